What follows belongs to an exercise in optimizing a design on an open flow for a short achievable clock period and few clock cycles; a production flow would make more cautious choices. The RTL was checked by simulation tests, not by an equivalence proof against the original design. Order is by start time. A run may have started before the one above it ended, and the first run may already hold edits. Not every run is shown, and edits may drop behaviour that the tests do not exercise. Power is estimated from default activity; no workload was simulated.

**flow/config.mk**
```make
export PLATFORM = sky130hd
export DESIGN_NAME = cpu_top
export DESIGN_NICKNAME = cpu_top
export VERILOG_FILES = /design/flow/design.v
export SDC_FILE = /design/flow/constraint.sdc
export NUM_CORES = 4
export LEC_CHECK = 0
export CAP_MARGIN = 20
export CORE_MARGIN = 2
export CORE_UTILIZATION = 40
export PLACE_DENSITY = 0.6
export SETUP_SLACK_MARGIN = 0.2
export SLEW_MARGIN = 20
```
**flow/constraint.sdc**
```tcl
create_clock -name core_clock -period 10.0 [get_ports {clk}]
set_input_delay 2.0000 -clock core_clock [delete_from_list [all_inputs] [get_ports {clk}]]
set_output_delay 2.0000 -clock core_clock [all_outputs]
set_load 0.01 [all_outputs]
```
**flow/design.v**
```verilog
module alu (
    input  wire [17:0] A,         
    input  wire [17:0] B,         
    input  wire [2:0]  ALUctrl,   
    output reg  [17:0] ALU_out,   
    output wire        zero       
);
always @(*) begin
    case (ALUctrl)
        3'b000: ALU_out = A + B;                  
        3'b001: ALU_out = A - B;                  
        3'b010: ALU_out = ~(A & B);               
        3'b011: ALU_out = ~(A | B);               
        3'b100: ALU_out = A >> B[4:0];            
        3'b101: ALU_out = $signed(A) >>> B[4:0];  
        default: ALU_out = 18'b0;
    endcase
end
assign zero = (ALU_out == 18'b0);
endmodule
module extend_unit (
    input  wire [4:0]  imm,
    input  wire        ExtSel,
    output wire [17:0] ExtImm
);
assign ExtImm = (ExtSel == 1'b0) ?
                {{13{imm[4]}}, imm} :
                {13'b0, imm};
endmodule
module register_file (
    input  wire        clk,
    input  wire        reset,
    input  wire        regWrite,
    input  wire [3:0]  writeReg,
    input  wire [17:0] writeData,
    input  wire [3:0]  readReg1,
    input  wire [3:0]  readReg2,
    output wire [17:0] readData1,
    output wire [17:0] readData2
);
    reg [17:0] regs [0:15];
    integer i;
    always @(posedge clk or posedge reset) begin
        if (reset) begin
            for (i = 0; i < 16; i = i + 1)
                regs[i] <= 18'b0;
        end else if (regWrite) begin
            regs[writeReg] <= writeData;
        end
    end
    assign readData1 = regs[readReg1];
    assign readData2 = regs[readReg2];
endmodule
module control_unit (
    input  wire        clk,
    input  wire        reset,
    input  wire [4:0]  opcode,    
    output reg         IRWrite,   
    output reg         PCWrite,
    output reg         PCSrc,     
    output reg         RegWrite,
    output reg         RegDstSP,  
    output reg  [1:0]  WBSel,     
    output reg         ASelSP,    
    output reg         BSelRd,    
    output reg  [1:0]  ALUSrc,    
    output reg         ALUOutWrite,
    output reg         MDRWrite,
    output reg         MemWrite,
    output reg         AddrSP,    
    output reg         ExtSel,
    output reg  [2:0]  ALUCtrl,
    output reg         Halted
);
    reg [3:0] state, next_state;
    localparam FETCH        = 4'b0000,
               DECODE       = 4'b0001,
               EXECUTE      = 4'b0010,
               WB_RTYPE     = 4'b0011,
               MEM_READ     = 4'b0100,
               WB_LD        = 4'b0101,
               MEM_WRITE    = 4'b0110,
               STACK_WRITE  = 4'b0111,
               STACK_DEC    = 4'b1000,
               STACK_READ   = 4'b1001,
               POP_WRITE    = 4'b1010,
               STACK_INC    = 4'b1011,
               JUMP_JAL     = 4'b1100,
               HALT         = 4'b1101;
    localparam OP_ADD   = 5'b00000,
               OP_SUB   = 5'b00001,
               OP_NAND  = 5'b00010,
               OP_NOR   = 5'b00011,
               OP_SRL   = 5'b00100,
               OP_SRA   = 5'b00101,
               OP_ADDI  = 5'b00110,
               OP_SUBI  = 5'b00111,
               OP_NANDI = 5'b01000,
               OP_NORI  = 5'b01001,
               OP_JUMP  = 5'b01010,
               OP_JAL   = 5'b01011,
               OP_LD    = 5'b01100,
               OP_ST    = 5'b01101,
               OP_PUSH  = 5'b01110,
               OP_POP   = 5'b01111,
               OP_LUI   = 5'b10000,
               OP_CMOV  = 5'b10001,
               OP_HALT  = 5'b11111;
    always @(posedge clk or posedge reset) begin
        if (reset)
            state <= FETCH;
        else
            state <= next_state;
    end
    always @(*) begin
        next_state = FETCH;
        case (state)
            FETCH: next_state = DECODE;
            DECODE: begin
                case (opcode)
                    OP_ADD, OP_SUB, OP_NAND, OP_NOR, OP_SRL, OP_SRA,
                    OP_ADDI, OP_SUBI, OP_NANDI, OP_NORI,
                    OP_LUI, OP_CMOV:
                        next_state = EXECUTE;
                    OP_JUMP, OP_JAL:
                        next_state = JUMP_JAL;
                    OP_LD:   next_state = MEM_READ;
                    OP_ST:   next_state = MEM_WRITE;
                    OP_PUSH: next_state = STACK_WRITE;
                    OP_POP:  next_state = STACK_INC;
                    OP_HALT: next_state = HALT;
                    default: next_state = FETCH;  
                endcase
            end
            EXECUTE:     next_state = WB_RTYPE;
            WB_RTYPE:    next_state = FETCH;
            MEM_READ:    next_state = WB_LD;
            WB_LD:       next_state = FETCH;
            MEM_WRITE:   next_state = FETCH;
            STACK_WRITE: next_state = STACK_DEC;
            STACK_DEC:   next_state = FETCH;
            STACK_INC:   next_state = STACK_READ;
            STACK_READ:  next_state = POP_WRITE;
            POP_WRITE:   next_state = FETCH;
            JUMP_JAL:    next_state = FETCH;
            HALT:        next_state = HALT;
            default:     next_state = FETCH;
        endcase
    end
    always @(*) begin
        IRWrite     = 0;
        PCWrite     = 0;
        PCSrc       = 0;
        RegWrite    = 0;
        RegDstSP    = 0;
        WBSel       = 2'b00;
        ASelSP      = 0;
        BSelRd      = 0;
        ALUSrc      = 2'b00;
        ALUOutWrite = 0;
        MDRWrite    = 0;
        MemWrite    = 0;
        AddrSP      = 0;
        ExtSel      = 0;
        ALUCtrl     = 3'b000;
        Halted      = 0;
        case (state)
            FETCH: begin
                IRWrite = 1;
                PCWrite = 1;
            end
            EXECUTE: begin
                ALUOutWrite = 1;
                case (opcode)
                    OP_ADD:   ALUCtrl = 3'b000;
                    OP_SUB:   ALUCtrl = 3'b001;
                    OP_NAND:  ALUCtrl = 3'b010;
                    OP_NOR:   ALUCtrl = 3'b011;
                    OP_SRL:   ALUCtrl = 3'b100;
                    OP_SRA:   ALUCtrl = 3'b101;
                    OP_ADDI:  begin ALUCtrl = 3'b000; ALUSrc = 2'b01; end
                    OP_SUBI:  begin ALUCtrl = 3'b001; ALUSrc = 2'b01; end
                    OP_NANDI: begin ALUCtrl = 3'b010; ALUSrc = 2'b01; end
                    OP_NORI:  begin ALUCtrl = 3'b011; ALUSrc = 2'b01; end
                    default:  ALUCtrl = 3'b000;
                endcase
            end
            WB_RTYPE: begin
                RegWrite = 1;
            end
            MEM_READ: begin
                ALUSrc   = 2'b01;
                MDRWrite = 1;
            end
            WB_LD: begin
                RegWrite = 1;
                WBSel    = 2'b01;
            end
            MEM_WRITE: begin
                ALUSrc   = 2'b01;
                BSelRd   = 1;
                MemWrite = 1;
            end
            STACK_WRITE: begin
                ASelSP   = 1;
                AddrSP   = 1;
                BSelRd   = 1;
                MemWrite = 1;
            end
            STACK_DEC: begin
                ASelSP   = 1;
                ALUSrc   = 2'b10;
                ALUCtrl  = 3'b001;
                RegWrite = 1;
                RegDstSP = 1;
                WBSel    = 2'b11;
            end
            STACK_INC: begin
                ASelSP   = 1;
                ALUSrc   = 2'b10;
                ALUCtrl  = 3'b000;
                RegWrite = 1;
                RegDstSP = 1;
                WBSel    = 2'b11;
            end
            STACK_READ: begin
                ASelSP   = 1;
                AddrSP   = 1;
                MDRWrite = 1;
            end
            POP_WRITE: begin
                RegWrite = 1;
                WBSel    = 2'b01;
            end
            JUMP_JAL: begin
                PCWrite = 1;
                PCSrc   = 1;
                if (opcode == OP_JAL) begin
                    RegWrite = 1;
                    WBSel    = 2'b10;
                end
            end
            HALT: begin
                Halted = 1;
            end
            default: ;
        endcase
    end
endmodule
module cpu_top (
    input  wire        clk,
    input  wire        reset,
    output wire [11:0] imem_addr,
    input  wire [17:0] imem_data,
    output wire [11:0] dmem_addr,
    output wire [17:0] dmem_wdata,
    output wire        dmem_we,
    input  wire [17:0] dmem_rdata,
    output wire        halted
);
    wire IRWrite, PCWrite, PCSrc, RegWrite, RegDstSP;
    wire ASelSP, BSelRd, ALUOutWrite, MDRWrite, MemWrite, AddrSP, ExtSel;
    wire [1:0] WBSel, ALUSrc;
    wire [2:0] ALUCtrl;
    reg [17:0] IR;
    always @(posedge clk or posedge reset) begin
        if (reset)
            IR <= 18'd0;
        else if (IRWrite)
            IR <= imem_data;
    end
    wire [4:0] opcode = IR[17:13];
    wire [3:0] rd     = IR[12:9];
    wire [3:0] rs1    = IR[8:5];
    wire [3:0] rs2    = IR[4:1];
    wire [4:0] imm5   = IR[4:0];
    reg  [11:0] PC;
    wire [11:0] PC_next;
    wire [11:0] PC_plus1;
    wire [11:0] PC_branch;
    wire [11:0] PC_offset;
    assign PC_offset = opcode[0] ? {{3{IR[8]}}, IR[8:0]} : IR[11:0];
    assign PC_plus1  = PC + 12'd1;
    assign PC_branch = PC + PC_offset;  
    always @(posedge clk or posedge reset) begin
        if (reset)
            PC <= 12'd0;
        else if (PCWrite)
            PC <= PC_next;
    end
    assign PC_next   = (PCSrc) ? PC_branch : PC_plus1;
    assign imem_addr = PC;
    control_unit CU (
        .clk(clk),
        .reset(reset),
        .opcode(opcode),
        .IRWrite(IRWrite),
        .PCWrite(PCWrite),
        .PCSrc(PCSrc),
        .RegWrite(RegWrite),
        .RegDstSP(RegDstSP),
        .WBSel(WBSel),
        .ASelSP(ASelSP),
        .BSelRd(BSelRd),
        .ALUSrc(ALUSrc),
        .ALUOutWrite(ALUOutWrite),
        .MDRWrite(MDRWrite),
        .MemWrite(MemWrite),
        .AddrSP(AddrSP),
        .ExtSel(ExtSel),
        .ALUCtrl(ALUCtrl),
        .Halted(halted)
    );
    wire [17:0] regA, regB, writeBackData;
    wire [3:0]  readA  = ASelSP   ? 4'd15 : rs1;
    wire [3:0]  readB  = BSelRd   ? rd    : rs2;
    wire [3:0]  writeR = RegDstSP ? 4'd15 : rd;
    wire cmov_skip = (opcode == 5'b10001) && (regB == 18'd0);
    wire doWrite   = RegWrite && !cmov_skip;
    register_file RF (
        .clk(clk),
        .reset(reset),
        .regWrite(doWrite),
        .writeReg(writeR),
        .writeData(writeBackData),
        .readReg1(readA),
        .readReg2(readB),
        .readData1(regA),
        .readData2(regB)
    );
    wire [17:0] ExtImm;
    extend_unit EU (
        .imm(imm5),
        .ExtSel(ExtSel),
        .ExtImm(ExtImm)
    );
    wire [17:0] ALU_in2;
    wire [17:0] ALU_out;
    assign ALU_in2 = (ALUSrc == 2'b01) ? ExtImm :
                     (ALUSrc == 2'b10) ? 18'd1  : regB;
    alu ALU (
        .A(regA),
        .B(ALU_in2),
        .ALUctrl(ALUCtrl),
        .ALU_out(ALU_out),
        .zero()
    );
    reg [17:0] ALUOut;
    always @(posedge clk or posedge reset) begin
        if (reset)
            ALUOut <= 18'd0;
        else if (ALUOutWrite) begin
            if (opcode == 5'b10000)       
                ALUOut <= {IR[8:0], 9'd0};
            else if (opcode == 5'b10001)  
                ALUOut <= regA;
            else
                ALUOut <= ALU_out;
        end
    end
    reg [17:0] MDR;
    always @(posedge clk or posedge reset) begin
        if (reset)
            MDR <= 18'd0;
        else if (MDRWrite)
            MDR <= dmem_rdata;
    end
    assign dmem_addr  = AddrSP ? regA[11:0] : ALU_out[11:0];
    assign dmem_wdata = regB;
    assign dmem_we    = MemWrite;
    assign writeBackData = (WBSel == 2'b00) ? ALUOut :
                           (WBSel == 2'b01) ? MDR    :
                           (WBSel == 2'b10) ? {6'd0, PC} : ALU_out;
endmodule
```
**flow/run.sh**
```bash
#!/bin/bash
# synth_recipe.tcl (not shown) runs the flow's synth.tcl, then flattens the netlist and writes it again
# the make line also repeats each setting of config.mk as NAME=value (left out here)
make -C /OpenROAD-flow-scripts/flow DESIGN_CONFIG=/design/flow/config.mk WORK_HOME=/design/flow/orfs CLKGATE_MAP_FILE= SYNTH_SCRIPT=/design/flow/synth_recipe.tcl finish
```
==> qor.yml, run 1 <==
synth_top_family_by_area: "compound AO/OA/AOI/OAI gates"
cp-startpoint: "IR[2]"
synth.mux.area_fraction: 0.1073
finish.instance_area_um2: 27900
reg2reg_depth: 21
drt_iter0_drc: 3805
cts.path.max_buffers: 3
yosysSeqAreaShare: 0.3669
setup_viol: 0
ys_ff_latch: 358
vias_per_cell: 6.897
worst_slew_pin_slew_ns: 1.212
drive_above_1_share: 0.1451
core-area_um2: 60360
synth_common_cells: "nand2_1, dfrtp_1, o21ai_0"
critPathBufInv: 3
start_util: 0.4045
synth_top_cell_by_area: "dfrtp_1"
worstHoldPathType: "reg -> reg"
multi_input_area_um2: 14240
antenna_found_initial: 9
hold_depth: 2
cp_slowest_cell: "dfrtp_1"
wire_per_inst_um: 36.19
num-nets-final: 2943
clock.fmax_ghz: 0.1053
synth_cell_types: 104
synth_warnings: 5
async_flop_share: 1.000
r2r_slack_ns: 2.37
cts_buffers: 42
status: "timing/DRC/antenna clean"
min_period_ns: 9.495
crit_fanout: 28
synth.avg_cell_area_um2: 8.646
min_period_over_period: 0.9495
path_common_cell: "a21o_1"
slowest_delay_ns: 1.04
min_from: "RF.regs[14][7]"
yosysTopAreaCellShare: 0.3669
fp.dieH_um: 251.1
grt_pass1_vias: 24460
synthTopCellsByArea: "dfrtp_1, o21ai_0, nand2_1"
cts.sinks: 358
stdcell_count: 3685
postRouteAntennaNets: 0
timing.rr.end: "ALUOut[17]"
synth-xor-area-share: 0.01419
synth_edf_count: 0
grt_max_degree: 140
synthCells: 2824
clock_latency_ns: 0.61
drc: 0
nFillCells: 5880
die_w_um: 251.1
place_congestion: 1.066
rows: 90
synthSimpleGateAreaFrac: 0.1786
arrival_ns: 7.49
slew_headroom: 0.1892
hold_viol_final: 0
globalRouteOverflowTotal: 0
post-synth-top-count-cell: "nand2_1"
numPortBuffers: 81
drt-pass1-iter-count: 7
synth_nets: 2895
crit_chain: "buf_4, nand2b_1, mux2i_1, o31ai_1, o2111ai_1, o21ai_2, nand2_4, inv_1, ha_1, nor2_1, xnor2_1, ha_1, nor2b_1, o21ai_0, nand2_1, a21o_1, a21o_1, a21o_1, a311oi_1, xor2_1, o221ai_1, a21oi_1, a21oi_1, clkdlybuf4s50_1"
vias: 25420
fin_skew_ns: 0.04330
track_usage: 0.4157
clk_pin_slew_ns: 0.08
syn-cell-area_um2: 24420
grt_pass1_wl_um: 186900
io_pins: 82
routed_wirelength_um: 133400
hold_path_end: "RF.regs[14][7]"
critical-path-top-delay-family: "compound AO/OA/AOI/OAI gates"
dp.final_hpwl_um: 97160
synthFlopType: "dfrtp_1"
final-max-slew-violation-count: 0
hold_buffers: 0
area_growth_pct: 14.25
clock-root-buffer: "clkbuf_16"
synth_fa_ha_area_frac: 0.02203
path_class: "reg -> out"
setup_tns_ns: 0
dpl.cell_count: 3609
rsz0062_at_grt: "false"
drv_cap: 0
end_kind: "output port"
tritoncts: "yes"
synth-compound-area-share: 0.2570
h-tree-depth: 2
seq_area_um2: 8964
dieArea_um2: 63040
place_area_um2: 26410
startpoint_type: "flip-flop"
r2r-start: "CU.state[1]"
crit_required_ns: 8.00
## flip-flops by register name (all words and copies together), names as in the netlist
register / count
RF.regs: 288
ALUOut: 18
IR: 18
MDR: 18
PC: 12
CU.state: 4
## per-stage QoR
step           setup WS (ns)    util  hold slack [ns]
3_5_place_dp          0.9961  0.4375           0.4701
6_report              0.5052  0.4622           0.4773
5_1_grt               0.2324  0.4621           0.5102
2_1_floorplan          3.077       -           0.4498
3_3_place_gp           1.012  0.4372           0.4618
4_1_cts               0.3296  0.4614           0.4835
## cell usage in the layout (no fill, tap or decap), drive strengths merged, types with 38 or more instances in the layout
master           n
inv             62
dfrtp          358
nor3            45
mux2i          108
mux2           127
a21oi          125
o21ai          336
clkdlybuf4s50   81
a22oi           99
nand2b          42
buf            153
a31oi           38
nand2          419
o22ai           50
nand3           46
clkbuf          56
nor2           174
## worst max path at each step
stage,to,slack [ns],cells after the start
finish,dmem_addr[10],0.51,24
global route,dmem_addr[10],0.23,23
CTS,dmem_addr[10],0.33,23
detailed placement,dmem_addr[10],1.0,23
global placement,dmem_addr[10],1.01,24
floorplan,dmem_addr[10],3.08,25
## area by class of cell
cell class | count | share of cell area
Timing Repair Buffer | 234 | 0.07288
Clock buffer | 56 | 0.04391
Inverter | 60 | 0.008387
Clock inverter | 17 | 0.007670
Tap cell | 782 | 0.03507
Sequential cell | 358 | 0.3213
Antenna cell | 2 | 0.0001794
Multi-Input combinational cell | 2176 | 0.5106
## worst reg2reg max path, cell delays in order (launching register included)
cell and delay [ns]:
dfrtp_1 0.69, nand3b_1 0.32, inv_6 0.38, mux2i_4 0.82, mux2_2 0.44, a222oi_1 0.32, and4b_1 0.46, a21oi_1 0.15
a21oi_1 0.54, nand2_1 0.09, or2_1 0.26, o31ai_1 0.47, nand2_1 0.14, xnor2_1 0.16, ha_1 0.35, a21oi_1 0.14
o21ai_0 0.19, a21o_1 0.24, a21oi_1 0.18, xnor3_1 0.42, a21oi_1 0.53, o21ai_0 0.16
## repair_timing
action | 4_1_cts | 5_1_grt
resized for setup | 0 | 7
endpoints found under the setup margin | 0 | 4
buffers inserted | 0 | 0
## cells by family (layout without fill, tap and decap cells)
group / after synthesis / count (layout)
AOI/OAI and AO/OA: 944 / 944
and+or+nand+nor: 912 / 912
DFF: 358 / 358
buffers and inverters: 290 / 367
muxes: 238 / 238
adders and majority gates: 44 / 44
xor gates and xnor gates: 38 / 38
other: 0 / 2
## routing by layer
metal	GRT usage	part of all wire	vias up
met5	0	0.00037	-
met4	0.2782	0.082	8
met3	0.1175	0.11	554
met2	0.6135	0.42	1880
met1	0.5297	0.39	12400
li1	-	-	10570
Testbench counts, summed over its fixed seeds: cycles 88,488.
Power of run 1 is left out: the tool's default activity adds up to more than one toggle a clock period on the data nets, which glitch-free logic cannot reach.
==> run 2, diff against run 1 <==
==> flow/design.v (replaced) <==
module cpu_top (
    input  wire        clk,
    input  wire        reset,
    output wire [11:0] imem_addr,
    input  wire [17:0] imem_data,
    output wire [11:0] dmem_addr,
    output wire [17:0] dmem_wdata,
    output wire        dmem_we,
    input  wire [17:0] dmem_rdata,
    output wire        halted
);
    reg [11:0] pc;
    reg [17:0] ir;
    reg        ir_v;
    reg [11:0] ir_pc1;      
    reg        halted_r;
    reg [11:0] m_addr;
    reg [17:0] m_wdata;
    reg        m_we;
    reg        m_ld;
    reg [3:0]  m_rd;
    reg [17:0] R [0:15];
    wire [4:0]  f_op  = imem_data[17:13];
    wire        f_jmp = (f_op[4:1] == 4'b0101);                
    wire [11:0] f_off = f_op[0] ? {{3{imem_data[8]}}, imem_data[8:0]}
                                : imem_data[11:0];
    wire [11:0] pc1   = pc + 12'd1;
    wire [12:0] f_sum = {pc, 1'b1} + {f_off, 1'b1};              
    wire [11:0] f_tgt = f_sum[12:1];
    wire [4:0]  op  = ir[17:13];
    wire [3:0]  rd  = ir[12:9];
    wire [3:0]  rs1 = ir[8:5];
    wire [3:0]  rs2 = ir[4:1];
    wire [17:0] sx  = {{13{ir[4]}}, ir[4:0]};
    wire d_rr    = (op[4:3] == 2'b00) && (op[2:1] != 2'b11);    
    wire d_addsub= (op == 5'd0) || (op == 5'd1) || (op == 5'd6) || (op == 5'd7);
    wire d_logic = (op == 5'd2) || (op == 5'd3) || (op == 5'd8) || (op == 5'd9);
    wire d_shift = (op == 5'd4) || (op == 5'd5);
    wire d_imm   = (op == 5'd6) || (op == 5'd7) || (op == 5'd8) || (op == 5'd9);
    wire d_jal   = (op == 5'd11);
    wire d_ld    = (op == 5'd12);
    wire d_st    = (op == 5'd13);
    wire d_push  = (op == 5'd14);
    wire d_pop   = (op == 5'd15);
    wire d_lui   = (op == 5'd16);
    wire d_cmov  = (op == 5'd17);
    wire d_halt  = (op == 5'd31);
    wire use_rs1 = d_rr | d_imm | d_ld | d_st | d_cmov;
    wire use_rs2 = d_rr | d_cmov;
    wire use_rd  = d_st | d_push;
    wire use_sp  = d_push | d_pop;
    wire hazard = m_ld & ((use_rs1 & (m_rd == rs1)) |
                          (use_rs2 & (m_rd == rs2)) |
                          (use_rd  & (m_rd == rd))  |
                          (use_sp  & (m_rd == 4'd15)));
    wire run   = ir_v & ~halted_r;
    wire stall = run & hazard;
    wire go    = run & ~hazard;
    wire [17:0] a   = R[rs1];
    wire [17:0] br  = R[rs2];
    wire [17:0] rdv = R[rd];
    wire [17:0] sp  = R[15];
    wire [17:0] b     = d_imm ? sx : br;
    wire        sub   = op[0];
    wire [17:0] sum   = a + (b ^ {18{sub}}) + {17'd0, sub};
    wire [17:0] lgc   = op[0] ? ~(a | b) : ~(a & b);
    wire        sfill = op[0] & a[17];
    wire [18:0] shx   = $signed({sfill, a}) >>> br[4:0];
    wire [17:0] shr   = shx[17:0];
    wire [17:0] sp_pm = sp + {{17{~op[0]}}, 1'b1};                
    wire [17:0] x_res = ({18{d_addsub}}      & sum)
                      | ({18{d_logic}}       & lgc)
                      | ({18{d_shift}}       & shr)
                      | ({18{d_lui}}         & {ir[8:0], 9'd0})
                      | ({18{d_cmov}}        & a)
                      | ({18{d_jal}}         & {6'd0, ir_pc1})
                      | ({18{d_push|d_pop}}  & sp_pm);
    wire x_we = go & (d_rr | d_imm | d_lui | d_jal | d_push | d_pop |
                      (d_cmov & (br != 18'd0)));
    wire [3:0] x_wa = (d_push | d_pop) ? 4'd15 : rd;
    wire [11:0] ea = a[11:0] + sx[11:0];
    always @(posedge clk or posedge reset) begin
        if (reset) begin
            pc     <= 12'd0;
            ir     <= 18'd0;
            ir_v   <= 1'b0;
            ir_pc1 <= 12'd0;
        end else if (!stall) begin
            pc     <= f_jmp ? f_tgt : pc1;
            ir     <= imem_data;
            ir_v   <= 1'b1;
            ir_pc1 <= pc1;
        end
    end
    always @(posedge clk or posedge reset) begin
        if (reset) begin
            halted_r <= 1'b0;
            m_addr   <= 12'd0;
            m_wdata  <= 18'd0;
            m_we     <= 1'b0;
            m_ld     <= 1'b0;
            m_rd     <= 4'd0;
        end else begin
            if (go & d_halt)
                halted_r <= 1'b1;
            m_addr  <= d_push ? sp[11:0] : d_pop ? sp_pm[11:0] : ea;
            m_wdata <= rdv;
            m_we    <= go & (d_st | d_push);
            m_ld    <= go & (d_ld | d_pop);
            m_rd    <= rd;
        end
    end
    integer i;
    always @(posedge clk or posedge reset) begin
        if (reset) begin
            for (i = 0; i < 16; i = i + 1)
                R[i] <= 18'd0;
        end else begin
            for (i = 0; i < 16; i = i + 1) begin
                if (x_we && x_wa == i[3:0])
                    R[i] <= x_res;
                else if (m_ld && m_rd == i[3:0])
                    R[i] <= dmem_rdata;
            end
        end
    end
    assign imem_addr  = pc;
    assign dmem_addr  = m_addr;
    assign dmem_wdata = m_wdata;
    assign dmem_we    = m_we;
    assign halted     = halted_r;
endmodule
--- a/flow/config.mk
+++ b/flow/config.mk
@@ -6,8 +6,9 @@
 export NUM_CORES = 4
 export LEC_CHECK = 0
+export ABC_CLOCK_PERIOD_IN_PS = 2500
 export CAP_MARGIN = 20
 export CORE_MARGIN = 2
 export CORE_UTILIZATION = 40
 export PLACE_DENSITY = 0.6
-export SETUP_SLACK_MARGIN = 0.2
+export SETUP_SLACK_MARGIN = 5
 export SLEW_MARGIN = 20
==> run 2 against run 1 <==
  * Still clean on timing, DRC and antenna
  * Final cell count rose by 13%
  * Sequential share of layout area fell by 5.4 points
  * Clock skew fell by 0.022 ns
  * Routed wire length rose by 26%
  * Critical path type is now reg -> reg
  * Largest cell class unchanged
==> qor.yml, run 2 <==
clock_latency_ns: 0.61
powerDensity_nw_per_um2: 248.0
worstHoldPathType: "reg -> reg"
hold_buffers: 0
die_w_um: 275.4
largest_reg_flops: 288
synthCells: 3126
utilization: 0.4733
crit_fanout: 18
dp.final_hpwl_um: 111500
synthFlopType: "dfrtp_1"
slowest_delay_ns: 0.54
clkPwrFrac: 0.215
synth_cell_types: 98
grt_pass1_vias: 28930
dpl.cell_count: 4001
final_cell_mix: "mux2i_1, dfrtp_1, a21oi_1"
cp_slowest_cell: "dfrtp_4"
core-area_um2: 72960
startpoint_type: "flip-flop"
combPwrFrac: 0.433
drt-pass1-iter-count: 9
synthTopCellsByArea: "dfrtp_1, mux2i_1, a22oi_1"
hold_viol_final: 0
post-place-ws_ns: 2.923
finish.instance_area_um2: 34530
drv_cap: 0
syn-cell-area_um2: 29470
ir_drop_mv: 0.1829
yosysTopAreaCellShare: 0.3125
ys_ff_latch: 368
start_util: 0.4039
drt_iter0_drc: 4885
final-max-slew-violation-count: 0
synth_edf_count: 0
vias_per_cell: 7.336
yosysSeqAreaShare: 0.3125
slew_headroom: 0.1740
p_sw_mw: 3.850
antenna_found_initial: 12
drive_above_1_share: 0.1708
clock-root-buffer: "clkbuf_16"
path_class: "reg -> reg"
p_seq_frac: 0.353
post-synth-top-count-cell: "mux2i_1"
cts.path.max_buffers: 3
critical-path-top-delay-family: "compound AO/OA/AOI/OAI gates"
drc: 0
track_usage: 0.4330
place_area_um2: 31380
final_common_cell: "mux2i_1"
switching_share: 0.4495
synth_top_cell_by_area: "dfrtp_1"
numPortBuffers: 81
dieArea_um2: 75850
setup_tns_ns: 0
cts.sinks: 368
power_mw: 8.565
worst_slew_pin_slew_ns: 1.236
grt_pass1_wl_um: 230700
arrival_ns: 5.75
rows: 99
reg_top3: "R x288, ir x18, m_wdata x18"
h-tree-depth: 2
end_kind: "flip-flop"
grt_max_degree: 159
setup_ws_ns: 4.698
worst_hold_slack_ns: 0.5258
synth_common_cells: "mux2i_1, dfrtp_1, a21oi_1"
num-nets-final: 3266
area_growth_pct: 17.18
fin_skew_ns: 0.02163
intPower_mw: 4.715
synth.avg_cell_area_um2: 9.426
p_leak_nw: 13.94
setup_viol: 0
clock.fmax_ghz: 0.1886
min_period_ns: 5.302
min_period_over_period: 0.5302
fp.dieH_um: 275.4
vias: 30540
synth_nets: 3223
place_congestion: 1.065
crit_required_ns: 10.45
tritoncts: "yes"
regMostFlops: "R"
wire_per_inst_um: 40.37
crit_chain: "buf_8, nor2b_1, a221oi_1, nor3_2, o32a_4, mux2i_4, nor2b_2, or2_4, fa_2, a211o_1, a2111oi_4, o221ai_2, a31o_2, nand2_2, buf_6, o31ai_4, a311oi_2, buf_4, and3_4, mux2i_1"
async_flop_share: 1.000
critPathBufInv: 3
cts_buffers: 46
clk_pin_slew_ns: 0.07
globalRouteOverflowTotal: 0
status: "timing/DRC/antenna clean"
synth_warnings: 2
stdcell_count: 4163
io_pins: 82
postRouteAntennaNets: 0
rsz0062_at_grt: "true"
routed_wirelength_um: 168100
==> run 2: cell types whose count changed in the layout (fill, tap and decap cells not counted), sizes merged, moves of 41 or more <==
cell | previous run | this run
mux2i | 108 | 609
o21ai | 336 | 111
buf | 153 | 207
nand2 | 419 | 141
xnor2 | 22 | 70
nor2b | 17 | 58
mux2 | 127 | 82
a21oi | 125 | 176
==> run 2: cells by family (layout without fill, tap and decap cells) <==
group,count (synthesis),in the layout,share of synthesized area
AO/OA/AOI/OAI,876,877,0.2138
multiplexers,697,697,0.2432
AND/OR/NAND/NOR,690,691,0.1219
flip-flops,368,368,0.3125
buffers and inverters,343,417,0.05469
XOR/XNOR,84,84,0.02497
adder cells (fa/ha/maj),67,67,0.02879
other,1,3,0.0001273
==> run 2: area by class of cell <==
cell class | count | area [um^2]
Inverter | 45 | 183.9
Multi-Input combinational cell | 2417 | 19400
Clock inverter | 21 | 309.0
Sequential cell | 368 | 9235
Clock buffer | 60 | 1305
Timing Repair Buffer | 291 | 2895
Antenna cell | 2 | 5.005
Tap cell | 959 | 1200
Fill cell | 6695 | 38430
==> run 2: layer usage <==
layer / GRT usage / vias up / share of wire
met2: 0.6082 / 2501 / 0.40
met5: 0 / - / 0.00016
met3: 0.1329 / 690 / 0.13
li1: - / 12000 / -
met4: 0.2383 / 4 / 0.072
met1: 0.5889 / 15340 / 0.40
==> run 2: worst reg2reg max path: stages, from the launching register on <==
cell	delay, ns
dfrtp_4	0.54
buf_8	0.28
nor2b_1	0.12
a221oi_1	0.35
nor3_2	0.15
o32a_4	0.44
mux2i_4	0.20
nor2b_2	0.07
or2_4	0.25
fa_2	0.34
a211o_1	0.35
a2111oi_4	0.45
o221ai_2	0.19
a31o_2	0.32
nand2_2	0.10
buf_6	0.12
o31ai_4	0.05
a311oi_2	0.21
buf_4	0.20
and3_4	0.28
mux2i_1	0.12
==> run 2: power by group through the flow <==
stage          logic (mW)  clock network [mW]  registers [mW]
2_1_floorplan        2.23                   0            2.50
3_3_place_gp         3.24                   0            2.99
3_5_place_dp         3.31                   0            2.97
4_1_cts              3.53                1.85            2.95
5_1_grt              3.91                1.91            3.03
6_report             3.70                1.84            3.02
==> run 2: final timing paths <==
path                                from        to  slack (ns)  cells past startpoint
worst min-delay path            halted_r  halted_r        0.53                      1
worst min register to register  halted_r  halted_r        0.53                      1
max in group asynchronous          reset    ir[13]        6.83                      3
worst max register to register     ir[3]  R[1][16]        4.70                     20
min in group asynchronous          reset   R[7][7]        1.79                      2
worst max-delay path               ir[3]  R[1][16]        4.70                     20
==> run 2: timing repair <==
item / CTS / global route
endpoints found under the hold margin: 0 / 0
buffers inserted: 63 / 7
resized for setup: 126 / 34
pin swaps: 33 / 18
setup endpoints to repair: 290 / 208
gates cloned: 8 / 1
Testbench counts for the RTL of run 2, summed over its fixed seeds: cycles 23,427.
==> run 3, diff against run 2 <==
==> flow/design.v (replaced) <==
module cpu_top (
    input  wire        clk,
    input  wire        reset,
    output wire [11:0] imem_addr,
    input  wire [17:0] imem_data,
    output wire [11:0] dmem_addr,
    output wire [17:0] dmem_wdata,
    output wire        dmem_we,
    input  wire [17:0] dmem_rdata,
    output wire        halted
);
    reg [11:0] pc;
    reg [17:0] ir;
    reg        ir_v;
    reg [11:0] ir_pc1;         
    reg        x_v;
    reg [17:0] x_a, x_b, x_c;
    reg        x_add, x_sub, x_lgc, x_nor, x_shf, x_sra, x_pass;
    reg        x_wen;          
    reg        x_cmov;         
    reg [3:0]  x_wa;
    reg        x_ld, x_st, x_push, x_halt;
    reg [3:0]  x_rd;
    reg [11:0] m_addr;
    reg [17:0] m_wdata;
    reg        m_we;
    reg        m_ld;
    reg [3:0]  m_rd;
    reg        halted_r;
    reg [17:0] R [0:15];
    wire [4:0]  f_op   = imem_data[17:13];
    wire        f_jmp  = (f_op[4:1] == 4'b0101);                
    wire [11:0] pc1    = pc + 12'd1;
    wire [12:0] f_sj   = {pc, 1'b1} + {imem_data[11:0], 1'b1};    
    wire [12:0] f_sl   = {pc, 1'b1} + {{3{imem_data[8]}}, imem_data[8:0], 1'b1};  
    wire [11:0] f_next = !f_jmp   ? pc1 :
                         f_op[0]  ? f_sl[12:1] : f_sj[12:1];
    wire [17:0] s_add = x_a + x_b;
    wire [17:0] s_sub = x_a - x_b;
    wire [17:0] lgc   = x_nor ? ~(x_a | x_b) : ~(x_a & x_b);
    wire [18:0] shx   = $signed({x_sra & x_a[17], x_a}) >>> x_b[4:0];
    wire [17:0] x_res = ({18{x_add}}  & s_add)
                      | ({18{x_sub}}  & s_sub)
                      | ({18{x_lgc}}  & lgc)
                      | ({18{x_shf}}  & shx[17:0])
                      | ({18{x_pass}} & x_a);
    wire        x_we  = x_v & (x_wen | (x_cmov & (x_b != 18'd0)));
    wire [4:0]  op  = ir[17:13];
    wire [3:0]  rd  = ir[12:9];
    wire [3:0]  rs1 = ir[8:5];
    wire [3:0]  rs2 = ir[4:1];
    wire [17:0] sx  = {{13{ir[4]}}, ir[4:0]};
    wire d_rr    = (op[4:3] == 2'b00) && (op[2:1] != 2'b11);    
    wire d_imm   = (op == 5'd6) || (op == 5'd7) || (op == 5'd8) || (op == 5'd9);
    wire d_add   = (op == 5'd0) || (op == 5'd6);
    wire d_sub   = (op == 5'd1) || (op == 5'd7);
    wire d_lgc   = (op == 5'd2) || (op == 5'd3) || (op == 5'd8) || (op == 5'd9);
    wire d_shf   = (op == 5'd4) || (op == 5'd5);
    wire d_jal   = (op == 5'd11);
    wire d_ld    = (op == 5'd12);
    wire d_st    = (op == 5'd13);
    wire d_push  = (op == 5'd14);
    wire d_pop   = (op == 5'd15);
    wire d_lui   = (op == 5'd16);
    wire d_cmov  = (op == 5'd17);
    wire d_halt  = (op == 5'd31);
    wire use_rs1 = d_rr | d_imm | d_ld | d_st | d_cmov;
    wire use_rs2 = d_rr | d_cmov;
    wire use_rd  = d_st | d_push;
    wire use_sp  = d_push | d_pop;
    wire hazard = x_v & x_ld & ((use_rs1 & (x_rd == rs1)) |
                                (use_rs2 & (x_rd == rs2)) |
                                (use_rd  & (x_rd == rd))  |
                                (use_sp  & (x_rd == 4'd15)));
    wire run   = ir_v & ~halted_r;
    wire stall = run & hazard;
    wire go    = run & ~hazard & ~(x_v & x_halt);
    wire [3:0] ra = use_sp ? 4'd15 : rs1;
    function [17:0] rdreg(input [3:0] n);
        if (x_we && x_wa == n)
            rdreg = x_res;
        else if (m_ld && m_rd == n)
            rdreg = dmem_rdata;
        else
            rdreg = R[n];
    endfunction
    wire [17:0] va = rdreg(ra);
    wire [17:0] vb = rdreg(rs2);
    wire [17:0] vc = rdreg(rd);
    wire [17:0] d_a = d_lui ? {ir[8:0], 9'd0} :
                      d_jal ? {6'd0, ir_pc1}  : va;
    wire [17:0] d_b = (d_imm | d_ld | d_st) ? sx :
                      (d_push | d_pop) ? 18'd1 : vb;    
    always @(posedge clk or posedge reset) begin
        if (reset) begin
            pc     <= 12'd0;
            ir     <= 18'd0;
            ir_v   <= 1'b0;
            ir_pc1 <= 12'd0;
        end else if (!stall) begin
            pc     <= f_next;
            ir     <= imem_data;
            ir_v   <= 1'b1;
            ir_pc1 <= pc1;
        end
    end
    always @(posedge clk or posedge reset) begin
        if (reset) begin
            x_v    <= 1'b0;
            x_a    <= 18'd0;
            x_b    <= 18'd0;
            x_c    <= 18'd0;
            x_add  <= 1'b0;
            x_sub  <= 1'b0;
            x_lgc  <= 1'b0;
            x_nor  <= 1'b0;
            x_shf  <= 1'b0;
            x_sra  <= 1'b0;
            x_pass <= 1'b0;
            x_wen  <= 1'b0;
            x_cmov <= 1'b0;
            x_wa   <= 4'd0;
            x_ld   <= 1'b0;
            x_st   <= 1'b0;
            x_push <= 1'b0;
            x_halt <= 1'b0;
            x_rd   <= 4'd0;
        end else begin
            x_v    <= go;
            x_a    <= d_a;
            x_b    <= d_b;
            x_c    <= vc;
            x_add  <= d_add | d_ld | d_st | d_pop;
            x_sub  <= d_sub | d_push;
            x_lgc  <= d_lgc;
            x_nor  <= op[0];
            x_shf  <= d_shf;
            x_sra  <= op[0];
            x_pass <= d_lui | d_jal | d_cmov;
            x_wen  <= d_rr | d_imm | d_lui | d_jal | d_push | d_pop;
            x_cmov <= d_cmov;
            x_wa   <= use_sp ? 4'd15 : rd;
            x_ld   <= d_ld | d_pop;
            x_st   <= d_st | d_push;
            x_push <= d_push;
            x_halt <= d_halt;
            x_rd   <= rd;
        end
    end
    always @(posedge clk or posedge reset) begin
        if (reset) begin
            halted_r <= 1'b0;
            m_addr   <= 12'd0;
            m_wdata  <= 18'd0;
            m_we     <= 1'b0;
            m_ld     <= 1'b0;
            m_rd     <= 4'd0;
        end else begin
            if (x_v & x_halt)
                halted_r <= 1'b1;
            m_addr  <= x_push ? x_a[11:0] : s_add[11:0];
            m_wdata <= x_c;
            m_we    <= x_v & x_st;
            m_ld    <= x_v & x_ld;
            m_rd    <= x_rd;
        end
    end
    integer i;
    always @(posedge clk or posedge reset) begin
        if (reset) begin
            for (i = 0; i < 16; i = i + 1)
                R[i] <= 18'd0;
        end else begin
            for (i = 0; i < 16; i = i + 1) begin
                if (x_we && x_wa == i[3:0])
                    R[i] <= x_res;
                else if (m_ld && m_rd == i[3:0])
                    R[i] <= dmem_rdata;
            end
        end
    end
    assign imem_addr  = pc;
    assign dmem_addr  = m_addr;
    assign dmem_wdata = m_wdata;
    assign dmem_we    = m_we;
    assign halted     = halted_r;
endmodule
==> run 3 against run 2 <==
  * Still clean
  * Power fell by 3.6%
  * Final cell count increased by 8.8%
  * Final area rose by 0.98%
  * Critical path depth down 10
  * Synthesized cell count increased by 13%
  * Sequential cell count grew 75
  * Via count rose by 4.6%
  * First-iteration DRC count rose by 2.5%
  * Non-clock buffer count shrank 73
  * Critical path type unchanged
  * Largest cell class unchanged
==> qor.yml, run 3 <==
drv_cap: 0
hold_path_end: "m_wdata[5]"
setup_ws_ns: 5.238
synthCells: 3528
postRouteAntennaNets: 0
critPathBufInv: 2
end_kind: "flip-flop"
r2r-start: "ir[6]"
fin_skew_ns: 0.04881
p_leak_nw: 13.96
clock.fmax_ghz: 0.2100
routed-wl-met2_um: 58860
tritoncts: "yes"
synth.avg_cell_area_um2: 8.749
syn-cell-area_um2: 30870
status: "timing/DRC/antenna clean"
arrival_ns: 5.33
ir_drop_mv: 0.1360
setup_tns_ns: 0
min_period_over_period: 0.4762
ys_ff_latch: 443
vias: 31950
timing.rr.end: "x_a[11]"
dp.final_hpwl_um: 93350
rsz0062_at_grt: "false"
cts.sinks: 443
drive_above_1_share: 0.1332
post-cts-setup-buffers: 0
slowest_delay_ns: 1.01
dieArea_um2: 79410
synth_edf_count: 0
synth_nets: 3636
setup_viol: 0
drc: 0
powerDensity_nw_per_um2: 236.8
cts_resized: 0
dr_wl_met3_um: 22120
r2r_slack_ns: 5.24
hold_viol_final: 0
final_common_cell: "dfrtp_1"
wire_per_inst_um: 33.20
worstHoldPathType: "reg -> reg"
h-tree-depth: 2
antenna_found_initial: 10
globalRouteOverflowTotal: 0
place_congestion: 1.004
clock_latency_ns: 0.66
synthFlopType: "dfrtp_1"
hold_buffers: 0
finish.instance_area_um2: 34870
drt_iter0_drc: 5008
yosysSeqAreaShare: 0.3591
hold_depth: 0
slew_headroom: 0.1359
cts_buffers: 52
num-nets-final: 3558
vias_per_cell: 7.052
startpoint_type: "flip-flop"
min_period_ns: 4.762
synth_warnings: 2
crit_chain: "buf_4, nand2_1, nor3_2, buf_4, a22oi_1, nand2_1, o32ai_1, o21ai_0, a21boi_0, a31oi_1"
clock-root-buffer: "clkbuf_16"
core-area_um2: 76200
start_util: 0.4051
seq_area_um2: 11090
min_from: "x_c[5]"
drt-pass1-iter-count: 11
cp-startpoint: "ir[6]"
reg2reg_depth: 10
crit_required_ns: 10.57
critical-path-top-delay-family: "compound AO/OA/AOI/OAI gates"
synth_common_cells: "dfrtp_1, a21oi_1, nand2_1"
grt_max_degree: 68
top_layer: "met5"
final_cell_mix: "dfrtp_1, a21oi_1, nand2_1"
cts.path.max_buffers: 3
async_flop_share: 1.000
final-max-slew-violation-count: 0
post-synth-top-count-cell: "dfrtp_1"
utilization: 0.4576
track_usage: 0.3746
wl_met1_um: 58100
multi_input_area_um2: 18560
synth_top_cell_by_area: "dfrtp_1"
largest_reg_flops: 288
grt_pass1_vias: 29620
die_w_um: 281.8
yosysTopAreaCellShare: 0.3591
grt_pass1_wl_um: 215700
synthTopCellsByArea: "dfrtp_1, a22oi_1, a21oi_1"
place_area_um2: 33040
synth_cell_types: 94
post-place-ws_ns: 5.269
numPortBuffers: 81
fp.dieH_um: 281.8
nFillCells: 7400
regMostFlops: "R"
routed_wirelength_um: 150400
worst_slew_pin_slew_ns: 1.283
io_pins: 82
clk_pin_slew_ns: 0.06
area_growth_pct: 12.96
cp_slowest_cell: "o21ai_0"
rows: 101
path_class: "reg -> reg"
crit_fanout: 49
-- run 3: changes by cell type after synthesis, moves of 30 or more --
cell      before  now
nor2b_1       58  140
mux2_2        70  116
a211oi_1      33  143
inv_1         45   75
nand4_1       29   60
o21ai_0      108  235
buf_2         88   16
nor2_1       148  186
clkbuf_1     145  287
nand2_1      140  292
dfrtp_1      368  443
mux2i_1      608  120
a21oi_1      175  295
a22oi_1      136  236
-- run 3: kinds of logic (layout without fill, tap and decap cells) --
logic type	after synthesis	after routing	share of synthesized area
XOR/XNOR	75	75	0.02128
multiplexers	255	255	0.09510
adder cells (fa/ha/maj)	70	70	0.02910
other	1	10	0.0001215
AO/OA/AOI/OAI	1286	1286	0.2805
buffers and inverters	427	391	0.05505
flip-flops	443	443	0.3591
AND/OR/NAND/NOR	971	971	0.1597
-- run 3: through the flow --
stage,hold slack (ns),cells,power [mW]
after floorplan,0.3312,3528,4.940
after global placement,0.3322,4423,6.078
after detailed placement,0.3355,4423,6.098
after CTS,0.3487,4519,8.108
after global routing,0.3511,4522,8.635
final,0.3482,4531,8.257
-- run 3: final cells by class --
class	instances	area share
multi-input combinational	2658	0.5322
sequential	443	0.3180
timing repair buffer	218	0.05296
clock buffer	73	0.04363
tap	1030	0.03696
inverter	77	0.008397
clock inverter	23	0.007177
antenna	9	0.0006459
-- run 3: power by group --
group,switching (mW),internal (mW),total (mW)
Combinational,1.72,1.32,3.04
Sequential,0.855,2.36,3.21
Clock,0.863,1.14,2.01
-- run 3: routing by layer --
layer,GRT usage,up-vias
met5,0,-
met4,0.2199,6
met3,0.1637,789
met2,0.5052,2645
met1,0.4916,15390
li1,-,13120
-- run 3: worst max-delay path by stage --
stage | end | cells after the start | slack [ns]
floorplan | R[0][0] | 1 | 2.01
global placement | pc[11] | 10 | 5.26
detailed placement | pc[11] | 10 | 5.27
CTS | R[6][15] | 10 | 5.40
global route | R[2][15] | 10 | 5.12
finish | x_a[11] | 10 | 5.24
Testbench counts for the RTL of run 3, summed over its fixed seeds: cycles 23,491.
==> run 4, diff against run 3 <==
==> flow/flow/run.sh (new file) <==
#!/bin/bash
# The standard layout, with timing repair aimed at a period well under the
# 10 ns clock (setup margin 7 ns), so the resizer works on the paths that set
# the achieved period. The clock, constraints and synthesis are unchanged.
set -euo pipefail
bash standard.sh SETUP_SLACK_MARGIN=7 finish > standard_make.log 2>&1
==> flow/standard.sh (new file) <==
#!/bin/bash
# synth_recipe.tcl (not shown) runs the flow's synth.tcl, then flattens the netlist and writes it again
# the make line also repeats each setting of config.mk as NAME=value (left out here)
make -C /OpenROAD-flow-scripts/flow DESIGN_CONFIG=/design/flow/config.mk WORK_HOME=/design/flow/orfs CLKGATE_MAP_FILE= SYNTH_SCRIPT=/design/flow/synth_recipe.tcl "${@:-finish}"
--- a/flow/config.mk
+++ b/flow/config.mk
@@ -11,4 +11,4 @@
 export CORE_UTILIZATION = 40
 export PLACE_DENSITY = 0.6
-export SETUP_SLACK_MARGIN = 5
 export SLEW_MARGIN = 20
+export TNS_END_PERCENT = 100
removed: flow/run.sh
==> run 4 against run 3 <==
  * Still clean on timing, DRC and antenna
  * Area after synthesis did not move
  * Hold slack got worse by 0.010 ns
  * Combinational power rose by 43%
  * Via count rose by 6.8%
  * Critical path depth rose by 3
  * Clock skew fell by 0.014 ns
  * Non-clock buffer count rose by 239
  * Global-route usage rose by 2.4 points
  * Clock power fell by 4%
  * Synthesized cell count did not move
  * Final area rose by 13%
  * Fmax rose by 42%
  * Largest cell class unchanged
  * Largest power group is now combinational cells
  * Highest routed layer unchanged
==> qor.yml, run 4 <==
status: "timing/DRC/antenna clean"
clock-root-buffer: "clkbuf_16"
path_class: "reg -> reg"
worst_hold_slack_ns: 0.3378
crit_required_ns: 10.47
h-tree-depth: 2
rsz0062_at_grt: "true"
async_flop_share: 1.000
numPortBuffers: 81
start_util: 0.4051
worstHoldPathType: "reg -> reg"
largest_reg_flops: 288
synth_edf_count: 0
clock.fmax_ghz: 0.2982
area_growth_pct: 28.04
place_congestion: 1.026
min_period_ns: 3.353
synth_warnings: 2
synthFlopType: "dfrtp_1"
yosysTopAreaCellShare: 0.3591
tritoncts: "yes"
cts.sinks: 443
cts_buffers: 53
cp_slowest_cell: "or4_4"
drc: 0
antenna_found_initial: 9
crit_fanout: 6
powerDensity_nw_per_um2: 238.5
globalRouteOverflowTotal: 0
regMostFlops: "R"
startpoint_type: "flip-flop"
synth_top_cell_by_area: "dfrtp_1"
io_pins: 82
slew_headroom: 0.1855
worst_slew_pin_slew_ns: 1.216
synth_nets: 3636
hold_buffers: 0
num-nets-final: 3804
drt-pass1-iter-count: 10
setup_tns_ns: 0
arrival_ns: 3.82
drive_above_1_share: 0.2970
drv_cap: 0
slowest_delay_ns: 0.54
setup_viol: 0
synthCells: 3528
crit_chain: "inv_2, ha_4, or4_4, or3_4, a211oi_4, buf_6, o31ai_4, mux2i_2, o21bai_4, nor3_4, buf_12, buf_8, mux2i_1"
p_leak_nw: 15.83
ys_ff_latch: 443
min_period_over_period: 0.3353
clock_latency_ns: 0.65
grt_max_degree: 85
final_common_cell: "dfrtp_1"
vias: 34130
vias_per_cell: 7.146
hold_viol_final: 0
cts.path.max_buffers: 3
synth.avg_cell_area_um2: 8.749
grt_pass1_wl_um: 226700
drt_iter0_drc: 5783
clk_pin_slew_ns: 0.06
dp.final_hpwl_um: 94460
die_w_um: 281.8
final-max-slew-violation-count: 0
fp.dieH_um: 281.8
final_cell_mix: "dfrtp_1, nand2_1, buf_4"
synthTopCellsByArea: "dfrtp_1, a22oi_1, a21oi_1"
track_usage: 0.3989
core-area_um2: 76200
synth_common_cells: "dfrtp_1, a21oi_1, nand2_1"
yosysSeqAreaShare: 0.3591
post-synth-top-count-cell: "dfrtp_1"
ir_drop_mv: 0.1456
dpl.cell_count: 4418
fin_skew_ns: 0.03465
end_kind: "flip-flop"
routed_wirelength_um: 166100
syn-cell-area_um2: 30870
grt_pass1_vias: 30570
synth_cell_types: 94
rows: 101
wire_per_inst_um: 34.79
stdcell_count: 4776
dieArea_um2: 79410
postRouteAntennaNets: 0
[run 4: cell count changes in the layout (fill, tap and decap cells not counted), moves of 30 or more]
cell,previous run,this run
a21oi_1,295,229
a21oi_2,9,70
buf_12,0,39
buf_2,0,30
buf_4,136,268
buf_6,0,62
clkdlybuf4s50_1,81,15
dfrtp_1,441,401
dfrtp_2,2,41
ha_1,67,35
o21ai_0,233,171
o21ai_2,1,40
[run 4: routing by layer]
| layer | up-vias | track usage | routed length (um) |
|---|---|---|---|
| met2 | 3039 | 0.5436 | 64630 |
| li1 | 13640 | - | - |
| met3 | 922 | 0.1857 | 26400 |
| met5 | - | 0 | 220 |
| met4 | 8 | 0.2440 | 13740 |
| met1 | 16520 | 0.5077 | 61150 |
[run 4: area by class of cell]
class                           count  area, um^2
Inverter                           77       334.1
Fill cell                        6951       36680
Multi-Input combinational cell   2663       20500
Timing Repair inverter              1       5.005
Clock buffer                       69        1446
Timing Repair Buffer              457        4566
Tap cell                         1030        1289
Antenna cell                        9       22.52
Clock inverter                     27       220.2
Sequential cell                   443       11140
[run 4: path summary, 6_finish.rpt]
| path | from | end | slack [ns] | cells after the start |
|---|---|---|---|---|
| worst max-delay path | x_b[10] | R[1][15] | 6.65 | 13 |
| worst min-delay path | x_c[4] | m_wdata[4] | 0.34 | 0 |
| worst max register to register | x_b[10] | R[1][15] | 6.65 | 13 |
| worst min register to register | x_c[4] | m_wdata[4] | 0.34 | 0 |
| max in group asynchronous | reset | R[14][9] | 7.08 | 4 |
| min in group asynchronous | reset | pc[10] | 2.05 | 2 |
[run 4: what timing repair did]
item / CTS / global route
resized for setup: 529 / 280
cloned: 13 / 12
pin swaps: 59 / 101
endpoints found under the setup margin: 819 / 529
setup buffers: 126 / 102
[run 4: where the power goes]
group / switching, mW / internal [mW] / total (mW)
clock: 0.857 / 1.07 / 1.93
sequential: 0.776 / 2.37 / 3.14
combinational: 2.34 / 2.01 / 4.36
[run 4: cells by family (layout without fill, tap and decap cells)]
logic type | after synthesis | in the layout | share of synthesized area
adder cells (fa/ha/maj) | 70 | 70 | 0.02910
XOR/XNOR | 75 | 75 | 0.02128
AO/OA/AOI/OAI | 1286 | 1289 | 0.2805
flip-flops | 443 | 443 | 0.3591
AND/OR/NAND/NOR | 971 | 973 | 0.1597
other | 1 | 10 | 0.0001215
multiplexers | 255 | 255 | 0.09510
buffers and inverters | 427 | 631 | 0.05505
[run 4: critical path: cells and delay by family (launching register included)]
| kind | cells | cell delay, ns |
|---|---|---|
| flip-flops | 1 | 0.42 |
| buffers and inverters | 4 | 0.55 |
| multiplexers | 2 | 0.34 |
| AO/OA/AOI/OAI | 3 | 0.37 |
| AND/OR/NAND/NOR | 3 | 1.28 |
| adder cells (fa/ha/maj) | 1 | 0.20 |
[run 4: metrics by stage]
stage                     area, um^2  setup slack [ns]    util  power [mW]
after floorplan                31310             2.013       -       5.076
after global placement         33370             5.315  0.4379       6.164
after detailed placement       33390             5.355  0.4382       6.190
after CTS                      37400             6.708  0.4908       8.773
after global routing           39510             6.581  0.5184       9.763
final                          39520             6.647  0.5187       9.427
==> run 5, diff against run 4 <==
--- a/flow/design.v
+++ b/flow/design.v
@@ -32,8 +32,6 @@
     wire        f_jmp  = (f_op[4:1] == 4'b0101);                
     wire [11:0] pc1    = pc + 12'd1;
-    wire [12:0] f_sj   = {pc, 1'b1} + {imem_data[11:0], 1'b1};    
-    wire [12:0] f_sl   = {pc, 1'b1} + {{3{imem_data[8]}}, imem_data[8:0], 1'b1};  
-    wire [11:0] f_next = !f_jmp   ? pc1 :
-                         f_op[0]  ? f_sl[12:1] : f_sj[12:1];
+    wire [11:0] f_tj   = pc1 + imem_data[11:0];                         
+    wire [11:0] f_tl   = pc1 + {{3{imem_data[8]}}, imem_data[8:0]};     
     wire [17:0] s_add = x_a + x_b;
     wire [17:0] s_sub = x_a - x_b;
@@ -44,6 +42,7 @@
                       | ({18{x_lgc}}  & lgc)
                       | ({18{x_shf}}  & shx[17:0])
-                      | ({18{x_pass}} & x_a);
-    wire        x_we  = x_v & (x_wen | (x_cmov & (x_b != 18'd0)));
+                      | ({18{x_pass}} & x_a)
+                      | ({18{x_cmov}} & ((x_b != 18'd0) ? x_a : x_c));
+    wire        x_we  = x_v & x_wen;
     wire [4:0]  op  = ir[17:13];
     wire [3:0]  rd  = ir[12:9];
@@ -67,5 +66,5 @@
     wire use_rs1 = d_rr | d_imm | d_ld | d_st | d_cmov;
     wire use_rs2 = d_rr | d_cmov;
-    wire use_rd  = d_st | d_push;
+    wire use_rd  = d_st | d_push | d_cmov;        
     wire use_sp  = d_push | d_pop;
     wire hazard = x_v & x_ld & ((use_rs1 & (x_rd == rs1)) |
@@ -92,12 +91,22 @@
     wire [17:0] d_b = (d_imm | d_ld | d_st) ? sx :
                       (d_push | d_pop) ? 18'd1 : vb;    
+    wire        f_sh = stall;
+    wire        f_si = ~stall & ~f_jmp;
+    wire        f_sj = ~stall &  f_jmp & ~f_op[0];
+    wire        f_sl = ~stall &  f_jmp &  f_op[0];
+    wire [11:0] f_next = ({12{f_sh}} & pc)   | ({12{f_si}} & pc1)
+                       | ({12{f_sj}} & f_tj) | ({12{f_sl}} & f_tl);
+    always @(posedge clk or posedge reset) begin
+        if (reset)
+            pc <= 12'd0;
+        else
+            pc <= f_next;
+    end
     always @(posedge clk or posedge reset) begin
         if (reset) begin
-            pc     <= 12'd0;
             ir     <= 18'd0;
             ir_v   <= 1'b0;
             ir_pc1 <= 12'd0;
         end else if (!stall) begin
-            pc     <= f_next;
             ir     <= imem_data;
             ir_v   <= 1'b1;
@@ -137,6 +146,6 @@
             x_shf  <= d_shf;
             x_sra  <= op[0];
-            x_pass <= d_lui | d_jal | d_cmov;
-            x_wen  <= d_rr | d_imm | d_lui | d_jal | d_push | d_pop;
+            x_pass <= d_lui | d_jal;
+            x_wen  <= d_rr | d_imm | d_lui | d_jal | d_push | d_pop | d_cmov;
             x_cmov <= d_cmov;
             x_wa   <= use_sp ? 4'd15 : rd;
==> run 5 against run 4 <==
  * Combinational power about the same
  * Die area increased by 1.6%
  * Register-to-register slack got worse by 0.02 ns
  * Still clean on timing, DRC and antenna
  * Clock power increased by 7%
  * Area after synthesis increased by 1.6%
  * Worst setup slack got worse by 0.015 ns
  * Critical path type unchanged
  * Sequential power about the same
==> qor.yml, run 5 <==
start_util: 0.4042
crit_fanout: 4
routed_wirelength_um: 163300
place_congestion: 1.001
grt_pass1_vias: 31010
synthCells: 3564
path_class: "reg -> reg"
fp.dieH_um: 284
synth_warnings: 2
worst_hold_slack_ns: 0.4215
dieArea_um2: 80660
synth_top_cell_by_area: "dfrtp_1"
yosysSeqAreaShare: 0.3535
synth_fa_ha_area_frac: 0.02865
wire_per_inst_um: 34.47
hold_viol_final: 0
worstHoldPathType: "reg -> reg"
globalRouteOverflowTotal: 0
synth.avg_cell_area_um2: 8.799
synth_nets: 3672
crit_chain: "buf_12, ha_4, fa_2, or2_1, a221oi_2, o211a_1, a311oi_4, buf_4, o21ba_4, a211oi_4, a21oi_4, buf_4, buf_16, mux2i_2"
powerDensity_nw_per_um2: 240.3
drive_above_1_share: 0.2849
synth_common_cells: "dfrtp_1, a21oi_1, nand2_1"
rsz0062_at_grt: "true"
slew_headroom: 0.2005
io_pins: 82
rows: 102
startpoint_type: "flip-flop"
reg2reg_depth: 14
synth.mux.area_fraction: 0.1073
dp.final_hpwl_um: 97480
clk_pin_slew_ns: 0.07
cts_buffers: 52
post-place-ws_ns: 5.313
area_growth_pct: 26.02
synth_top_family_by_area: "compound AO/OA/AOI/OAI gates"
crit_required_ns: 10.56
grt_pass1_wl_um: 227300
multi_input_area_um2: 20920
hold_buffers: 0
min_period_over_period: 0.3368
status: "timing/DRC/antenna clean"
h-tree-depth: 2
cp_slowest_cell: "dfrtp_1"
r2r-start: "x_b[0]"
core-area_um2: 77590
setup_viol: 0
synth-xor-area-share: 0.02011
post-synth-top-count-cell: "dfrtp_1"
min_period_ns: 3.368
arrival_ns: 3.93
clock.fmax_ghz: 0.2969
fin_skew_ns: 0.03200
nFillCells: 7211
worst_slew_pin_slew_ns: 1.199
ys_ff_latch: 443
final-max-slew-violation-count: 0
vias_per_cell: 7.129
synth_edf_count: 0
drc: 0
drt_iter0_drc: 5291
hold_depth: 0
drt-pass1-iter-count: 11
clock_latency_ns: 0.66
seq_area_um2: 11150
vias: 33760
p_leak_nw: 15.84
grt_max_degree: 74
track_usage: 0.3831
setup_ws_ns: 6.632
cts.path.max_buffers: 3
timing.rr.end: "x_c[16]"
regMostFlops: "R"
async_flop_share: 1.000
synthFlopType: "dfrtp_1"
synth_cell_types: 96
tritoncts: "yes"
clock-root-buffer: "clkbuf_16"
setup_tns_ns: 0
end_kind: "flip-flop"
r2r_slack_ns: 6.63
yosysTopAreaCellShare: 0.3535
numPortBuffers: 81
drv_cap: 0
final_cell_mix: "dfrtp_1, nand2_1, a22oi_1"
ir_drop_mv: 0.1417
final_common_cell: "dfrtp_1"
synthSimpleGateAreaFrac: 0.1556
cts.sinks: 443
hold_path_end: "m_wdata[3]"
min_from: "x_c[3]"
largest_reg_flops: 288
postRouteAntennaNets: 0
synthTopCellsByArea: "dfrtp_1, a22oi_1, mux2_2"
synth-compound-area-share: 0.2809
slowest_delay_ns: 0.41
die_w_um: 284
syn-cell-area_um2: 31360
antenna_found_initial: 7
path_common_cell: "buf_4"
num-nets-final: 3762
-- run 5: per-layer routing --
metal  GRT usage  wire, um  up-vias  share of wire
li1            -         -    13630              -
met1      0.4740     57750    16220           0.35
met2      0.5462     66240     2928           0.41
met3      0.1507     24210      972           0.15
met4      0.2624     14860       10          0.091
met5    0.001786       194        -         0.0012
-- run 5: through the flow --
stage,utilization,cells,power (mW),cell area [um^2]
floorplan,-,3564,5.109,31730
global placement,0.4345,4448,6.246,33720
detailed placement,0.4349,4449,6.260,33740
CTS,0.4862,4669,8.913,37730
global route,0.5092,4732,9.857,39510
finish,0.5093,4736,9.497,39520
-- run 5: final cells by class --
type | count | area share
multi-input combinational | 2695 | 0.5295
clock buffer | 66 | 0.03631
timing repair inverter | 1 | 0.0001266
clock inverter | 26 | 0.008802
sequential | 443 | 0.2823
timing repair buffer | 390 | 0.1023
tap | 1040 | 0.03293
antenna | 4 | 0.0002533
inverter | 71 | 0.007567
-- run 5: timing repair --
action                     CTS  global route
cloned                      14            11
setup endpoints to repair  778           590
gates resized for setup    489           318
pin swaps                   74            78
buffers inserted           114            52
-- run 5: how the worst max path moves through the flow --
stage               startpoint  slack, ns       to
global route            x_b[0]       6.53  x_b[14]
detailed placement       reset       5.31    ir[1]
finish                  x_b[0]       6.63  x_c[16]
global placement         reset       5.32    ir[1]
floorplan                reset       2.01  R[0][0]
CTS                     x_b[0]       6.59  x_b[14]
-- run 5: cells by family after synthesis --
logic type               after synthesis
AO/OA/AOI/OAI                       1309
AND/OR/NAND/NOR                      954
flip-flops                           443
buffers and inverters                429
multiplexers                         286
XOR/XNOR                              72
adder cells (fa/ha/maj)               70
other                                  1
-- run 5: power by group --
group | switching (mW) | total (mW) | internal (mW) | leakage [nW]
sequential | 0.752 | 3.11 | 2.36 | 5.20
combinational | 2.32 | 4.33 | 2.00 | 9.76
clock | 0.864 | 2.06 | 1.20 | 0.883
-- run 5: worst max-delay path: cells and delay by family, from the launching register on --
family	cells	cell delay [ns]
AO/OA/AOI/OAI	6	1.36
buffers and inverters	4	0.64
adder cells (fa/ha/maj)	2	0.50
flip-flops	1	0.41
AND/OR/NAND/NOR	1	0.23
multiplexers	1	0.14
Testbench counts for the RTL of run 5, summed over its fixed seeds: cycles 23,505.
==> run 6, diff against run 5 <==
--- a/flow/design.v
+++ b/flow/design.v
@@ -11,4 +11,5 @@
 );
     reg [11:0] pc;
+    reg [11:0] pc1;            
     reg [17:0] ir;
     reg        ir_v;
@@ -31,7 +32,10 @@
     wire [4:0]  f_op   = imem_data[17:13];
     wire        f_jmp  = (f_op[4:1] == 4'b0101);                
-    wire [11:0] pc1    = pc + 12'd1;
-    wire [11:0] f_tj   = pc1 + imem_data[11:0];                         
-    wire [11:0] f_tl   = pc1 + {{3{imem_data[8]}}, imem_data[8:0]};     
+    wire [11:0] f_off  = f_op[0] ? {{3{imem_data[8]}}, imem_data[8:0]}    
+                                 : imem_data[11:0];                       
+    wire [11:0] f_t0   = pc1 + f_off;                                     
+    wire [12:0] f_t1s  = {pc1, 1'b1} + {f_off, 1'b1};
+    wire [11:0] f_t1   = f_t1s[12:1];                                     
+    wire [11:0] pc2    = pc1 + 12'd1;
     wire [17:0] s_add = x_a + x_b;
     wire [17:0] s_sub = x_a - x_b;
@@ -91,87 +95,67 @@
     wire [17:0] d_b = (d_imm | d_ld | d_st) ? sx :
                       (d_push | d_pop) ? 18'd1 : vb;    
-    wire        f_sh = stall;
-    wire        f_si = ~stall & ~f_jmp;
-    wire        f_sj = ~stall &  f_jmp & ~f_op[0];
-    wire        f_sl = ~stall &  f_jmp &  f_op[0];
-    wire [11:0] f_next = ({12{f_sh}} & pc)   | ({12{f_si}} & pc1)
-                       | ({12{f_sj}} & f_tj) | ({12{f_sl}} & f_tl);
+    always @(posedge clk or posedge reset) begin
+        if (reset) begin
+            pc  <= 12'd0;
+            pc1 <= 12'd1;
+        end else if (!stall) begin
+            pc  <= f_jmp ? f_t0 : pc1;
+            pc1 <= f_jmp ? f_t1 : pc2;
+        end
+    end
     always @(posedge clk or posedge reset) begin
         if (reset)
-            pc <= 12'd0;
-        else
-            pc <= f_next;
+            ir_v <= 1'b0;
+        else if (!stall)
+            ir_v <= 1'b1;
     end
-    always @(posedge clk or posedge reset) begin
-        if (reset) begin
-            ir     <= 18'd0;
-            ir_v   <= 1'b0;
-            ir_pc1 <= 12'd0;
-        end else if (!stall) begin
+    always @(posedge clk) begin
+        if (!stall) begin
             ir     <= imem_data;
-            ir_v   <= 1'b1;
             ir_pc1 <= pc1;
         end
     end
     always @(posedge clk or posedge reset) begin
-        if (reset) begin
-            x_v    <= 1'b0;
-            x_a    <= 18'd0;
-            x_b    <= 18'd0;
-            x_c    <= 18'd0;
-            x_add  <= 1'b0;
-            x_sub  <= 1'b0;
-            x_lgc  <= 1'b0;
-            x_nor  <= 1'b0;
-            x_shf  <= 1'b0;
-            x_sra  <= 1'b0;
-            x_pass <= 1'b0;
-            x_wen  <= 1'b0;
-            x_cmov <= 1'b0;
-            x_wa   <= 4'd0;
-            x_ld   <= 1'b0;
-            x_st   <= 1'b0;
-            x_push <= 1'b0;
-            x_halt <= 1'b0;
-            x_rd   <= 4'd0;
-        end else begin
-            x_v    <= go;
-            x_a    <= d_a;
-            x_b    <= d_b;
-            x_c    <= vc;
-            x_add  <= d_add | d_ld | d_st | d_pop;
-            x_sub  <= d_sub | d_push;
-            x_lgc  <= d_lgc;
-            x_nor  <= op[0];
-            x_shf  <= d_shf;
-            x_sra  <= op[0];
-            x_pass <= d_lui | d_jal;
-            x_wen  <= d_rr | d_imm | d_lui | d_jal | d_push | d_pop | d_cmov;
-            x_cmov <= d_cmov;
-            x_wa   <= use_sp ? 4'd15 : rd;
-            x_ld   <= d_ld | d_pop;
-            x_st   <= d_st | d_push;
-            x_push <= d_push;
-            x_halt <= d_halt;
-            x_rd   <= rd;
-        end
+        if (reset)
+            x_v <= 1'b0;
+        else
+            x_v <= go;
+    end
+    always @(posedge clk) begin
+        x_a    <= d_a;
+        x_b    <= d_b;
+        x_c    <= vc;
+        x_add  <= d_add | d_ld | d_st | d_pop;
+        x_sub  <= d_sub | d_push;
+        x_lgc  <= d_lgc;
+        x_nor  <= op[0];
+        x_shf  <= d_shf;
+        x_sra  <= op[0];
+        x_pass <= d_lui | d_jal;
+        x_wen  <= d_rr | d_imm | d_lui | d_jal | d_push | d_pop | d_cmov;
+        x_cmov <= d_cmov;
+        x_wa   <= use_sp ? 4'd15 : rd;
+        x_ld   <= d_ld | d_pop;
+        x_st   <= d_st | d_push;
+        x_push <= d_push;
+        x_halt <= d_halt;
+        x_rd   <= rd;
     end
     always @(posedge clk or posedge reset) begin
         if (reset) begin
             halted_r <= 1'b0;
-            m_addr   <= 12'd0;
-            m_wdata  <= 18'd0;
             m_we     <= 1'b0;
             m_ld     <= 1'b0;
-            m_rd     <= 4'd0;
         end else begin
             if (x_v & x_halt)
                 halted_r <= 1'b1;
-            m_addr  <= x_push ? x_a[11:0] : s_add[11:0];
-            m_wdata <= x_c;
             m_we    <= x_v & x_st;
             m_ld    <= x_v & x_ld;
-            m_rd    <= x_rd;
         end
+    end
+    always @(posedge clk) begin
+        m_addr  <= x_push ? x_a[11:0] : s_add[11:0];
+        m_wdata <= x_c;
+        m_rd    <= x_rd;
     end
     integer i;
==> flow/flow/run.sh (replaced) <==
#!/bin/bash
# The standard layout, with two changes to how it is made:
#  - timing repair aims at a period well under the 10 ns clock (setup
#    margin 7 ns), so the resizer works on the paths that set the achieved
#    period;
#  - synthesis leaves adders to ABC instead of mapping them to the
#    library's full/half-adder cells (ADDER_MAP_FILE empty), which gives
#    faster carry logic. Registers, their names and cell types are the
#    same as the standard synthesis's.
# The clock, constraints and all other steps are unchanged.
set -euo pipefail
bash standard.sh ADDER_MAP_FILE= SETUP_SLACK_MARGIN=7 finish > standard_make.log 2>&1
==> run 6 against run 5 <==
  * Still clean
  * Synthesized cell count is 1.7% higher
  * Routed wire length fell by 1.1%
  * Global-route usage increased by 0.82 points
  * Utilization up 2.8 points
  * Fmax shrank 3.0%
  * Final area is 3.2% higher
  * Sequential cell count up 12
  * Die area is 2.1% lower
  * Count of clock-buffer cells in the layout increased by 12
  * Area after synthesis shrank 2.2%
  * Clock power increased by 4%
  * Combinational power decreased by 3%
  * Critical path type is now in -> reg
  * Largest power group unchanged
==> qor.yml, run 6 <==
drive_above_1_share: 0.3130
synth_edf_count: 30
grt_pass1_vias: 31130
postRouteAntennaNets: 0
place_congestion: 1.066
setup_viol: 0
syn-cell-area_um2: 30680
min_period_over_period: 0.3473
crit_required_ns: 10.54
ir_drop_mv: 0.1876
powerDensity_nw_per_um2: 238.4
core-area_um2: 75950
dpl.cell_count: 4489
arrival_ns: 4.01
synthTopCellsByArea: "dfrtp_1, dfxtp_1, mux2i_1"
clock_latency_ns: 0.66
grtUsageMet1: 0.4910
globalRouteOverflowTotal: 0
p_leak_nw: 16.02
rows: 101
rsz0062_at_grt: "true"
wire_per_inst_um: 33.09
fp.dieH_um: 280.9
cts.path.max_buffers: 3
numPortBuffers: 81
routed_wirelength_um: 161500
yosysTopAreaCellShare: 0.2578
min_from: "x_c[2]"
ys_ff_latch: 455
slew_headroom: 0.1714
r2r-start: "x_b[0]"
end_kind: "flip-flop"
post-synth-top-count-cell: "nand2_1"
setup_tns_ns: 0
largest_reg_flops: 288
busiest_layer: "met2"
drt_iter0_drc: 5448
area_growth_pct: 32.92
grt_max_degree: 67
final-max-slew-violation-count: 0
yosysSeqAreaShare: 0.3585
drc: 0
status: "timing/DRC/antenna clean"
synth_nets: 3663
vias_per_cell: 7.005
grt_pass1_wl_um: 224100
worstHoldPathType: "reg -> reg"
synth_cell_types: 93
clk_pin_slew_ns: 0.06
num-nets-final: 3835
drv_cap: 0
stdcell_count: 4881
dieArea_um2: 78920
synth_warnings: 2
vias: 34190
path_class: "in -> reg"
synth_common_cells: "nand2_1, dfrtp_1, a21oi_1"
synthFlopType: "dfrtp_1"
io_pins: 82
track_usage: 0.3913
startpoint_type: "primary input"
clock.fmax_ghz: 0.2880
dp.final_hpwl_um: 92180
fin_skew_ns: 0.04964
hold_viol_final: 0
use_met2: 0.5367
drt-pass1-iter-count: 10
grt_util_met3: 0.1698
antenna_found_initial: 11
h-tree-depth: 2
min_period_ns: 3.473
synth_top_cell_by_area: "dfrtp_1"
tritoncts: "yes"
worst_slew_pin_slew_ns: 1.238
die_w_um: 280.9
regMostFlops: "R"
final_common_cell: "dfrtp_1"
async_flop_share: 0.6967
crit_fanout: 8
synth.avg_cell_area_um2: 8.463
start_util: 0.4039
cp-startpoint: "imem_data[5]"
cts.sinks: 455
synthCells: 3625
final_cell_mix: "dfrtp_1, buf_4, nand2_1"
cts_buffers: 53
clock-root-buffer: "clkbuf_16"
-- run 6: report_power, final --
group	total (mW)	internal, mW	leakage, nW	switching (mW)
Combinational	4.20	2.03	10.2	2.17
Sequential	3.38	2.45	4.87	0.933
Clock	2.14	1.26	0.913	0.880
Total	9.72	5.74	16.0	3.98
-- run 6: through the flow --
step / setup WS (ns) / power [mW] / util / hold slack, ns / instance area [um^2]
after CTS: 6.462 / 8.913 / 0.5003 / 0.3590 / 38000
after global routing: 6.424 / 10.05 / 0.5368 / 0.3681 / 40770
after floorplan: 3.776 / 5.022 / - / 0.3257 / 31100
after global placement: 5.025 / 6.028 / 0.4337 / 0.3558 / 32940
final: 6.527 / 9.721 / 0.5369 / 0.3564 / 40780
after detailed placement: 4.983 / 6.054 / 0.4345 / 0.3581 / 33000
-- run 6: area by class of cell --
cell class              instances  area (um^2)
inverters                      43        198.9
repair buffers                484         5194
well taps                    1030         1289
multi-input cells            2759        21130
clock buffers                  78         1562
clock inverters                20        305.3
fillers                      6658        35170
repair inverters                1        5.005
flip-flops and latches        455        11060
diodes                         11        27.53
-- run 6: per-layer routing --
metal  part of all wire  routed length [um]
met5            0.00072                 116
met3               0.15               24450
met4              0.095               15360
met1               0.36               58830
met2               0.39               62750
-- run 6: cells by family (layout without fill, tap and decap cells) --
| logic type | Yosys count | in the layout | share of synthesized area |
|---|---|---|---|
| flops | 455 | 455 | 0.3585 |
| xor+xnor | 141 | 141 | 0.04026 |
| simple gates | 1015 | 1015 | 0.1571 |
| fa+ha+maj | 28 | 28 | 0.009381 |
| mux | 309 | 309 | 0.1089 |
| compound gates | 1263 | 1265 | 0.2730 |
| other cells | 1 | 12 | 0.0001222 |
| buf+inv | 413 | 626 | 0.05282 |
-- run 6: critical path, cell delays in order --
cell and delay (ns):
buf_12 0.11, or2_4 0.25, a311oi_4 0.34, o31ai_2 0.11, a221oi_2 0.26, a21boi_2 0.26
o21ai_2 0.07, xnor2_1 0.15, nand2_1 0.08, xnor2_1 0.12, mux2_4 0.26
-- run 6: path summary, 6_finish.rpt --
path | to | slack [ns] | cells after the start
max in group asynchronous | R[3][13] | 7.16 | 4
min reg2reg | m_wdata[2] | 0.36 | 0
max | pc[11] | 6.53 | 11
max reg2reg | x_a[16] | 6.67 | 16
min in group asynchronous | R[14][2] | 2.00 | 2
min | m_wdata[2] | 0.36 | 0
-- run 6: repair_timing --
action	4_1_cts	5_1_grt
endpoints found under the setup margin	665	397
hold buffers	0	0
pin swaps	116	147
endpoints found under the hold margin	0	0
gates cloned	24	9
buffers inserted	150	98
gates resized for setup	669	446
Testbench counts for the RTL of run 6, summed over its fixed seeds: cycles 23,505.
==> run 7, diff against run 6 <==
--- a/flow/design.v
+++ b/flow/design.v
@@ -25,8 +25,10 @@
     reg [11:0] m_addr;
     reg [17:0] m_wdata;
-    reg        m_we;
     reg        m_ld;
     reg [3:0]  m_rd;
     reg        halted_r;
+    reg [11:0] pc_o;
+    reg        we_o;
+    reg        halted_o;
     reg [17:0] R [0:15];
     wire [4:0]  f_op   = imem_data[17:13];
@@ -104,4 +106,16 @@
         end
     end
+    always @(posedge clk) begin
+        if (reset) begin
+            pc_o     <= 12'd0;
+            we_o     <= 1'b0;
+            halted_o <= 1'b0;
+        end else begin
+            if (!stall)
+                pc_o <= f_jmp ? f_t0 : pc1;
+            we_o     <= x_v & x_st;
+            halted_o <= halted_r | (x_v & x_halt);
+        end
+    end
     always @(posedge clk or posedge reset) begin
         if (reset)
@@ -145,10 +159,8 @@
         if (reset) begin
             halted_r <= 1'b0;
-            m_we     <= 1'b0;
             m_ld     <= 1'b0;
         end else begin
             if (x_v & x_halt)
                 halted_r <= 1'b1;
-            m_we    <= x_v & x_st;
             m_ld    <= x_v & x_ld;
         end
@@ -173,8 +185,8 @@
         end
     end
-    assign imem_addr  = pc;
+    assign imem_addr  = pc_o;
     assign dmem_addr  = m_addr;
     assign dmem_wdata = m_wdata;
-    assign dmem_we    = m_we;
-    assign halted     = halted_r;
+    assign dmem_we    = we_o;
+    assign halted     = halted_o;
 endmodule
==> flow/flow/run.sh (replaced) <==
#!/bin/bash
# The standard layout, with timing repair aimed at a period well under the
# 10 ns clock (setup margin 7 ns), so the resizer works on the paths that
# set the achieved period. Synthesis, clock, constraints and all other
# steps are unchanged.
set -euo pipefail
bash standard.sh SETUP_SLACK_MARGIN=7 finish > standard_make.log 2>&1
==> run 7 against run 6 <==
  * Largest cell class unchanged
  * Power up 0.77%
  * Global-route usage about the same
  * Critical path depth up 2
  * Utilization down 2.1 points
  * Combinational power up 3%
  * Sequential power down 2%
  * Final area down 2.2%
==> qor.yml, run 7 <==
status: "timing/DRC/antenna clean"
synth_edf_count: 30
ir_drop_mv: 0.1475
drv_cap: 0
antenna_found_initial: 11
regMostFlops: "R"
synthFlopType: "dfrtp_1"
final_common_cell: "nand2_1"
hold_viol_final: 0
drt_iter0_drc: 5520
clk_pin_slew_ns: 0.06
ys_ff_latch: 456
cp_slowest_cell: "fa_2"
io_pins: 82
routed-wl-met2_um: 66350
die_w_um: 282.6
p_leak_nw: 15.61
h-tree-depth: 2
dp.final_hpwl_um: 98480
post-place-ws_ns: 5.238
numPortBuffers: 81
track_usage: 0.3908
postRouteAntennaNets: 0
cts_buffers: 54
place_congestion: 1.022
num-nets-final: 3877
slowest_delay_ns: 0.34
globalRouteOverflowTotal: 0
largest_reg_flops: 288
grt_pass1_wl_um: 226800
end_kind: "flip-flop"
powerDensity_nw_per_um2: 245.7
synthSimpleGateAreaFrac: 0.1675
routed_wirelength_um: 164200
path_class: "in -> reg"
nFillCells: 7089
fp.dieH_um: 282.6
dr_wl_met3_um: 24980
worst_hold_slack_ns: 0.3693
hold_buffers: 0
path_common_cell: "a21oi_2"
post-synth-top-count-cell: "nand2_1"
vias: 34010
drt-pass1-iter-count: 10
synth_nets: 3739
core-area_um2: 77210
clock_latency_ns: 0.68
vias_per_cell: 7.002
yosysSeqAreaShare: 0.3526
synth_top_family_by_area: "compound AO/OA/AOI/OAI gates"
synth_cell_types: 92
cts.path.max_buffers: 3
rsz0062_at_grt: "true"
start_util: 0.4022
synth.avg_cell_area_um2: 8.553
fin_skew_ns: 0.04751
area_growth_pct: 28.36
setup_viol: 0
startpoint_type: "primary input"
arrival_ns: 3.99
crit_fanout: 3
top_layer: "met5"
grt_max_degree: 151
slew_headroom: 0.2744
syn-cell-area_um2: 31060
final-max-slew-violation-count: 0
clock-root-buffer: "clkbuf_16"
crit_required_ns: 10.54
async_flop_share: 0.6667
worst_slew_pin_slew_ns: 1.085
synth-compound-area-share: 0.2739
rows: 102
utilization: 0.5163
place_area_um2: 33570
clock.fmax_ghz: 0.2893
tritoncts: "yes"
finish.instance_area_um2: 39860
synthTopCellsByArea: "dfrtp_1, dfxtp_1, mux2i_1"
synth-xor-area-share: 0.01890
synth_common_cells: "nand2_1, a21oi_1, dfrtp_1"
min_period_over_period: 0.3457
setup_tns_ns: 0
dieArea_um2: 79890
synth_top_cell_by_area: "dfrtp_1"
setup_ws_ns: 6.543
drive_above_1_share: 0.2706
synth_fa_ha_area_frac: 0.02917
final_cell_mix: "nand2_1, dfrtp_1, a21oi_1"
wl_met1_um: 59430
worstHoldPathType: "reg -> reg"
yosysTopAreaCellShare: 0.2441
grt_pass1_vias: 31060
synth.mux.area_fraction: 0.1030
synthCells: 3631
drc: 0
critical-path-top-delay-family: "compound AO/OA/AOI/OAI gates"
cts.sinks: 456
critPathBufInv: 4
crit_chain: "buf_12, inv_12, ha_4, inv_4, fa_2, a21o_1, a21oi_2, o21bai_2, a21oi_2, buf_4, xor2_1, o22ai_1, a22o_1"
wire_per_inst_um: 33.82
min_period_ns: 3.457
synth_warnings: 2
-- run 7: cell count changes after synthesis, sizes merged, moves of 12 or more --
cell	previous run	this run
o211ai	37	25
ha	0	66
nor2	264	216
maj3	28	0
nor3	41	56
clkbuf	300	284
dfrtp	316	303
nand2b	34	47
mux2i	211	179
inv	42	79
xor2	56	21
a31oi	30	17
xnor2	85	46
dfxtp	108	122
-- run 7: worst register-to-register path: stages (launching register included) --
cell	delay, ns
dfxtp_4	0.36
buf_12	0.10
buf_12	0.11
ha_4	0.13
inv_2	0.04
fa_2	0.37
nor2b_2	0.16
o31a_1	0.31
o2111ai_4	0.20
a31oi_4	0.28
buf_6	0.13
a31oi_4	0.09
mux2i_4	0.24
nor3_4	0.21
buf_12	0.16
buf_6	0.11
buf_12	0.13
o211ai_1	0.09
-- run 7: cells by family (layout without fill, tap and decap cells) --
kind of cell	after synthesis	after routing
AND/OR/NAND/NOR	1041	1042
buffers and inverters	432	611
AO/OA/AOI/OAI	1277	1280
XOR/XNOR	67	67
adder cells (fa/ha/maj)	70	70
flip-flops	456	456
multiplexers	287	287
other	1	4
-- run 7: worst paths after layout --
kind | to | depth (start not counted) | slack, ns | startpoint
min reg2reg | m_wdata[15] | 0 | 0.37 | x_c[15]
max reg2reg | x_b[14] | 17 | 6.64 | x_b[0]
max | pc1[6] | 13 | 6.54 | imem_data[0]
min | m_wdata[15] | 0 | 0.37 | x_c[15]
min in group asynchronous | x_v | 3 | 1.84 | reset
max in group asynchronous | R[11][16] | 4 | 7.09 | reset
-- run 7: area by class of cell --
class	instances	area, um^2	share of cell area
multi-input combinational	2747	20810	0.5220
timing repair inverter	1	5.005	0.0001255
timing repair buffer	428	4378	0.1098
clock inverter	28	337.8	0.008474
sequential	456	11070	0.2776
tap	1040	1301	0.03264
clock buffer	73	1609	0.04036
inverter	81	350.3	0.008788
antenna	3	7.507	0.0001883
-- run 7: layer usage --
layer | vias to the layer above | GRT usage
li1 | 13930 | -
met1 | 16240 | 0.4930
met2 | 2887 | 0.5591
met3 | 939 | 0.1564
met4 | 16 | 0.2332
met5 | - | 0
-- run 7: through the flow --
step	total power [mW]	instances
2_1_floorplan	5.053	3631
3_3_place_gp	6.183	4532
3_5_place_dp	6.200	4534
4_1_cts	8.942	4759
5_1_grt	10.17	4856
6_report	9.796	4857
-- run 7: repair_timing --
item	CTS	global route
resized for setup	557	293
cloned	12	11
pin swaps	89	114
buffers inserted	112	84
setup endpoints to repair	660	406
-- run 7: report_power, final --
part	leakage, nW	switching, mW	total [mW]	internal, mW
Combinational	9.82	2.28	4.31	2.03
Clock	0.952	0.901	2.19	1.29
Sequential	4.83	0.841	3.30	2.46
Testbench counts for the RTL of run 7, summed over its fixed seeds: cycles 23,505.
==> run 8, diff against run 7 <==
--- a/flow/design.v
+++ b/flow/design.v
@@ -10,5 +10,6 @@
     output wire        halted
 );
-    reg [11:0] pc;
+    reg        stall_r;        
+    reg        f_long;         
     reg [11:0] pc1;            
     reg [17:0] ir;
@@ -27,4 +28,7 @@
     reg        m_ld;
     reg [3:0]  m_rd;
+    reg        m_wea;          
+    reg [3:0]  m_wa;
+    reg [17:0] m_res;
     reg        halted_r;
     reg [11:0] pc_o;
@@ -34,9 +38,15 @@
     wire [4:0]  f_op   = imem_data[17:13];
     wire        f_jmp  = (f_op[4:1] == 4'b0101);                
+    localparam JK = 4;
     wire [11:0] f_off  = f_op[0] ? {{3{imem_data[8]}}, imem_data[8:0]}    
                                  : imem_data[11:0];                       
-    wire [11:0] f_t0   = pc1 + f_off;                                     
-    wire [12:0] f_t1s  = {pc1, 1'b1} + {f_off, 1'b1};
-    wire [11:0] f_t1   = f_t1s[12:1];                                     
+    wire [JK:0]   f_l0   = {1'b0, pc1[JK-1:0]} + {1'b0, f_off[JK-1:0]};
+    wire [JK+1:0] f_l1s  = {1'b0, pc1[JK-1:0], 1'b1} + {1'b0, f_off[JK-1:0], 1'b1};
+    wire [JK:0]   f_l1   = f_l1s[JK+1:1];                                 
+    wire [11-JK:0] f_hi  = pc1[11:JK];
+    wire [11-JK:0] f_hip = f_hi + 1'b1;
+    wire          f_near = (f_off[11:JK] == {(12-JK){1'b0}});
+    wire [11:0] f_t0   = {f_l0[JK] ? f_hip : f_hi, f_l0[JK-1:0]};         
+    wire [11:0] f_t1   = {f_l1[JK] ? f_hip : f_hi, f_l1[JK-1:0]};         
     wire [11:0] pc2    = pc1 + 12'd1;
     wire [17:0] s_add = x_a + x_b;
@@ -56,4 +66,8 @@
     wire [3:0]  rs2 = ir[4:1];
     wire [17:0] sx  = {{13{ir[4]}}, ir[4:0]};
+    wire [11:0] r_off = op[0] ? {{3{ir[8]}}, ir[8:0]} : ir[11:0];
+    wire [11:0] r_t0  = ir_pc1 + r_off;
+    wire [12:0] r_t1s = {ir_pc1, 1'b1} + {r_off, 1'b1};
+    wire [11:0] r_t1  = r_t1s[12:1];
     wire d_rr    = (op[4:3] == 2'b00) && (op[2:1] != 2'b11);    
     wire d_imm   = (op == 5'd6) || (op == 5'd7) || (op == 5'd8) || (op == 5'd9);
@@ -70,15 +84,17 @@
     wire d_cmov  = (op == 5'd17);
     wire d_halt  = (op == 5'd31);
-    wire use_rs1 = d_rr | d_imm | d_ld | d_st | d_cmov;
-    wire use_rs2 = d_rr | d_cmov;
-    wire use_rd  = d_st | d_push | d_cmov;        
     wire use_sp  = d_push | d_pop;
-    wire hazard = x_v & x_ld & ((use_rs1 & (x_rd == rs1)) |
-                                (use_rs2 & (x_rd == rs2)) |
-                                (use_rd  & (x_rd == rd))  |
-                                (use_sp  & (x_rd == 4'd15)));
+    wire [3:0] f_rd  = imem_data[12:9];
+    wire [3:0] f_rs1 = imem_data[8:5];
+    wire [3:0] f_rs2 = imem_data[4:1];
+    wire f_use_rs1 = (f_op <= 5'd9) | (f_op == 5'd12) | (f_op == 5'd13) | (f_op == 5'd17);
+    wire f_use_rs2 = (f_op <= 5'd5) | (f_op == 5'd17);
+    wire f_use_rd  = (f_op == 5'd13) | (f_op == 5'd14) | (f_op == 5'd17);  
+    wire f_use_sp  = (f_op == 5'd14) | (f_op == 5'd15);
+    wire f_dep = (f_use_rs1 & (f_rs1 == rd)) | (f_use_rs2 & (f_rs2 == rd)) |
+                 (f_use_rd  & (f_rd  == rd)) | (f_use_sp  & (rd == 4'd15));
     wire run   = ir_v & ~halted_r;
-    wire stall = run & hazard;
-    wire go    = run & ~hazard & ~(x_v & x_halt);
+    wire stall = stall_r;
+    wire go    = run & ~stall_r & ~(x_v & x_halt);
     wire [3:0] ra = use_sp ? 4'd15 : rs1;
     function [17:0] rdreg(input [3:0] n);
@@ -87,4 +103,6 @@
         else if (m_ld && m_rd == n)
             rdreg = dmem_rdata;
+        else if (m_wea && m_wa == n)
+            rdreg = m_res;
         else
             rdreg = R[n];
@@ -99,9 +117,14 @@
     always @(posedge clk or posedge reset) begin
         if (reset) begin
-            pc  <= 12'd0;
-            pc1 <= 12'd1;
-        end else if (!stall) begin
-            pc  <= f_jmp ? f_t0 : pc1;
-            pc1 <= f_jmp ? f_t1 : pc2;
+            pc1     <= 12'd1;
+            f_long  <= 1'b0;
+            stall_r <= 1'b0;
+        end else begin
+            if (f_long)
+                pc1 <= r_t1;
+            else if (!stall)
+                pc1 <= f_jmp ? f_t1 : pc2;
+            f_long <= ~f_long & ~stall & f_jmp & ~f_near;
+            stall_r <= go & (d_ld | d_pop) & ~f_long & f_dep;
         end
     end
@@ -112,5 +135,7 @@
             halted_o <= 1'b0;
         end else begin
-            if (!stall)
+            if (f_long)
+                pc_o <= r_t0;
+            else if (!stall)
                 pc_o <= f_jmp ? f_t0 : pc1;
             we_o     <= x_v & x_st;
@@ -120,4 +145,6 @@
     always @(posedge clk or posedge reset) begin
         if (reset)
+            ir_v <= 1'b0;
+        else if (f_long)
             ir_v <= 1'b0;
         else if (!stall)
@@ -160,8 +187,10 @@
             halted_r <= 1'b0;
             m_ld     <= 1'b0;
+            m_wea    <= 1'b0;
         end else begin
             if (x_v & x_halt)
                 halted_r <= 1'b1;
             m_ld    <= x_v & x_ld;
+            m_wea   <= x_we;
         end
     end
@@ -170,4 +199,6 @@
         m_wdata <= x_c;
         m_rd    <= x_rd;
+        m_wa    <= x_wa;
+        m_res   <= x_res;
     end
     integer i;
@@ -178,8 +209,8 @@
         end else begin
             for (i = 0; i < 16; i = i + 1) begin
-                if (x_we && x_wa == i[3:0])
-                    R[i] <= x_res;
-                else if (m_ld && m_rd == i[3:0])
+                if (m_ld && m_rd == i[3:0])
                     R[i] <= dmem_rdata;
+                else if (m_wea && m_wa == i[3:0])
+                    R[i] <= m_res;
             end
         end
==> run 8 against run 7 <==
  * Fmax grew 2.9%
  * Final area grew 0.43%
  * Hold slack lost 0.044 ns
  * First-iteration DRC count grew 11%
  * Global-route usage grew 0.35 points
  * Clock skew shrank 0.0066 ns
  * Count of clock-buffer cells in the layout grew 13
  * Synthesized cell count grew 5.5%
  * Clock power grew 2%
  * Worst setup slack gained 0.097 ns
  * Combinational power grew 9.7%
  * Area after synthesis grew 5.8%
  * Largest power group unchanged
==> qor.yml, run 8 <==
status: "timing/DRC/antenna clean"
yosysTopAreaCellShare: 0.2330
clock-root-buffer: "clkbuf_16"
antenna_found_initial: 13
min_period_ns: 3.360
hold_path_end: "m_rd[2]"
cts_buffers: 57
r2r_slack_ns: 6.66
drt-pass1-iter-count: 9
numPortBuffers: 81
crit_chain: "clkdlybuf4s50_1, mux2i_1, a21oi_1"
drt_iter0_drc: 6154
synth.avg_cell_area_um2: 8.584
clock_latency_ns: 0.65
core-area_um2: 81720
synthFlopType: "dfrtp_1"
min_period_over_period: 0.3360
dieArea_um2: 84470
synthTopCellsByArea: "dfrtp_1, mux2i_1, dfxtp_1"
place_area_um2: 34940
crit_fanout: 19
powerDensity_nw_per_um2: 282.4
cts.sinks: 481
synth_fa_ha_area_frac: 0.03106
final_common_cell: "mux2i_1"
area_growth_pct: 21.81
drc: 0
hold_viol_final: 0
routed_wirelength_um: 175600
dp.final_hpwl_um: 106900
synth-compound-area-share: 0.2423
cp_slowest_cell: "clkdlybuf4s50_1"
die_w_um: 290.6
final_cell_mix: "mux2i_1, nand2_1, a21oi_1"
critical-path-top-delay-family: "buffers and inverters"
grt_pass1_wl_um: 243300
place_congestion: 1.033
hold_buffers: 0
arrival_ns: 3.87
cp_num_cells: 3
finish.instance_area_um2: 40040
tritoncts: "yes"
crit_required_ns: 10.51
clk_pin_slew_ns: 0.06
synthCells: 3829
path_class: "in -> reg"
synth_common_cells: "mux2i_1, nand2_1, a21oi_1"
drive_above_1_share: 0.2103
synth_top_cell_by_area: "dfrtp_1"
postRouteAntennaNets: 0
timing.rr.end: "x_a[12]"
slew_headroom: 0.2066
critPathBufInv: 1
rows: 105
power_mw: 11.31
r2r-start: "ir[8]"
drv_cap: 0
worstHoldPathType: "reg -> reg"
synth_nets: 3945
ys_ff_latch: 481
synth_cell_types: 100
vias: 35520
synth-xor-area-share: 0.02372
grt_pass1_vias: 32360
io_pins: 82
slowest_delay_ns: 1.03
reg2reg_depth: 9
synth_top_family_by_area: "compound AO/OA/AOI/OAI gates"
ir_drop_mv: 0.1368
hold_depth: 0
largest_reg_flops: 288
num-nets-final: 4015
clock.fmax_ghz: 0.2976
synthSimpleGateAreaFrac: 0.1570
final-max-slew-violation-count: 0
synth_edf_count: 30
syn-cell-area_um2: 32870
min_from: "x_rd[2]"
wire_per_inst_um: 34.95
vias_per_cell: 7.068
synth.mux.area_fraction: 0.1380
worst_slew_pin_slew_ns: 1.186
globalRouteOverflowTotal: 0
rsz0062_at_grt: "true"
fin_skew_ns: 0.04094
grt_max_degree: 128
async_flop_share: 0.6383
regMostFlops: "R"
post-synth-top-count-cell: "mux2i_1"
fp.dieH_um: 290.6
p_leak_nw: 16.11
cts.path.max_buffers: 3
h-tree-depth: 2
track_usage: 0.3943
synth_warnings: 2
end_kind: "flip-flop"
yosysSeqAreaShare: 0.3489
setup_viol: 0
setup_tns_ns: 0
startpoint_type: "primary input"
start_util: 0.4022
## run 8: metrics by stage
step                      hold slack [ns]  setup slack (ns)  utilization  cells
after floorplan                    0.3096             2.566            -   3829
after global placement             0.3105             5.305       0.4274   4731
after detailed placement           0.3121             5.298       0.4275   4732
after CTS                          0.3250             6.728       0.4718   4934
after global routing               0.3372             6.676       0.4898   5019
final                              0.3249             6.640       0.4899   5025
## run 8: what timing repair did
item,4_1_cts,5_1_grt
hold endpoints to repair,0,0
resized for setup,460,191
pin swaps,55,81
endpoints found under the setup margin,426,121
cloned,10,5
setup buffers,86,76
## run 8: worst max path at each step
| stage | from | end | slack (ns) |
|---|---|---|---|
| 3_3_place_gp | imem_data[0] | pc_o[9] | 5.30 |
| 4_1_cts | x_b[0] | x_b[12] | 6.73 |
| 3_5_place_dp | imem_data[0] | pc_o[10] | 5.30 |
| 2_1_floorplan | reset | we_o | 2.57 |
| 5_1_grt | imem_data[0] | pc_o[9] | 6.68 |
| 6_report | dmem_rdata[12] | x_c[12] | 6.64 |
## run 8: cells by family (layout without fill, tap and decap cells)
family,Yosys count,after routing
AND/OR/NAND/NOR,1071,1073
buffers and inverters,468,582
AO/OA/AOI/OAI,1218,1219
adder cells (fa/ha/maj),78,78
other,0,9
multiplexers,424,424
XOR/XNOR,89,89
flip-flops,481,481
## run 8: per-layer routing
metal  GRT usage  vias up  wire length, um
li1            -    14370                -
met1      0.5061    16950            65210
met2      0.5468     3197            68960
met3      0.1660      978            26620
met4      0.2371       16            14520
met5    0.002269        -              330
## run 8: final cells by class
type                            instances  area [um^2]
Antenna cell                            9        22.52
Timing Repair Buffer                  372         3555
Inverter                              103        452.9
Multi-Input combinational cell       2883        21120
Clock inverter                         20        254.0
Fill cell                            7676        41680
Timing Repair inverter                  1        5.005
Clock buffer                           86         1720
Tap cell                             1070         1339
Sequential cell                       481        11570
## run 8: worst reg2reg max path, cell delays in order, from the launching register on
cell      delay (ns)
edfxtp_1        0.36
buf_6           0.27
buf_16          0.25
nor2b_2         0.59
nand2_2         0.41
nor3_1          0.29
a221oi_1        0.09
a211oi_1        0.53
a211oi_1        0.14
o311ai_1        0.32
## run 8: power by group
group / internal, mW / total, mW / switching (mW)
combinational: 2.13 / 4.73 / 2.59
clock: 1.32 / 2.24 / 0.925
sequential: 2.85 / 4.34 / 1.49
Testbench counts for the RTL of run 8, summed over its fixed seeds: cycles 23,505.
==> run 9, diff against run 8 <==
==> flow/flow/run.sh (replaced) <==
#!/bin/bash
# The standard layout, with two changes to how it is made:
#  - timing repair aims at a period well under the 10 ns clock (setup
#    margin 7 ns), so the resizer works on the paths that set the achieved
#    period;
#  - the resizer may swap a cell for a drive strength with a different
#    footprint (MATCH_CELL_FOOTPRINT 0); placement is legalised after it.
# Synthesis, clock, constraints and all other steps are unchanged.
set -euo pipefail
bash standard.sh SETUP_SLACK_MARGIN=7 MATCH_CELL_FOOTPRINT=0 finish > standard_make.log 2>&1
==> run 9 against run 8 <==
  * Clock skew decreased by 0.012 ns
  * Hold slack got worse by 0.00095 ns
  * Power decreased by 2.0%
  * Sequential share of layout area decreased by 0.058 points
  * Sequential power about the same
  * Register-to-register slack about the same
  * Final area about the same
  * Critical path type is now reg -> reg
  * Critical endpoint is now x_a[3]
  * Largest power group unchanged
==> qor.yml, run 9 <==
status: "timing/DRC/antenna clean"
die_w_um: 290.6
synthTopCellsByArea: "dfrtp_1, mux2i_1, dfxtp_1"
antenna_found_initial: 12
synthFlopType: "dfrtp_1"
clock_latency_ns: 0.65
crit_chain: "buf_8, buf_12, nand2b_2, nor2_4, buf_12, a22oi_1, mux4_2, nand4b_1, a22oi_2, a211oi_4, a221o_1"
worstHoldPathType: "reg -> reg"
ys_ff_latch: 481
path_class: "reg -> reg"
tritoncts: "yes"
drv_cap: 0
drc: 0
yosysTopAreaCellShare: 0.2330
final_cell_mix: "mux2i_1, nand2_1, a21oi_1"
synth_nets: 3945
synth.mux.area_fraction: 0.1380
drt_iter0_drc: 6043
slew_headroom: 0.2212
vias_per_cell: 6.971
post-synth-top-count-cell: "mux2i_1"
routed_wirelength_um: 170200
path_common_cell: "buf_12"
setup_tns_ns: 0
clock.fmax_ghz: 0.3001
clk_pin_slew_ns: 0.06
syn-cell-area_um2: 32870
async_flop_share: 0.6383
synthCells: 3829
globalRouteOverflowTotal: 0
synthSimpleGateAreaFrac: 0.1570
numPortBuffers: 81
fp.dieH_um: 290.6
synth-compound-area-share: 0.2423
hold_viol_final: 0
critical-path-top-delay-family: "compound AO/OA/AOI/OAI gates"
synth.avg_cell_area_um2: 8.584
synth_edf_count: 30
hold_buffers: 0
clock-root-buffer: "clkbuf_16"
cp_slowest_cell: "a211oi_4"
synth_fa_ha_area_frac: 0.03106
place_congestion: 1.094
final-max-slew-violation-count: 0
synth_cell_types: 100
cts_buffers: 55
dieArea_um2: 84470
critPathBufInv: 3
fin_skew_ns: 0.02943
stdcell_count: 5020
synth_warnings: 2
wire_per_inst_um: 33.90
dp.final_hpwl_um: 102900
powerDensity_nw_per_um2: 276.4
min_period_ns: 3.332
drive_above_1_share: 0.2031
startpoint_type: "flip-flop"
slowest_delay_ns: 0.62
core-area_um2: 81720
final_common_cell: "mux2i_1"
end_kind: "flip-flop"
h-tree-depth: 2
yosysSeqAreaShare: 0.3489
rows: 105
utilization: 0.4903
rsz0062_at_grt: "true"
synth_top_cell_by_area: "dfrtp_1"
ir_drop_mv: 0.1509
synth-xor-area-share: 0.02372
p_leak_nw: 16.27
worst_slew_pin_slew_ns: 1.167
drt-pass1-iter-count: 10
cts.sinks: 481
grt_pass1_wl_um: 233600
cts.path.max_buffers: 3
start_util: 0.4022
vias: 34990
track_usage: 0.3758
place_area_um2: 34920
area_growth_pct: 21.91
postRouteAntennaNets: 0
setup_viol: 0
grt_pass1_vias: 31960
largest_reg_flops: 288
synth_top_family_by_area: "compound AO/OA/AOI/OAI gates"
finish.instance_area_um2: 40070
arrival_ns: 3.90
crit_required_ns: 10.57
dpl.cell_count: 4735
num-nets-final: 4015
regMostFlops: "R"
crit_fanout: 26
min_period_over_period: 0.3332
io_pins: 82
grt_max_degree: 75
synth_common_cells: "mux2i_1, nand2_1, a21oi_1"
==> run 9: report_power, final <==
part / internal [mW] / switching (mW) / leakage [nW] / total [mW]
Combinational: 2.04 / 2.52 / 10.1 / 4.56
Clock: 1.30 / 0.907 / 0.946 / 2.20
Sequential: 2.84 / 1.47 / 5.19 / 4.32
==> run 9: cell families after synthesis <==
family,Yosys count
compound gates,1218
simple gates,1071
flops,481
fa+ha+maj,78
mux,424
xor+xnor,89
buf+inv,468
==> run 9: routing by layer <==
metal | global-route usage | wire length [um] | part of all wire | vias up
met5 | 0.01872 | 343 | 0.0020 | -
li1 | - | - | - | 14350
met3 | 0.1601 | 26980 | 0.16 | 959
met2 | 0.5229 | 66500 | 0.39 | 3084
met1 | 0.4737 | 61480 | 0.36 | 16580
met4 | 0.2377 | 14850 | 0.087 | 18
==> run 9: area by class of cell <==
class / instances / area (um^2)
sequential: 481 / 11550
clock inverter: 27 / 339.1
clock buffer: 74 / 1592
multi-input combinational: 2882 / 20950
inverter: 103 / 432.9
tap: 1070 / 1339
antenna: 7 / 17.52
fill: 7674 / 41650
timing repair buffer: 376 / 3849
==> run 9: final timing paths <==
kind / start / end / slack [ns] / cells after the start
worst max-delay path: ir[8] / x_a[3] / 6.67 / 11
worst max register to register: ir[8] / x_a[3] / 6.67 / 11
worst min register to register: x_rd[1] / m_rd[1] / 0.32 / 0
max in group asynchronous: reset / R[3][14] / 7.47 / 5
worst min-delay path: x_rd[1] / m_rd[1] / 0.32 / 0
min in group asynchronous: reset / pc1[11] / 1.74 / 3
==> run 9: per-stage QoR <==
| step | setup slack [ns] | power (mW) | hold slack (ns) |
|---|---|---|---|
| after floorplan | 2.566 | 6.359 | 0.3096 |
| after global placement | 5.302 | 7.984 | 0.3106 |
| after detailed placement | 5.272 | 8.014 | 0.3121 |
| after CTS | 6.788 | 10.54 | 0.3247 |
| after global routing | 6.611 | 11.50 | 0.3297 |
| final | 6.668 | 11.08 | 0.3240 |
==> run 9: repair_timing <==
| item | CTS | global route |
|---|---|---|
| gates resized for setup | 421 | 164 |
| pin swaps | 53 | 74 |
| endpoints found under the setup margin | 433 | 197 |
| buffers inserted | 88 | 65 |
| cloned | 10 | 12 |
==> run 10, diff against run 9 <==
--- a/flow/design.v
+++ b/flow/design.v
@@ -16,4 +16,5 @@
     reg        ir_v;
     reg [11:0] ir_pc1;         
+    reg [15:0] ra_oh, rb_oh, rc_oh;   
     reg        x_v;
     reg [17:0] x_a, x_b, x_c;
@@ -98,5 +99,13 @@
     wire go    = run & ~stall_r & ~(x_v & x_halt);
     wire [3:0] ra = use_sp ? 4'd15 : rs1;
-    function [17:0] rdreg(input [3:0] n);
+    function [17:0] rfsel(input [15:0] oh);
+        integer j;
+        begin
+            rfsel = 18'd0;
+            for (j = 0; j < 16; j = j + 1)
+                rfsel = rfsel | ({18{oh[j]}} & R[j]);
+        end
+    endfunction
+    function [17:0] rdreg(input [3:0] n, input [17:0] rf);
         if (x_we && x_wa == n)
             rdreg = x_res;
@@ -106,9 +115,9 @@
             rdreg = m_res;
         else
-            rdreg = R[n];
+            rdreg = rf;
     endfunction
-    wire [17:0] va = rdreg(ra);
-    wire [17:0] vb = rdreg(rs2);
-    wire [17:0] vc = rdreg(rd);
+    wire [17:0] va = rdreg(ra,  rfsel(ra_oh));
+    wire [17:0] vb = rdreg(rs2, rfsel(rb_oh));
+    wire [17:0] vc = rdreg(rd,  rfsel(rc_oh));
     wire [17:0] d_a = d_lui ? {ir[8:0], 9'd0} :
                       d_jal ? {6'd0, ir_pc1}  : va;
@@ -155,4 +164,7 @@
             ir     <= imem_data;
             ir_pc1 <= pc1;
+            ra_oh  <= f_use_sp ? 16'h8000 : 16'd1 << f_rs1;
+            rb_oh  <= 16'd1 << f_rs2;
+            rc_oh  <= 16'd1 << f_rd;
         end
     end
==> run 10 against run 9 <==
  * Via count fell by 5.7%
  * Power rose by 2.9%
  * Critical endpoint is now pc_o[10]
  * Hold slack got worse by 0.0039 ns
  * Critical path depth rose by 2
  * Sequential share of layout area rose by 4.8 points
  * Final area fell by 3.5%
  * Combinational power fell by 1%
  * Largest power group unchanged
  * Area after synthesis rose by 0.44%
==> qor.yml, run 10 <==
grt_pass1_wl_um: 218400
ir_drop_mv: 0.1693
dp.final_hpwl_um: 88770
clock-root-buffer: "clkbuf_16"
worst_slew_pin_slew_ns: 1.266
crit_required_ns: 10.59
postRouteAntennaNets: 0
drt-pass1-iter-count: 11
h-tree-depth: 2
crit_chain: "buf_12, ha_4, inv_2, fa_2, nor2b_2, o21ai_2, a21oi_4, buf_6, nand4_1, xor2_1, o21ai_1, nand2b_1, a21oi_2"
synth-xor-area-share: 0.02282
clock_latency_ns: 0.67
drc: 0
p_leak_nw: 15.92
synth_top_family_by_area: "compound AO/OA/AOI/OAI gates"
seq_area_um2: 12990
combPwrFrac: 0.395
p_sw_mw: 4.800
cts_buffers: 60
multi_input_area_um2: 19280
globalRouteOverflowTotal: 0
slowest_delay_ns: 0.35
switching_share: 0.4211
utilization: 0.4724
top_layer: "met5"
yosysSeqAreaShare: 0.3910
hold_viol_final: 0
intPower_mw: 6.598
vias_per_cell: 6.924
cp_slowest_cell: "fa_2"
num-nets-final: 3748
core-area_um2: 81850
synthSimpleGateAreaFrac: 0.1243
end_kind: "flip-flop"
cts.path.max_buffers: 3
synthFlopType: "dfrtp_1"
synth_fa_ha_area_frac: 0.03093
clkPwrFrac: 0.217
synth.avg_cell_area_um2: 9.022
clock.fmax_ghz: 0.3160
drive_above_1_share: 0.1615
syn-cell-area_um2: 33010
cts.sinks: 529
yosysTopAreaCellShare: 0.2320
p_seq_frac: 0.389
startpoint_type: "primary input"
synth_top_cell_by_area: "dfrtp_1"
status: "timing/DRC/antenna clean"
vias: 32980
wire_per_inst_um: 32.43
die_w_um: 291.3
worstHoldPathType: "reg -> reg"
largest_reg_flops: 288
path_class: "in -> reg"
synth_nets: 3775
async_flop_share: 0.5803
synth.mux.area_fraction: 0.1265
tritoncts: "yes"
setup_tns_ns: 0
synth_warnings: 2
regMostFlops: "R"
numPortBuffers: 81
rows: 105
routed_wirelength_um: 154500
hold_buffers: 0
slew_headroom: 0.1539
arrival_ns: 3.76
nFillCells: 7673
fin_skew_ns: 0.03285
place_congestion: 0.9723
rsz0062_at_grt: "true"
min_period_ns: 3.165
ys_ff_latch: 529
clk_pin_slew_ns: 0.06
fp.dieH_um: 291.3
antenna_found_initial: 10
io_pins: 82
dr_wl_met3_um: 23310
synthTopCellsByArea: "dfrtp_1, mux2i_1, dfxtp_1"
area_growth_pct: 17.14
synthCells: 3659
track_usage: 0.3501
min_period_over_period: 0.3165
drt_iter0_drc: 5329
final_cell_mix: "mux2i_1, nor2_1, dfrtp_1"
final-max-slew-violation-count: 0
routed-wl-met2_um: 61150
synth_cell_types: 90
dieArea_um2: 84840
grt_pass1_vias: 30210
drv_cap: 0
wl_met1_um: 58730
post-synth-top-count-cell: "mux2i_1"
setup_viol: 0
crit_fanout: 6
grt_max_degree: 83
synth-compound-area-share: 0.2504
start_util: 0.4033
final_common_cell: "mux2i_1"
synth_common_cells: "mux2i_1, nor2_1, dfrtp_1"
powerDensity_nw_per_um2: 294.8
synth_edf_count: 78
-- run 10: cell types whose count changed in the layout (fill, tap and decap cells not counted), moves of 42 or more --
| cell | change |
|---|---|
| edfxtp_1 | +48 |
| a21oi_1 | -42 |
| buf_4 | -58 |
| a221oi_1 | +177 |
| a22o_1 | +172 |
| a22oi_1 | -170 |
| nand3_1 | -70 |
-- run 10: layout make-up --
class | count | share of cell area
Antenna cell | 9 | 0.0005824
Clock buffer | 86 | 0.04582
Clock inverter | 28 | 0.01055
Inverter | 104 | 0.01081
Multi-Input combinational cell | 2668 | 0.4985
Sequential cell | 529 | 0.3360
Tap cell | 1070 | 0.03462
Timing Repair Buffer | 268 | 0.06297
Timing Repair inverter | 1 | 0.0001294
-- run 10: repair_timing --
item / 4_1_cts / 5_1_grt
endpoints found under the setup margin: 431 / 110
pin swaps: 42 / 45
cloned: 5 / 0
resized for setup: 337 / 122
setup buffers: 47 / 39
-- run 10: path summary, 6_finish.rpt --
| check | start | end | slack, ns | cells past startpoint |
|---|---|---|---|---|
| max reg2reg | ir[17] | x_a[12] | 6.98 | 9 |
| max | imem_data[0] | pc_o[10] | 6.83 | 13 |
| min reg2reg | x_rd[0] | m_rd[0] | 0.32 | 0 |
| max in group asynchronous | reset | R[0][13] | 7.43 | 4 |
| min in group asynchronous | reset | pc1[3] | 1.72 | 2 |
| min | x_rd[0] | m_rd[0] | 0.32 | 0 |
-- run 10: logic make-up (layout without fill, tap and decap cells) --
family                     Yosys count  count (layout)
muxes                              398             398
other                                0               9
and+or+nand+nor                    913             913
DFF                                529             529
adders and majority gates           78              78
buffers and inverters              462             487
AOI/OAI and AO/OA                 1193            1193
xor gates and xnor gates            86              86
-- run 10: through the flow --
stage	total power, mW	cells	instance area (um^2)	hold slack [ns]	setup slack (ns)
after floorplan	6.641	3659	33120	0.3096	2.587
after global placement	8.145	4547	34740	0.3105	5.172
after detailed placement	8.174	4549	34780	0.3121	5.176
after CTS	10.91	4715	37870	0.3202	6.842
after global routing	11.89	4756	38650	0.3259	6.754
final	11.40	4763	38670	0.3201	6.835
-- run 10: per-layer routing --
layer	up-vias	GRT usage
li1	13550	-
met1	15840	0.4575
met2	2729	0.4826
met3	844	0.1502
met4	17	0.1861
met5	-	0.02723
-- run 10: critical path, delay by kind of cell --
| kind | cells | cell delay [ns] |
|---|---|---|
| simple gates | 3 | 0.34 |
| fa+ha+maj | 2 | 0.48 |
| buf+inv | 3 | 0.28 |
| compound gates | 4 | 0.48 |
| xor+xnor | 1 | 0.17 |
-- run 10: power groups by stage --
stage          combinational (mW)  clock, mW  sequential, mW
3_3_place_gp                 3.79          0            4.36
6_report                     4.50       2.47            4.43
5_1_grt                      4.82       2.57            4.51
3_5_place_dp                 3.82          0            4.35
4_1_cts                      4.10       2.48            4.33
2_1_floorplan                2.88          0            3.76
Testbench counts for the RTL of run 10, summed over its fixed seeds: cycles 23,505.
==> run 11, diff against run 10 <==
--- a/flow/design.v
+++ b/flow/design.v
@@ -43,12 +43,13 @@
                                  : imem_data[11:0];                       
     wire [JK:0]   f_l0   = {1'b0, pc1[JK-1:0]} + {1'b0, f_off[JK-1:0]};
-    wire [JK+1:0] f_l1s  = {1'b0, pc1[JK-1:0], 1'b1} + {1'b0, f_off[JK-1:0], 1'b1};
-    wire [JK:0]   f_l1   = f_l1s[JK+1:1];                                 
+    wire [11:0]   pc2    = pc1 + 12'd1;
+    wire [JK:0]   f_l1   = {1'b0, pc2[JK-1:0]} + {1'b0, f_off[JK-1:0]};
     wire [11-JK:0] f_hi  = pc1[11:JK];
     wire [11-JK:0] f_hip = f_hi + 1'b1;
     wire          f_near = (f_off[11:JK] == {(12-JK){1'b0}});
     wire [11:0] f_t0   = {f_l0[JK] ? f_hip : f_hi, f_l0[JK-1:0]};         
-    wire [11:0] f_t1   = {f_l1[JK] ? f_hip : f_hi, f_l1[JK-1:0]};         
-    wire [11:0] pc2    = pc1 + 12'd1;
+    wire [11-JK:0] f_h2  = pc2[11:JK];
+    wire [11-JK:0] f_h2p = f_h2 + 1'b1;
+    wire [11:0] f_t1   = {f_l1[JK] ? f_h2p : f_h2, f_l1[JK-1:0]};         
     wire [17:0] s_add = x_a + x_b;
     wire [17:0] s_sub = x_a - x_b;
==> flow/flow/run.sh (replaced) <==
#!/bin/bash
# The standard layout, with three changes to how it is made:
#  - timing repair aims at a period well under the 10 ns clock (setup
#    margin 7 ns), so the resizer works on the paths that set the achieved
#    period;
#  - the resizer may swap a cell for a drive strength with a different
#    footprint (MATCH_CELL_FOOTPRINT 0); placement is legalised after it;
#  - synthesis leaves adders to ABC instead of mapping them to the
#    library's full/half-adder cells (ADDER_MAP_FILE empty). Registers,
#    their names and cell types are the same as the standard synthesis's.
# The clock, constraints and all other steps are unchanged.
set -euo pipefail
bash standard.sh SETUP_SLACK_MARGIN=7 MATCH_CELL_FOOTPRINT=0 ADDER_MAP_FILE= finish > standard_make.log 2>&1
==> run 11 against run 10 <==
  * Power decreased by 2.8%
  * Via count fell by 1.4%
  * Highest routed layer unchanged
  * Combinational power fell by 9.3%
  * Sequential cell count unchanged
  * Still clean
  * Final cell count grew 0.84%
==> qor.yml, run 11 <==
num-nets-final: 3717
clock-root-buffer: "clkbuf_16"
critical-path-top-delay-family: "flip-flops"
grtUsageMet1: 0.4550
grt_pass1_vias: 29820
p_leak_nw: 15.45
routed_wirelength_um: 149500
timing.rr.end: "x_b[3]"
status: "timing/DRC/antenna clean"
drive_above_1_share: 0.1527
wire_per_inst_um: 31.12
synth_common_cells: "nor2_1, mux2i_1, clkbuf_1"
cts.sinks: 529
fin_skew_ns: 0.05967
setup_tns_ns: 0
ir_drop_mv: 0.1710
synth_cell_types: 84
track_usage: 0.3391
syn-cell-area_um2: 33110
largest_reg_flops: 288
final-max-slew-violation-count: 0
powerDensity_nw_per_um2: 290.0
startpoint_type: "flip-flop"
io_pins: 82
use_met2: 0.4610
power_mw: 11.08
finish.instance_area_um2: 38200
end_kind: "output port"
place_congestion: 0.9692
synthFlopType: "dfrtp_1"
slew_headroom: 0.1825
hold_path_end: "m_rd[3]"
critPathBufInv: 1
vias: 32510
arrival_ns: 1.12
drt-pass1-iter-count: 10
crit_chain: "buf_6"
drt_iter0_drc: 5642
place_area_um2: 34760
path_class: "reg -> out"
hold_depth: 0
clock.fmax_ghz: 0.3210
final_common_cell: "nor2_1"
rsz0062_at_grt: "true"
core-area_um2: 81980
final_cell_mix: "nor2_1, mux2i_1, dfrtp_1"
min_from: "x_rd[3]"
synthTopCellsByArea: "dfrtp_1, mux2i_1, dfxtp_1"
busiest_layer: "met2"
cp_slowest_cell: "dfxtp_2"
grt_util_met3: 0.1386
rows: 105
h-tree-depth: 2
yosysSeqAreaShare: 0.3899
antenna_found_initial: 13
synth_top_cell_by_area: "dfrtp_1"
reg2reg_depth: 9
globalRouteOverflowTotal: 0
regMostFlops: "R"
setup_ws_ns: 6.884
synthCells: 3736
min_period_over_period: 0.3116
clock_latency_ns: 0.69
ys_ff_latch: 529
cts_buffers: 59
post-place-ws_ns: 5.111
fp.dieH_um: 291.7
drc: 0
worst_slew_pin_slew_ns: 1.226
synth_nets: 3774
synth_edf_count: 78
nFillCells: 7907
yosysTopAreaCellShare: 0.2313
start_util: 0.4039
crit_required_ns: 8.00
utilization: 0.4660
setup_viol: 0
grt_max_degree: 82
vias_per_cell: 6.770
dieArea_um2: 85090
tritoncts: "yes"
synth.avg_cell_area_um2: 8.863
dp.final_hpwl_um: 85980
grt_pass1_wl_um: 213700
drv_cap: 0
min_period_ns: 3.116
r2r_slack_ns: 7.01
synth_warnings: 2
postRouteAntennaNets: 0
async_flop_share: 0.5803
r2r-start: "x_b[15]"
numPortBuffers: 81
post-synth-top-count-cell: "nor2_1"
area_growth_pct: 15.38
die_w_um: 291.7
slowest_delay_ns: 0.34
cts.path.max_buffers: 3
worstHoldPathType: "reg -> reg"
clk_pin_slew_ns: 0.06
crit_fanout: 2
hold_viol_final: 0
-- run 11: cell types whose count changed in the layout (fill, tap and decap cells not counted), sizes merged, moves of 57 or more --
cell | previous run | this run
a221oi | 213 | 153
a22o | 210 | 150
a22oi | 28 | 147
ha | 72 | 0
inv | 100 | 33
nor2 | 336 | 396
xnor2 | 42 | 99
-- run 11: cell families after synthesis --
kind of cell / count (synthesis) / share of synthesized area
mux: 398 / 0.1280
buf+inv: 435 / 0.05026
flops: 529 / 0.3899
xor+xnor: 167 / 0.04440
compound gates: 1162 / 0.2397
fa+ha+maj: 38 / 0.01156
simple gates: 1007 / 0.1363
-- run 11: through the flow --
stage	hold WS, ns	std cells
after floorplan	0.3096	3736
after global placement	0.3101	4588
after detailed placement	0.3121	4589
after CTS	0.3260	4746
after global routing	0.3316	4800
final	0.3262	4803
-- run 11: area by class of cell --
cell class	count	area, um^2	area share
multi-input cells	2772	19060	0.4990
flip-flops and latches	529	13000	0.3404
repair buffers	281	2526	0.06613
clock buffers	77	1624	0.04251
well taps	1070	1339	0.03505
clock inverters	31	485.5	0.01271
inverters	36	146.4	0.003832
diodes	7	17.52	0.0004585
-- run 11: worst max-delay path by stage --
stage | slack (ns) | depth (start not counted) | end | startpoint
after global placement | 5.15 | 10 | pc1[11] | imem_data[1]
after global routing | 6.82 | 10 | pc1[11] | imem_data[1]
final | 6.88 | 1 | imem_addr[2] | pc_o[2]
after CTS | 6.85 | 1 | imem_addr[1] | pc_o[1]
after floorplan | 2.59 | 2 | we_o | reset
after detailed placement | 5.11 | 10 | pc1[11] | imem_data[1]
-- run 11: what timing repair did --
action                     in CTS  in global routing
hold buffers                    0                  0
setup endpoints to repair     415                 99
pin swaps                      23                 40
gates cloned                    6                  0
gates resized for setup       278                 78
buffers inserted               43                 50
-- run 11: report_power, final --
| group | internal [mW] | switching, mW |
|---|---|---|
| logic | 1.92 | 2.16 |
| registers | 3.09 | 1.51 |
| clock network | 1.41 | 0.992 |
| total | 6.42 | 4.66 |
-- run 11: layer usage --
metal,vias to the layer above,part of all wire
li1,13660,-
met1,15480,0.38
met2,2635,0.39
met3,725,0.16
met4,10,0.069
met5,-,0.00057
Testbench counts for the RTL of run 11, summed over its fixed seeds: cycles 23,505.
==> run 12, diff against run 11 <==
--- a/flow/design.v
+++ b/flow/design.v
@@ -39,17 +39,14 @@
     wire [4:0]  f_op   = imem_data[17:13];
     wire        f_jmp  = (f_op[4:1] == 4'b0101);                
-    localparam JK = 4;
+    localparam JK = 6;
     wire [11:0] f_off  = f_op[0] ? {{3{imem_data[8]}}, imem_data[8:0]}    
                                  : imem_data[11:0];                       
-    wire [JK:0]   f_l0   = {1'b0, pc1[JK-1:0]} + {1'b0, f_off[JK-1:0]};
-    wire [11:0]   pc2    = pc1 + 12'd1;
-    wire [JK:0]   f_l1   = {1'b0, pc2[JK-1:0]} + {1'b0, f_off[JK-1:0]};
-    wire [11-JK:0] f_hi  = pc1[11:JK];
-    wire [11-JK:0] f_hip = f_hi + 1'b1;
-    wire          f_near = (f_off[11:JK] == {(12-JK){1'b0}});
-    wire [11:0] f_t0   = {f_l0[JK] ? f_hip : f_hi, f_l0[JK-1:0]};         
-    wire [11-JK:0] f_h2  = pc2[11:JK];
-    wire [11-JK:0] f_h2p = f_h2 + 1'b1;
-    wire [11:0] f_t1   = {f_l1[JK] ? f_h2p : f_h2, f_l1[JK-1:0]};         
+    wire [JK-1:0] f_l0   = pc1[JK-1:0] + f_off[JK-1:0];
+    wire [JK+1:0] f_l1s  = {1'b0, pc1[JK-1:0], 1'b1} + {1'b0, f_off[JK-1:0], 1'b1};
+    wire [JK:0]   f_l1   = f_l1s[JK+1:1];                                 
+    wire          f_near = (f_off[11:JK] == {(12-JK){1'b0}}) & ~f_l1[JK];
+    wire [11:0] f_t0   = {pc1[11:JK], f_l0};                              
+    wire [11:0] f_t1   = {pc1[11:JK], f_l1[JK-1:0]};                      
+    wire [11:0] pc2    = pc1 + 12'd1;
     wire [17:0] s_add = x_a + x_b;
     wire [17:0] s_sub = x_a - x_b;
@@ -125,4 +122,12 @@
     wire [17:0] d_b = (d_imm | d_ld | d_st) ? sx :
                       (d_push | d_pop) ? 18'd1 : vb;    
+    wire        n_long = f_long;
+    wire        n_hold = ~f_long & stall_r;
+    wire        n_seq  = ~f_long & ~stall_r & ~f_jmp;
+    wire        n_jmp  = ~f_long & ~stall_r &  f_jmp;
+    wire [11:0] pc_next  = ({12{n_long}} & r_t0) | ({12{n_hold}} & pc_o)
+                         | ({12{n_seq}}  & pc1)  | ({12{n_jmp}}  & f_t0);
+    wire [11:0] pc1_next = ({12{n_long}} & r_t1) | ({12{n_hold}} & pc1)
+                         | ({12{n_seq}}  & pc2)  | ({12{n_jmp}}  & f_t1);
     always @(posedge clk or posedge reset) begin
         if (reset) begin
@@ -131,8 +136,5 @@
             stall_r <= 1'b0;
         end else begin
-            if (f_long)
-                pc1 <= r_t1;
-            else if (!stall)
-                pc1 <= f_jmp ? f_t1 : pc2;
+            pc1 <= pc1_next;
             f_long <= ~f_long & ~stall & f_jmp & ~f_near;
             stall_r <= go & (d_ld | d_pop) & ~f_long & f_dep;
@@ -145,8 +147,5 @@
             halted_o <= 1'b0;
         end else begin
-            if (f_long)
-                pc_o <= r_t0;
-            else if (!stall)
-                pc_o <= f_jmp ? f_t0 : pc1;
+            pc_o <= pc_next;
             we_o     <= x_v & x_st;
             halted_o <= halted_r | (x_v & x_halt);
==> run 12 against run 11 <==
  * Clock skew is 0.030 ns lower
  * Final cell count hardly changed
  * Sequential cell count stayed put
  * Area after synthesis is 0.45% lower
  * Via count is 0.35% higher
  * Hold slack worse by 0.00057 ns
  * Highest routed layer unchanged
==> qor.yml, run 12 <==
drt-pass1-iter-count: 20
grt_pass1_wl_um: 212900
cp-startpoint: "pc_o[6]"
clk_pin_slew_ns: 0.06
hold_buffers: 0
critPathBufInv: 1
synthCells: 3735
cts.sinks: 529
dieArea_um2: 84710
arrival_ns: 1.14
crit_fanout: 2
synth_edf_count: 78
fin_skew_ns: 0.02944
dpl.cell_count: 4584
grt_pass1_vias: 30120
drc: 0
wire_per_inst_um: 31.13
yosysSeqAreaShare: 0.3916
min_period_over_period: 0.3137
setup_viol: 0
rsz0062_at_grt: "true"
clock.fmax_ghz: 0.3188
track_usage: 0.3390
synth_top_cell_by_area: "dfrtp_1"
ys_ff_latch: 529
cp_slowest_cell: "dfxtp_2"
status: "timing/DRC/antenna clean"
grt_max_degree: 87
io_pins: 82
min_period_ns: 3.137
drv_cap: 0
final-max-slew-violation-count: 0
slew_headroom: 0.1769
globalRouteOverflowTotal: 0
die_w_um: 291.1
path_class: "reg -> out"
hold_viol_final: 0
setup_tns_ns: 0
ir_drop_mv: 0.1905
place_congestion: 0.9873
slowest_delay_ns: 0.35
synthTopCellsByArea: "dfrtp_1, mux2i_1, dfxtp_1"
synthFlopType: "dfrtp_1"
synth_warnings: 2
synth.avg_cell_area_um2: 8.825
end_kind: "output port"
power_mw: 10.95
min_from: "x_rd[3]"
cts.path.max_buffers: 3
stdcell_count: 4799
yosysTopAreaCellShare: 0.2323
p_leak_nw: 15.44
routed_wirelength_um: 149400
area_growth_pct: 16.27
startpoint_type: "flip-flop"
vias_per_cell: 6.799
drt_iter0_drc: 5446
largest_reg_flops: 288
worst_hold_slack_ns: 0.3256
vias: 32630
h-tree-depth: 2
final_cell_mix: "nor2_1, mux2i_1, dfrtp_1"
synth_cell_types: 75
clock_latency_ns: 0.69
powerDensity_nw_per_um2: 285.8
regMostFlops: "R"
post-synth-top-count-cell: "nor2_1"
synth_nets: 3773
utilization: 0.4682
synth_common_cells: "nor2_1, clkbuf_1, mux2i_1"
rows: 105
postRouteAntennaNets: 0
drive_above_1_share: 0.1532
clock-root-buffer: "clkbuf_16"
tritoncts: "yes"
worst_slew_pin_slew_ns: 1.235
dp.final_hpwl_um: 86270
worstHoldPathType: "reg -> reg"
fp.dieH_um: 291.1
core-area_um2: 81850
r2r-start: "ir[9]"
async_flop_share: 0.5803
numPortBuffers: 81
start_util: 0.4027
crit_required_ns: 8.00
final_common_cell: "nor2_1"
critical-path-top-delay-family: "flip-flops"
num-nets-final: 3713
antenna_found_initial: 4
syn-cell-area_um2: 32960
cts_buffers: 59
crit_chain: "buf_6"
==> run 12: cell types whose count changed after synthesis, sizes merged, moves of 22 or more <==
cell,delta
a21oi,+29
and3,+29
inv,+22
nand3,-26
nor2,-29
o21ai,+28
==> run 12: cell type report <==
type                       count  area [um^2]
fill                        7797        43520
multi-input combinational   2748        19010
sequential                   529        12990
timing repair buffer         280         2693
clock buffer                  73         1620
tap                         1070         1339
clock inverter                39        437.9
inverter                      56        222.7
antenna                        3        7.507
timing repair inverter         1        5.005
==> run 12: repair_timing <==
item	in CTS	in global routing
resized for setup	313	115
setup buffers	37	53
cloned	4	0
setup endpoints to repair	439	106
endpoints found under the hold margin	0	0
pin swaps	25	26
==> run 12: cell families after synthesis <==
logic type,after synthesis,synth area share
buffers and inverters,458,0.05265
AO/OA/AOI/OAI,1225,0.2516
flip-flops,529,0.3916
adder cells (fa/ha/maj),31,0.009566
XOR/XNOR,167,0.04438
multiplexers,369,0.1195
AND/OR/NAND/NOR,956,0.1307
==> run 12: worst paths after layout <==
path	cells after the start	to	slack, ns
setup / recovery	1	imem_addr[6]	6.86
hold / removal	0	m_rd[3]	0.33
setup reg to reg	8	x_c[17]	6.87
hold reg to reg	0	m_rd[3]	0.33
max in group asynchronous	5	R[14][17]	7.45
min in group asynchronous	2	pc1[6]	1.70
==> run 12: metrics by stage <==
stage          setup slack [ns]  instance area (um^2)
2_1_floorplan             2.573                 33100
3_3_place_gp              5.113                 34580
3_5_place_dp              5.076                 34640
4_1_cts                   6.864                 37360
5_1_grt                   6.841                 38320
6_report                  6.863                 38320
==> run 12: metal layers <==
layer  GRT usage  share of wire  vias to the layer above
met3      0.1468           0.16                      851
li1            -              -                    13720
met1      0.4351           0.37                    15360
met4      0.1961          0.078                        2
met5    0.005105       0.000074                        -
met2      0.4702           0.40                     2691
==> run 12: power by group <==
part	internal, mW	switching [mW]
Clock	1.34	1.02
Combinational	1.86	2.21
Sequential	3.08	1.44
Total	6.28	4.67
Testbench counts for the RTL of run 12, summed over its fixed seeds: cycles 23,576.
==> run 13, diff against run 12 <==
==> flow/flow/run.sh (replaced) <==
#!/bin/bash
# The standard layout, with two changes to how it is made:
#  - timing repair aims at a period well under the 10 ns clock (setup
#    margin 7 ns), so the resizer works on the paths that set the achieved
#    period;
#  - the resizer may swap a cell for a drive strength with a different
#    footprint (MATCH_CELL_FOOTPRINT 0); placement is legalised after it.
# Synthesis, clock, constraints and all other steps are unchanged.
set -euo pipefail
bash standard.sh SETUP_SLACK_MARGIN=7 MATCH_CELL_FOOTPRINT=0 finish > standard_make.log 2>&1
--- a/flow/config.mk
+++ b/flow/config.mk
@@ -10,4 +10,6 @@
 export CORE_MARGIN = 2
 export CORE_UTILIZATION = 40
+export CTS_CLUSTER_DIAMETER = 120
+export CTS_CLUSTER_SIZE = 16
 export PLACE_DENSITY = 0.6
 export SLEW_MARGIN = 20
==> run 13 against run 12 <==
  * Still clean
  * Via count down 1.2%
  * Routed wire length down 0.34%
  * Utilization down 1.0 points
  * Non-clock buffer count down 24
  * Hold slack worse by 0.051 ns
  * First-iteration DRC count down 2.0%
  * Sequential share of layout area up 1.3 points
  * Fmax up 2.2%
  * Count of clock-buffer cells in the layout down 8
  * Global-route usage up 0.99 points
  * Critical path type unchanged
==> qor.yml, run 13 <==
status: "timing/DRC/antenna clean"
synthTopCellsByArea: "dfrtp_1, mux2i_1, dfxtp_1"
fp.dieH_um: 289.7
fin_skew_ns: 0.06035
wl_met1_um: 55570
synth_edf_count: 78
drt-pass1-iter-count: 11
crit_required_ns: 8.00
numPortBuffers: 81
r2r-start: "x_a[10]"
setup_tns_ns: 0
multi_input_area_um2: 18710
clk_pin_slew_ns: 0.09
critical-path-top-delay-family: "flip-flops"
largest_reg_flops: 288
path_class: "reg -> out"
finish.instance_area_um2: 36950
synthFlopType: "dfrtp_1"
rsz0062_at_grt: "true"
async_flop_share: 0.5803
critPathBufInv: 1
final_common_cell: "mux2i_1"
globalRouteOverflowTotal: 0
clock-root-buffer: "clkbuf_16"
dr_wl_met3_um: 23300
num-nets-final: 3674
final-max-slew-violation-count: 0
vias: 32230
worst_hold_slack_ns: 0.2745
final_cell_mix: "mux2i_1, nor2_1, a21oi_1"
cts.sinks: 529
vias_per_cell: 6.920
place_area_um2: 34430
drc: 0
cts_buffers: 39
synth_nets: 3736
yosysTopAreaCellShare: 0.2345
synth_warnings: 2
post-place-ws_ns: 5.740
regMostFlops: "R"
grt_max_degree: 80
io_pins: 82
postRouteAntennaNets: 0
routed_wirelength_um: 148900
slowest_delay_ns: 0.37
timing.rr.end: "x_b[17]"
dpl.cell_count: 4500
nFillCells: 7664
h-tree-depth: 2
clock_latency_ns: 0.63
synth.avg_cell_area_um2: 9.021
synth_common_cells: "mux2i_1, nor2_1, a21oi_1"
setup_viol: 0
synth_top_cell_by_area: "dfrtp_1"
ir_drop_mv: 0.1370
crit_fanout: 2
hold_depth: 0
cp_num_cells: 1
track_usage: 0.3489
power_mw: 10.37
synth_cell_types: 84
r2r_slack_ns: 6.93
grt_pass1_vias: 29220
start_util: 0.4047
seq_area_um2: 12990
place_congestion: 0.9819
hold_buffers: 0
wire_per_inst_um: 31.97
cp_slowest_cell: "dfxtp_2"
drive_above_1_share: 0.1325
dieArea_um2: 83920
end_kind: "output port"
drt_iter0_drc: 5335
synthCells: 3619
area_growth_pct: 13.17
startpoint_type: "flip-flop"
setup_ws_ns: 6.931
tritoncts: "yes"
hold_viol_final: 0
grt_pass1_wl_um: 212600
core-area_um2: 80680
slew_headroom: 0.1651
stdcell_count: 4658
ys_ff_latch: 529
min_period_over_period: 0.3069
rows: 104
clock.fmax_ghz: 0.3259
antenna_found_initial: 12
die_w_um: 289.7
top_layer: "met5"
cts.path.max_buffers: 3
reg2reg_depth: 10
yosysSeqAreaShare: 0.3954
crit_chain: "buf_6"
hold_path_end: "m_rd[1]"
routed-wl-met2_um: 58760
powerDensity_nw_per_um2: 280.7
p_leak_nw: 14.97
min_from: "x_rd[1]"
syn-cell-area_um2: 32650
worstHoldPathType: "reg -> reg"
arrival_ns: 1.07
min_period_ns: 3.069
post-synth-top-count-cell: "mux2i_1"
dp.final_hpwl_um: 86140
worst_slew_pin_slew_ns: 1.249
drv_cap: 0
utilization: 0.4580
run 13: layer usage:
metal  vias to the layer above  track usage
met1                     15300       0.4490
li1                      13330            -
met2                      2764       0.4826
met3                       842       0.1616
met4                         6       0.1871
met5                         -     0.005114
run 13: worst max path at each step:
stage                 start      endpoint
floorplan             reset          we_o
global placement      reset      R[1][15]
detailed placement    reset          we_o
CTS                 pc_o[2]  imem_addr[2]
global route        x_a[10]       x_a[17]
finish              pc_o[2]  imem_addr[2]
run 13: kinds of logic after synthesis:
family,after synthesis,share of synthesized area
fa+ha+maj,79,0.03166
xor+xnor,93,0.02495
buf+inv,455,0.05404
flops,529,0.3954
mux,374,0.1214
compound gates,1185,0.2490
simple gates,904,0.1236
run 13: repair_timing:
action,in CTS,in global routing
endpoints found under the hold margin,0,0
buffers inserted,30,37
resized for setup,290,87
endpoints found under the setup margin,426,100
cloned,5,0
pin swaps,22,39
run 13: power breakdown:
group	switching (mW)	total, mW	internal (mW)
Sequential	1.36	4.44	3.08
Clock	0.843	1.62	0.782
Combinational	2.36	4.31	1.95
run 13: final cells by class:
cell class	count	area share
Antenna cell	13	0.0008805
Clock buffer	65	0.02963
Clock inverter	4	0.001930
Inverter	95	0.01036
Multi-Input combinational cell	2635	0.5063
Sequential cell	529	0.3517
Tap cell	1060	0.03590
Timing Repair Buffer	256	0.06316
Timing Repair inverter	1	0.0001355

[separate check: timing with driven ports]
Ports are ideal in the flow. The routed layouts listed here were re-timed in OpenROAD.
Step 1: set_driving_cell puts a clkbuf_16 on clk and a buf_2 on each other input, an assumption about the parent block.
Step 2 times the ports against the registers' clock, not the clock port: input delays grow and output delays shrink by t, the midpoint of the rising clock arrivals with the driver on.
a / b / c = ideal / step 1 / step 2; a / b = the first two.
run	shift t [ns]	setup slack, ns	worst setup path at the end	slew at the worst register clock pin (ns)
run 1	0.652	0.505 / 0.437 / 1.089	register to output	0.08 / 0.08
run 2	0.671	4.698 / 4.698 / 4.698	register to register	0.07 / 0.07
run 3	0.707	5.238 / 5.238 / 5.195	input to register	0.07 / 0.07
run 4	0.707	6.647 / 6.647 / 6.025	input to register	0.07 / 0.07
run 5	0.708	6.632 / 6.632 / 6.007	input to register	0.07 / 0.07
run 6	0.708	6.527 / 6.549 / 5.841	input to register	0.07 / 0.07
run 7	0.726	6.543 / 6.573 / 5.847	input to register	0.07 / 0.07
run 8	0.703	6.640 / 6.639 / 5.936	input to register	0.07 / 0.07
run 9	0.702	6.668 / 6.668 / 6.118	input to register	0.07 / 0.07
run 10	0.724	6.835 / 6.801 / 6.110	input to register	0.07 / 0.07
run 11	0.730	6.884 / 6.818 / 6.179	input to register	0.07 / 0.07
run 12	0.740	6.863 / 6.797 / 6.263	input to register	0.07 / 0.07
run 13	0.670	6.931 / 6.866 / 6.371	input to register	0.09 / 0.09
After both steps every run listed still meets setup and hold. For run 10, which loses most, drivers alone change the setup slack by -0.034 ns; drivers and shift together by -0.725 ns.
